What follows belongs to an exercise in optimizing a design on an open flow for small area, a short achievable clock period and few clock cycles per item; a production flow would make more cautious choices. Where RTL was checked, it was by simulation tests only, not by an equivalence proof against the original. The runs stand in the order in which they began. Some may have run side by side, so a run need not build on the results above it, and the first need not be the original design. The series may have gaps, and a smaller design here may also do less where the tests do not look. For run 1, only the layout was checked, not whether the RTL still works. Power and IR drop assume default switching activity.

===== constraint.sdc =====
create_clock -name core_clock -period 20.0 [get_ports {cpu_clk}]
set_input_delay 4.0000 -clock core_clock [delete_from_list [all_inputs] [get_ports {cpu_clk}]]
set_output_delay 4.0000 -clock core_clock [all_outputs]
set_load 0.01 [all_outputs]

===== run.sh =====
#!/bin/bash
# synth_recipe.tcl (not shown) runs the flow's synth.tcl, then flattens the netlist and writes it again
# the make line also repeats each setting of config.mk as NAME=value (left out here)
make -C /OpenROAD-flow-scripts/flow DESIGN_CONFIG=/design/flow/config.mk WORK_HOME=/design/flow/orfs CLKGATE_MAP_FILE= SYNTH_SCRIPT=/design/flow/synth_recipe.tcl finish

===== design.v =====
module ALU (
   input wire [31:0] A,
   input wire [31:0] B,
   input wire [ 2:0] alu_op,
   input wire [ 2:0] br_op,
   output reg [31:0] ALU_C,
   output reg        ALU_F
);
reg [31:0] sub_result;
always @(*) begin
   case (alu_op)
      3'b000: ALU_C = A + B;
      3'b001: ALU_C = A - B;
      3'b010: ALU_C = A & B;
      3'b011:  ALU_C = A | B;
      3'b100: ALU_C = A ^ B;
      3'b101: ALU_C = A << B[4:0];
      3'b110: ALU_C = A >> B[4:0];
      3'b111: ALU_C = $signed(A) >>> B[4:0];
      default: ALU_C = 0;
   endcase
end
always @(*) begin
   sub_result = A - B; 
   case (br_op)
      3'b111:
         ALU_F = 1'b0;
      3'b000:
         if (sub_result == 0)
            ALU_F = 1'b1;
         else
            ALU_F = 1'b0;
      3'b010:
         if ($signed(A) < $signed(B))
            ALU_F = 1'b1;
         else
            ALU_F = 1'b0;
      3'b001:
         if (sub_result != 0)
            ALU_F = 1'b1;
         else
            ALU_F = 1'b0;
      3'b011:
         if (!($signed(A) < $signed(B)))
            ALU_F = 1'b1;
         else
            ALU_F = 1'b0;
      default: ALU_F = 1'b0;
   endcase
end
endmodule   
module ALUB_MUX (
   input wire        alub_sel,
   input wire [31:0] rD2,
   input wire [31:0] ext,
   output reg [31:0] B
);
   always @(*) begin
      case (alub_sel)
         1'b0: B = rD2;
         1'b1: B = ext;
         default: B = rD2;
      endcase
   end
endmodule  
module Controller (
   input  wire [31:0] inst,
   output wire [ 2:0] sext_op,
   output wire [ 1:0] npc_op,
   output wire        ram_we,
   output wire [ 2:0] alu_op,
   output wire        alub_sel,
   output wire        rf_we,
   output wire [ 1:0] rf_wsel,
   output wire [ 2:0] br_op
);
   wire [6:0] opcode = inst[6:0];
   wire [2:0] funct3 = inst[14:12];
   wire [6:0] funct7 = inst[31:25];
   reg [16:0] ctrl_info;
   always @(*) begin
      case (opcode)
         7'b0110011:
            case (funct3)
               3'b000:
                  case (funct7)
                     7'b0000000: ctrl_info = 16'b111_00_0_000_0_1_00_111;      
                     7'b0100000: ctrl_info = 16'b111_00_0_001_0_1_00_111;      
                     default:    ctrl_info = 16'b111_00_0_000_0_0_00_111;     
                  endcase
               3'b111:  ctrl_info = 16'b111_00_0_010_0_1_00_111;      
               3'b110:  ctrl_info = 16'b111_00_0_011_0_1_00_111;      
               3'b100:  ctrl_info = 16'b111_00_0_100_0_1_00_111;      
               3'b001:  ctrl_info = 16'b111_00_0_101_0_1_00_111;      
               3'b101: 
                  case (funct7)
                     7'b0000000: ctrl_info = 16'b111_00_0_110_0_1_00_111;      
                     7'b0100000: ctrl_info = 16'b111_00_0_111_0_1_00_111;      
                     default:    ctrl_info = 16'b111_00_0_000_0_0_00_111;     
                  endcase
               default: ctrl_info = 16'b111_00_0_000_0_0_00_111;
            endcase
         7'b0010011:
            case (funct3)
               3'b000:  ctrl_info = 16'b000_00_0_000_1_1_00_111;      
               3'b111:  ctrl_info = 16'b000_00_0_010_1_1_00_111;      
               3'b110:  ctrl_info = 16'b000_00_0_011_1_1_00_111;      
               3'b100:  ctrl_info = 16'b000_00_0_100_1_1_00_111;      
               3'b001:  ctrl_info = 16'b000_00_0_101_1_1_00_111;      
               3'b101:
                  case(funct7)
                     7'b0000000:  ctrl_info = 16'b000_00_0_110_1_1_00_111;      
                     7'b0100000:  ctrl_info = 16'b000_00_0_111_1_1_00_111;      
                     default:     ctrl_info = 16'b111_00_0_000_0_0_00_111;     
                  endcase
               default: ctrl_info = 16'b111_00_0_000_0_0_00_111;    
            endcase
         7'b0000011: ctrl_info = 16'b000_00_0_000_1_1_01_111;   
         7'b1100111: ctrl_info = 16'b000_11_0_000_0_1_10_111;     
         7'b0100011: ctrl_info = 16'b001_00_1_000_1_0_10_111;     
         7'b1100011: 
            case (funct3)
               3'b000:  ctrl_info = 16'b010_10_0_000_0_0_00_000;      
               3'b001:  ctrl_info = 16'b010_10_0_000_0_0_00_001;      
               3'b100:  ctrl_info = 16'b010_10_0_000_0_0_00_010;      
               3'b101:  ctrl_info = 16'b010_10_0_000_0_0_00_011;      
               default: ctrl_info = 16'b111_00_0_000_0_0_00_111;     
            endcase
         7'b0110111: ctrl_info = 16'b011_00_0_000_0_1_11_111;    
         7'b1101111: ctrl_info = 16'b100_01_0_000_0_1_10_111;    
         default:   ctrl_info = 16'b111_00_0_000_0_0_00_111;   
      endcase
   end
   assign sext_op  = ctrl_info[15:13];
   assign npc_op   = ctrl_info[12:11];
   assign ram_we   = ctrl_info[10];
   assign alu_op   = ctrl_info[9:7];
   assign alub_sel = ctrl_info[6];
   assign rf_we    = ctrl_info[5];
   assign rf_wsel  = ctrl_info[4:3];
   assign br_op    = ctrl_info[2:0];
endmodule   
module NPC (
   input wire [31:0] pc,
   input wire [ 1:0] op,
   input wire [31:0] baseadr,
   input wire [31:0] offset,
   input wire        br,
   output reg [31:0] npc,
   output reg [31:0] pc4
);
   always @(*) begin
      case (op)
         2'b00:   npc = pc + 4;
         2'b01:   npc = pc + offset;
         2'b10:    if (br) begin
                        npc = pc + offset;
                     end 
                     else npc = pc + 4;
         2'b11:  npc = baseadr + offset;
         default:    npc = 32'h00000000;
      endcase
   end
   always @(*) begin
      pc4 = pc + 4;
   end
endmodule   
module PC (
   input wire        cpu_rst,
   input wire        cpu_clk,
   input wire [31:0] din,
   output reg [31:0] pc
);
   always @(posedge cpu_clk or posedge cpu_rst) begin
      if (cpu_rst) begin
         pc <= 32'h00000000;
      end else pc <= din;
   end
endmodule   
module RF (
   input  wire        cpu_clk,
   input  wire        cpu_rst,
   input  wire [ 4:0] rR1,    
   input  wire [ 4:0] rR2,    
   input  wire [ 4:0] wR,     
   input  wire        we,     
   input  wire [31:0] wD,     
   output reg  [31:0] rD1,    
   output reg  [31:0] rD2     
);
   reg [31:0] registers [31:0];    
   integer i;
   always @(posedge cpu_clk) begin
      if (cpu_rst) begin
         for (i = 0; i < 32; i = i + 1) begin
            registers[i] <= 0;
         end
      end
      if (we) begin
         if (wR == 0) begin
            registers[wR] <= 0;
         end
         else registers[wR] <= wD;
      end
   end
   always @(*) begin
      rD1 = registers[rR1];
      rD2 = registers[rR2];
   end
endmodule   
module RF_MUX (
   input wire [ 1:0] rf_wsel,
   input wire [31:0] pc4,
   input wire [31:0] ext,
   input wire [31:0] ALU_C,
   input wire [31:0] rdo,
   output reg [31:0] wD
);
   always @(*) begin
      case (rf_wsel)
         2'b00: wD = ALU_C;
         2'b01: wD = rdo;
         2'b10: wD = pc4;
         2'b11: wD = ext;
         default: wD = 32'h00000000;
      endcase
   end
endmodule   
module SEXT (
   input wire [ 2:0] op,
   input wire [24:0] din,
   output reg [31:0] ext
);
   always @(*) begin
      case (op)
         3'b000: ext = {(din[24]? 20'hFFFFF : 20'h00000), din[24:13]};
         3'b001: ext = {(din[24]? 20'hFFFFF : 20'h00000), din[24:18], din[4:0]};
         3'b010: ext = {(din[24]? 20'hFFFFF : 20'h00000), din[0], din[23:18], din[4:1], 1'b0};
         3'b011: ext = {din[24:5], 12'h000};
         3'b100: ext = {(din[24]? 12'hFFF : 12'h000), din[12:5], din[13], din[23:14], 1'b0};
         default: ext = 32'h00000000;
      endcase
   end
endmodule  
`timescale 1ns / 1ps
module myCPU (
    input  wire         cpu_rst,
    input  wire         cpu_clk,
    output wire [15:0]  inst_addr,
    input  wire [31:0]  inst
    ,
    output wire [31:0] ram_addr,
    input  wire [31:0] ram_rdata,
    output wire        ram_wen,
    output wire [31:0] ram_wdata,
    output reg         debug_wb_have_inst,
    output reg [31:0]  debug_wb_pc,
    output reg         debug_wb_ena,
    output reg [ 4:0]  debug_wb_reg,
    output reg [31:0]  debug_wb_value
);
    wire [31:0] npc_out;
    wire [31:0] pc_out;
    wire [31:0] pc4;
    wire [2:0] sext_op;
    wire [1:0] npc_op;
    wire ram_we;
    wire [2:0] alu_op;
    wire alub_sel;
    wire rf_we;
    wire [1:0] rf_wsel;
    wire [2:0] br_op;
    wire [31:0] ALU_C;
    wire ALU_F;
    wire [31:0] B;
    wire [31:0] ext;
    wire [24:0] sext_din = inst[31:7];
    wire [4:0] rR1 = inst[19:15];
    wire [4:0] rR2 = inst[24:20];
    wire [4:0] wR  = inst[11:7];
    wire [31:0] wD;
    wire [31:0] rD1;
    wire [31:0] rD2;
    wire [31:0] rdo = ram_rdata;
    assign ram_addr = ALU_C;
    assign ram_wen = ram_we;
    assign ram_wdata = rD2;
    assign inst_addr = pc_out[17:2]; 
    PC pc_inst (
        .cpu_rst(cpu_rst),
        .cpu_clk(cpu_clk),
        .din(npc_out),
        .pc(pc_out)
    );
    NPC npc_inst (
        .pc(pc_out),
        .op(npc_op),
        .baseadr(rD1),
        .offset(ext),
        .br(ALU_F),
        .npc(npc_out),
        .pc4(pc4)
    );
    SEXT sext_inst (
        .op(sext_op),
        .din(sext_din),
        .ext(ext)
    );
    RF rf_inst (
        .cpu_clk(cpu_clk),
        .cpu_rst(cpu_rst),
        .rR1(rR1),
        .rR2(rR2),
        .wR(wR),
        .we(rf_we),
        .wD(wD),
        .rD1(rD1),
        .rD2(rD2)
    );
    RF_MUX rf_mux_inst (
        .rf_wsel(rf_wsel),
        .pc4(pc4),
        .ext(ext),
        .ALU_C(ALU_C),
        .rdo(rdo),
        .wD(wD)
    );
    ALU alu_inst (
        .A(rD1),
        .B(B),
        .alu_op(alu_op),
        .br_op(br_op),
        .ALU_C(ALU_C),
        .ALU_F(ALU_F)
    );
    ALUB_MUX alub_mux_inst (
        .alub_sel(alub_sel),
        .rD2(rD2),
        .ext(ext),
        .B(B)
    );
    Controller controller_inst (
        .inst(inst),
        .sext_op(sext_op),
        .npc_op(npc_op),
        .ram_we(ram_we),
        .alu_op(alu_op),
        .alub_sel(alub_sel),
        .rf_we(rf_we),
        .rf_wsel(rf_wsel),
        .br_op(br_op)
    );
    always @(posedge cpu_clk) begin
        debug_wb_have_inst <= 1'b1 ;
        debug_wb_pc        <= pc_out ;
        debug_wb_ena       <= rf_we ;
        debug_wb_reg       <= inst[11:7] ;
        debug_wb_value     <= wD;
    end
endmodule

===== config.mk =====
export PLATFORM = sky130hd
export DESIGN_NAME = myCPU
export DESIGN_NICKNAME = myCPU
export VERILOG_FILES = /design/flow/design.v
export SDC_FILE = /design/flow/constraint.sdc
export NUM_CORES = 4
export LEC_CHECK = 0
export CAP_MARGIN = 20
export CORE_MARGIN = 2
export CORE_UTILIZATION = 40
export SLEW_MARGIN = 20

==> impl_metrics.ini, run 1 <==
[yosys]
synth_area_sq_um = 69580
post-synth-top-area-fraction_pct = 44.19
yosys-top-cells-area = edfxtp_1 (44%), mux4_2 (11%), mux2i_1 (7.8%), nor2_1 (6.2%), ha_1 (2.9%)
synth_top_area_cell = edfxtp_1
async_flop_share_pct = 2.842
ys_warn_count = 9
synth_cell_types = 107
syn_inst = 6253
synth_ff_type = edfxtp_1
avgSynthCellArea_sq_um = 11.13
synth_most_common_cell = nor2_1
ys_seq_elements = 1126
yosys-top-cells-count = nor2_1 (1142), edfxtp_1 (1024), mux2i_1 (544)
ys_seq_area_share_pct = 47.36
synth-edff-count = 1024

[timing]
worstMarginPinSlew_ns = 1.184
fin_skew_ns = 0.06066
final_max_slew_viol_count = 0
min_period_ns = 16.86
tns_ns = 0
setup_viol = 0
max_slew_margin_pct = 21.08
timing.final.crit_share_pct = 84.30
fin_ws_ns = 3.139
whs_ns = 0.4501
hold_viol = 0
grt_setup_unrepaired = no
max_freq_ghz = 0.05931

[pwr]
p_leak_nw = 29.96
power.total_w = 0.007719
cellPowerDensity_nw_per_um2 = 98.28
ir_drop_v = 0.00006364

[clock_network]
cts_root_buf = clkbuf_16
cts_buffer_depth = 3
cts_hold_buf = 0
post_cts_buffers = 0
cts_tree = yes
cts_resized = 0
clock_latency_ns = 0.85
clock-sinks = 1126
cts_made_buffers = 130
htree_levels = 4
clk_pin_slew_worst_paths_ns = 0.05

[global_route]
grt_overflow = 0
antenna_found_initial = 11
grt_use_total_pct = 35.18
grt_max_degree = 109
first_global_vias = 56344
grt_pass1_wl_um = 441700

[worst_setup_path]
worstReg2RegStart = rf_inst.registers[13][0]$_SDFFCE_PN0P_
cp_slowest_stage_delay_ns = 0.92
crit_fanout = 43
r2r-end = pc_inst.pc[1]$_DFFE_PP0P_
path_class = in2out
reg2reg_slack_ns = 11.43
reg2reg_depth = 22
startpoint = inst[14]
cp_top_family = compound AO/OA/AOI/OAI gates
cp.depth = 22
cp.arrival_ns = 12.86
path_cells = clkdlybuf4s50_1 -> nor2b_1 -> or3_1 -> a32oi_2 -> a311o_2 -> o31ai_4 -> buf_4 -> inv_2 -> ha_1 -> fa_1 -> nor2b_1 -> o21ai_0 -> nand3_1 -> a221o_1 -> a221oi_1 -> o21ai_0 -> a22oi_1 -> o31a_1 -> nor2_1 -> o21ai_0 -> o2111ai_1 -> clkdlybuf4s50_1
cp-end-kind = output pin
crit_buf_inv = 4
start_kind = input port
path_common_cell = o21ai_0
cp.required_ns = 16.00
critPathCapture = ram_addr[26]
slowest_stage = clkdlybuf4s50_1

[layout]
area_delta_synth_final_pct = 12.88
largest_reg_flops = 1024
drive_gt1_share_pct = 15.02
fin_util_pct = 45.28
largest_register = rf_inst.registers
fin_nets = 6505

[hold_path]
min_path_type = reg2reg
min_path_cells = 0

[placed_design]
gp_congestion = 0.9823
dp_hpwl_um = 204300
pre_cts_slack_ns = 3.509
io_buffers = 216

[drt]
drt-initial-drc-count = 10417
vias = 58981
wirelength_um = 321600
dr.pass1.iters = 6
viasPerCell = 6.776
wl_per_cell_um = 36.95
drc = 0
postRouteAntennaNets = 0

[die]
num_rows = 153
initial_core_util_pct = 40.12
die_x_um = 421.1
coreArea_sq_um = 173400
die-area_sq_um = 177300
ios = 218
die_h_um = 421.1

[outcome]
outcome = no timing/DRC/antenna violations

[job]
drv_cap = 0
[through the flow]
step | cell area, sq um | instances
after global routing | 78540 | 8702
after floorplan | 69700 | 6284
after global placement | 74290 | 8466
after CTS | 78470 | 8700
after detailed placement | 74290 | 8466
final | 78540 | 8704
[worst min path at each step]
stage	from	to	slack, ns
finish	pc_inst.pc[28]$_DFF_PP0_	debug_wb_pc[28]$_DFF_P_	0.45
global route	pc_inst.pc[26]$_DFF_PP0_	debug_wb_pc[26]$_DFF_P_	0.46
CTS	pc_inst.pc[28]$_DFF_PP0_	debug_wb_pc[28]$_DFF_P_	0.45
detailed placement	pc_inst.pc[28]$_DFF_PP0_	debug_wb_pc[28]$_DFF_P_	0.44
global placement	pc_inst.pc[26]$_DFF_PP0_	debug_wb_pc[26]$_DFF_P_	0.43
floorplan	pc_inst.pc[0]$_DFFE_PP0P_	debug_wb_pc[0]$_DFF_P_	0.39
[worst reg2reg max path, cell delays in order (launching register included)]
cell and delay, ns:
edfxtp_1 0.42, mux2i_1 0.20, a22oi_1 0.13, nand2_1 0.15, o22ai_1 0.22, o31ai_4 0.22
buf_4 0.55, inv_2 0.58, ha_1 0.44, fa_1 0.52, nand2b_1 0.22, a211o_1 0.33
nand2_1 0.16, a31oi_2 0.23, o41ai_1 0.54, xor2_1 0.15, or4_1 0.59, or4_1 0.51
nor4_1 0.34, a21oi_1 0.26, mux2_2 0.57, a21oi_2 0.83, o221ai_1 0.26
[routing by layer]
metal	part of all wire [%]	wire, um	track usage [%]
met5	0.034	110	0
met4	7.4	23740	21.58
met3	13	43170	10.06
met2	44	141400	53.59
met1	35	113200	44.26
[area by class of cell]
cell class / count / area (sq um)
Multi-Input combinational cell: 4457 / 34180
Tap cell: 2325 / 2909
Sequential cell: 1126 / 32950
Clock inverter: 59 / 619.3
Timing Repair Buffer: 417 / 3769
Antenna cell: 2 / 5.005
Fill cell: 16020 / 94900
Inverter: 143 / 538.0
Clock buffer: 175 / 3566
[placed cells by master, fill, tap and decap left out, types with 105 or more instances in the layout]
cell type | synthesis | layout
o22ai_1 | 105 | 105
nand3_1 | 141 | 139
nor3_1 | 155 | 153
edfxtp_1 | 1024 | 1024
clkdlybuf4s50_1 | 0 | 208
buf_4 | 35 | 197
mux2i_1 | 544 | 543
nor2_1 | 1142 | 1136
a22oi_1 | 132 | 130
a21oi_1 | 236 | 233
inv_1 | 131 | 130
o21ai_0 | 180 | 178
clkbuf_16 | 0 | 133
nand2_1 | 372 | 308
ha_1 | 160 | 160
mux4_2 | 352 | 352
[logic make-up after synthesis]
kind of cell    synth area share, %
compound gates                10.83
fa+ha+maj                     2.992
mux                           20.04
flops                         47.36
simple gates                  12.88
buf+inv                       4.334
xor+xnor                      1.561
other cells                 0.01079
[power breakdown]
group | internal [W] | switching (W) | leakage, nW
Combinational | 0.000815 | 0.00165 | 16.4
Clock | 0.00135 | 0.00106 | 2.04
Sequential | 0.00273 | 0.000123 | 11.5
Total | 0.00489 | 0.00283 | 30.0
==> run 2: changes to the inputs <==
==> design.v (replaced) <==
`timescale 1ns / 1ps
module myCPU (
    input  wire         cpu_rst,
    input  wire         cpu_clk,
    output wire [15:0]  inst_addr,
    input  wire [31:0]  inst,
    output wire [31:0]  ram_addr,
    input  wire [31:0]  ram_rdata,
    output wire         ram_wen,
    output wire [31:0]  ram_wdata,
    output reg          debug_wb_have_inst,
    output reg  [31:0]  debug_wb_pc,
    output reg          debug_wb_ena,
    output reg  [ 4:0]  debug_wb_reg,
    output reg  [31:0]  debug_wb_value
);
    reg         v2;          
    reg  [29:0] pc2;         
    reg  [31:0] A, B, C;     
    reg         cin;         
    reg  [ 4:0] rd2;
    reg         s_wr;        
    reg         s_hasrd;     
    reg         s_sw, s_lw, s_jal, s_jalr, s_br;
    reg         s_add, s_and, s_or, s_xor, s_sl, s_sr, s_sra;
    reg  [ 1:0] s_bop;       
    wire [31:0] sum = A + B + {31'b0, cin};
    wire [31:0] a_rev;
    genvar gi;
    generate
        for (gi = 0; gi < 32; gi = gi + 1) begin : g_rev
            assign a_rev[gi] = A[31 - gi];
        end
    endgenerate
    wire [31:0] sh_in   = s_sl ? a_rev : A;
    wire        sh_fill = s_sra & A[31];
    wire [32:0] sh_ext  = {sh_fill, sh_in};
    wire [32:0] sh_out  = $signed(sh_ext) >>> B[4:0];
    wire [31:0] sh_res;
    generate
        for (gi = 0; gi < 32; gi = gi + 1) begin : g_rev2
            assign sh_res[gi] = s_sl ? sh_out[31 - gi] : sh_out[gi];
        end
    endgenerate
    wire [29:0] pc4 = pc2 + 30'd1;
    wire [29:0] tgt = pc2 + C[31:2];
    wire [31:0] wD = ({32{s_add}}        & sum)
                   | ({32{s_and}}        & (A & B))
                   | ({32{s_or}}         & (A | B))
                   | ({32{s_xor}}        & (A ^ B))
                   | ({32{s_sl | s_sr}}  & sh_res)
                   | ({32{s_jal | s_jalr}} & {pc4, 2'b00})
                   | ({32{s_lw}}         & ram_rdata);
    wire eq   = (A == B);
    wire lt   = $signed(A) < $signed(B);
    wire cond = s_bop[1] ? (lt ^ s_bop[0]) : (eq ^ s_bop[0]);
    wire take = s_jal | (s_br & cond);
    wire [29:0] npc = s_jalr ? sum[31:2] : (take ? tgt : pc4);
    assign inst_addr = npc[15:0];
    assign ram_addr  = sum;
    assign ram_wdata = C;
    assign ram_wen   = s_sw;
    reg [31:0] regs [1:31];
    reg [31:1] valid;
    integer i;
    always @(posedge cpu_clk) begin
        for (i = 1; i < 32; i = i + 1)
            if (s_wr && rd2 == i) regs[i] <= wD;
    end
    always @(posedge cpu_clk or posedge cpu_rst) begin
        if (cpu_rst) valid <= 31'b0;
        else for (i = 1; i < 32; i = i + 1)
            if (s_wr && rd2 == i) valid[i] <= 1'b1;
    end
    wire [4:0] op = inst[6:2];
    wire d_lui  = (op == 5'b01101);
    wire d_jal  = (op == 5'b11011);
    wire d_jalr = (op == 5'b11001);
    wire d_br   = (op == 5'b11000);
    wire d_lw   = (op == 5'b00000);
    wire d_sw   = (op == 5'b01000);
    wire d_opi  = (op == 5'b00100);
    wire d_op   = (op == 5'b01100);
    wire [2:0] f3 = inst[14:12];
    wire d_alu  = d_op | d_opi;
    wire d_sub  = d_op & (f3 == 3'b000) & inst[30];
    wire [4:0] rs1 = d_lui ? 5'd0 : inst[19:15];
    wire [4:0] rs2 = inst[24:20];
    wire [4:0] rd  = inst[11:7];
    reg [31:0] rf1, rf2;
    always @(*) begin
        rf1 = 32'b0;
        rf2 = 32'b0;
        for (i = 1; i < 32; i = i + 1) begin
            rf1 = rf1 | ({32{(rs1 == i) & valid[i]}} & regs[i]);
            rf2 = rf2 | ({32{(rs2 == i) & valid[i]}} & regs[i]);
        end
    end
    wire [31:0] rv1 = (s_wr && rd2 == rs1) ? wD : rf1;
    wire [31:0] rv2 = (s_wr && rd2 == rs2) ? wD : rf2;
    wire [31:0] imm_i = {{20{inst[31]}}, inst[31:20]};
    wire [31:0] imm_s = {{20{inst[31]}}, inst[31:25], inst[11:7]};
    wire [31:0] imm_b = {{20{inst[31]}}, inst[7], inst[30:25], inst[11:8], 1'b0};
    wire [31:0] imm_u = {inst[31:12], 12'b0};
    wire [31:0] imm_j = {{12{inst[31]}}, inst[19:12], inst[20], inst[30:21], 1'b0};
    wire        use_imm = !(d_op | d_br);
    wire [31:0] imm     = d_sw ? imm_s : (d_lui ? imm_u : imm_i);
    always @(posedge cpu_clk) begin
        A   <= rv1;
        B   <= use_imm ? imm : (d_sub ? ~rv2 : rv2);
        C   <= d_sw ? rv2 : (d_jal ? imm_j : imm_b);
        cin <= d_sub;
        rd2 <= rd;
        s_hasrd <= !(d_sw | d_br);
        s_lw  <= d_lw;
        s_add <= (d_alu & (f3 == 3'b000)) | d_lui;
        s_and <= d_alu & (f3 == 3'b111);
        s_or  <= d_alu & (f3 == 3'b110);
        s_xor <= d_alu & (f3 == 3'b100);
        s_sl  <= d_alu & (f3 == 3'b001);
        s_sr  <= d_alu & (f3 == 3'b101);
        s_sra <= inst[30];
        s_bop <= {f3[2], f3[0]};
    end
    always @(posedge cpu_clk or posedge cpu_rst) begin
        if (cpu_rst) begin
            v2     <= 1'b0;
            pc2    <= {30{1'b1}};   
            s_wr   <= 1'b0;
            s_sw   <= 1'b0;
            s_jal  <= 1'b0;
            s_jalr <= 1'b0;
            s_br   <= 1'b0;
        end else begin
            v2     <= 1'b1;
            pc2    <= npc;
            s_wr   <= !(d_sw | d_br) && rd != 5'd0;
            s_sw   <= d_sw;
            s_jal  <= d_jal;
            s_jalr <= d_jalr;
            s_br   <= d_br;
        end
    end
    always @(posedge cpu_clk or posedge cpu_rst) begin
        if (cpu_rst) debug_wb_have_inst <= 1'b0;
        else         debug_wb_have_inst <= v2;
    end
    always @(posedge cpu_clk) begin
        debug_wb_pc    <= {pc2, 2'b00};
        debug_wb_ena   <= s_hasrd;
        debug_wb_reg   <= rd2;
        debug_wb_value <= wD;
    end
endmodule
==> impl_metrics.ini, run 2 <==
[worst_setup_path]
start_kind = flop
cp_slowest_stage_delay_ns = 0.64
reg2reg_depth = 13
cp-end-kind = output pin
cp.required_ns = 16.00
slowest_stage = clkdlybuf4s50_1
cp.arrival_ns = 6.30
r2r-end = C[6]$_DFF_P_
worstReg2RegStart = B[2]$_DFF_P_
path_cells = inv_1 -> ha_1 -> or4_1 -> nor4b_1 -> nand3b_1 -> o32a_1 -> a21o_1 -> a31oi_4 -> buf_4 -> mux2_2 -> a21oi_1 -> clkdlybuf4s50_1
reg2reg_slack_ns = 14.34
crit_fanout = 47
path_class = reg2out

[yosys]
syn_inst = 4650
yosys-top-cells-area = edfxtp_1 (51%), dfxtp_1 (6.2%), a22oi_1 (5.1%), a221oi_1 (4.2%), a22o_1 (3.9%)
ys_seq_area_share_pct = 59.89
synth_top_area_cell = edfxtp_1
async_flop_share_pct = 5.479
synthSimpleGateAreaFrac_pct = 8.418
muxShareOfSynthArea_pct = 3.547
synthXorXnorAreaFrac_pct = 1.403
synth_ff_type = edfxtp_1
ys_seq_elements = 1241
avgSynthCellArea_sq_um = 12.62
synth_area_sq_um = 58700
post-synth-top-area-fraction_pct = 50.75
synth_most_common_cell = edfxtp_1
synth_fa_ha_area_share_pct = 2.788
synth_compound_area_share_pct = 20.36
synth-edff-count = 992
synth_cell_types = 90
yosys-top-cells-count = edfxtp_1 (992), a22oi_1 (398), clkbuf_1 (327)
synth_top_family_by_area = compound AO/OA/AOI/OAI gates
ys_warn_count = 2

[layout]
drive_gt1_share_pct = 13.88
fin_nets = 4989
largest_register = regs
area_delta_synth_final_pct = 16.44
largest_reg_flops = 992
layout_common_cells = edfxtp_1 (992), a22oi_1 (398), a221oi_1 (279)
fin_area_sq_um = 68340
final_common_cell = edfxtp_1
fin_util_pct = 46.89

[timing]
worstMarginPinSlew_ns = 1.314
min_period_ns = 10.30
grt_setup_unrepaired = no
final_max_slew_viol_count = 0
max_slew_margin_pct = 11.76
fin_skew_ns = 0.06183
tns_ns = 0
whs_ns = 0.3275
setup_viol = 0
timing.final.crit_share_pct = 51.48
max_freq_ghz = 0.09713
hold_viol = 0

[drt]
wirelength_um = 298900
vias = 51656
drc = 0
postRouteAntennaNets = 0
viasPerCell = 7.537
drt-initial-drc-count = 11920
dr.pass1.iters = 10
wl_per_cell_um = 43.60

[die]
initial_core_util_pct = 40.27
coreArea_sq_um = 145700
num_rows = 140
die_h_um = 387.1
die_x_um = 387.1
ios = 218
die-area_sq_um = 149800

[global_route]
grt_max_degree = 69
antenna_found_initial = 26
grt_use_total_pct = 38.48
first_global_vias = 47899
grt_pass1_wl_um = 400800
grt_overflow = 0

[pwr]
switching_share_pct = 31.11
p_leak_nw = 23.98
pwr-share-comb_pct = 21.9
p_sw_w = 0.002309
p_seq_share_pct = 42.2
clkPwrFrac_pct = 35.9
p_int_w = 0.005114
ir_drop_v = 0.00007083
cellPowerDensity_nw_per_um2 = 108.6

[clock_network]
post_cts_buffers = 0
cts_resized = 0
clk_pin_slew_worst_paths_ns = 0.06
clock-sinks = 1241
cts_root_buf = clkbuf_16
cts_buffer_depth = 3
htree_levels = 4
cts_made_buffers = 135
cts_tree = yes
cts_hold_buf = 0
clock_latency_ns = 0.82

[hold_path]
hold_end = debug_wb_ena$_DFF_P_
min_path_cells = 0
hp-start = s_hasrd$_DFF_P_
min_path_type = reg2reg

[placed_design]
dp_hpwl_um = 176300
gp_congestion = 1.011
placedInstanceArea_sq_um = 63470
io_buffers = 213

[job]
drv_cap = 0

[outcome]
outcome = no timing/DRC/antenna violations
[run 2: cell count changes after synthesis, sizes merged, moves of 169 or more]
cell,previous run,this run
nor2,1144,192
a22oi,133,398
nand2,372,195
mux4,352,48
a22o,33,260
mux2i,547,52
a221oi,26,280
buf,248,79
[run 2: cell type report]
| class | instances | area [sq um] |
|---|---|---|
| Antenna cell | 32 | 80.08 |
| Clock buffer | 170 | 3705 |
| Timing Repair Buffer | 412 | 3630 |
| Sequential cell | 1241 | 35150 |
| Fill cell | 12918 | 77400 |
| Multi-Input combinational cell | 2887 | 21910 |
| Tap cell | 1917 | 2399 |
| Inverter | 117 | 440.4 |
| Clock inverter | 78 | 1027 |
[run 2: metal layers]
metal / vias to the layer above / track usage (%) / part of all wire [%]
li1: 19204 / - / -
met1: 25178 / 46.80 / 34
met2: 5693 / 55.40 / 41
met3: 1561 / 16.78 / 17
met4: 20 / 25.06 / 8.5
met5: - / 0.6380 / 0.13
[run 2: metrics by stage]
step	setup slack, ns	total power [W]	instances
after global placement	10.61	0.004727	6573
after detailed placement	10.60	0.004731	6573
after floorplan	12.32	0.003995	4651
after CTS	9.763	0.007351	6821
final	9.704	0.007423	6854
after global routing	9.503	0.007596	6826
[run 2: critical path: cells and delay by family (launching register included)]
kind	cells	cell delay, ns
compound gates	4	1.20
flops	1	0.48
fa+ha+maj	1	0.48
buf+inv	3	1.21
simple gates	3	1.64
mux	1	0.41
[run 2: cell families after synthesis]
family | Yosys count
simple gates | 972
fa+ha+maj | 129
buf+inv | 523
flops | 1241
other cells | 2
compound gates | 1553
mux | 136
xor+xnor | 94
[run 2: how the worst max path moves through the flow]
stage	start	end	slack (ns)	cells past startpoint
floorplan	B[4]$_DFF_P_	inst_addr[10]	12.32	16
global placement	A[18]$_DFF_P_	inst_addr[0]	10.61	13
detailed placement	A[18]$_DFF_P_	inst_addr[6]	10.60	13
CTS	A[18]$_DFF_P_	inst_addr[6]	9.76	13
global route	A[19]$_DFF_P_	inst_addr[0]	9.50	12
finish	A[18]$_DFF_P_	inst_addr[6]	9.70	12
[run 2: power groups by stage]
stage | combinational (W) | sequential (W) | clock (W)
after floorplan | 0.000856 | 0.00314 | 0
after global placement | 0.00155 | 0.00317 | 0
after detailed placement | 0.00155 | 0.00318 | 0
after CTS | 0.00156 | 0.00312 | 0.00267
after global routing | 0.00169 | 0.00314 | 0.00276
final | 0.00163 | 0.00313 | 0.00267
Testbench counts for the RTL of run 2, summed over its fixed seeds: cycles 22,894, instrs 22,862.
==> run 3: changes to the inputs <==
==> flow/run.sh (new file) <==
#!/bin/bash
set -euo pipefail
bash standard.sh SETUP_SLACK_MARGIN=13 finish > standard_finish.log 2>&1
==> standard.sh (new file) <==
#!/bin/bash
# synth_recipe.tcl (not shown) runs the flow's synth.tcl, then flattens the netlist and writes it again
# the make line also repeats each setting of config.mk as NAME=value (left out here)
make -C /OpenROAD-flow-scripts/flow DESIGN_CONFIG=/design/flow/config.mk WORK_HOME=/design/flow/orfs CLKGATE_MAP_FILE= SYNTH_SCRIPT=/design/flow/synth_recipe.tcl "${@:-finish}"
removed: run.sh
==> impl_metrics.ini, run 3 <==
[yosys]
ys_warn_count = 2
yosys-top-cells-area = edfxtp_1 (51%), dfxtp_1 (6.2%), a22oi_1 (5.1%), a221oi_1 (4.2%), a22o_1 (3.9%)
synth_most_common_cell = edfxtp_1
synth_area_sq_um = 58700
synth_top_area_cell = edfxtp_1
avgSynthCellArea_sq_um = 12.62
synth_ff_type = edfxtp_1
ys_seq_area_share_pct = 59.89
ys_seq_elements = 1241
post-synth-top-area-fraction_pct = 50.75
synth_cell_types = 90
async_flop_share_pct = 5.479
synth-edff-count = 992
syn_inst = 4650
yosys-top-cells-count = edfxtp_1 (992), a22oi_1 (398), clkbuf_1 (327)

[layout]
largest_register = regs
layout_common_cells = edfxtp_1 (992), a22oi_1 (398), a221oi_1 (279)
largest_reg_flops = 992
area_delta_synth_final_pct = 21.63
final_common_cell = edfxtp_1
fin_nets = 5137
drive_gt1_share_pct = 21.42

[timing]
setup_viol = 0
tns_ns = 0
timing.final.crit_share_pct = 42.56
fin_skew_ns = 0.05710
max_freq_ghz = 0.1175
worstMarginPinSlew_ns = 1.388
hold_viol = 0
whs_ns = 0.3298
min_period_ns = 8.512
grt_setup_unrepaired = yes
max_slew_margin_pct = 6.819
final_max_slew_viol_count = 0

[clock_network]
clock-sinks = 1241
cts_hold_buf = 0
clock_latency_ns = 0.81
clk_pin_slew_worst_paths_ns = 0.06
cts_tree = yes
cts_root_buf = clkbuf_16
htree_levels = 4
cts_made_buffers = 137
cts_buffer_depth = 3

[pwr]
cellPowerDensity_nw_per_um2 = 109.0
p_leak_nw = 25.29
ir_drop_v = 0.00007291

[drt]
viasPerCell = 7.525
vias = 52615
drc = 0
dr.pass1.iters = 12
wl_per_cell_um = 43.58
drt-initial-drc-count = 11760
postRouteAntennaNets = 0
wirelength_um = 304700

[die]
initial_core_util_pct = 40.27
num_rows = 140
die_h_um = 387.1
die_x_um = 387.1
coreArea_sq_um = 145700
die-area_sq_um = 149800
ios = 218

[worst_setup_path]
cp-end-kind = output pin
cp.required_ns = 16.00
start_kind = flop
path_class = reg2out
crit_fanout = 5
cp.arrival_ns = 4.51

[job]
drv_cap = 0

[global_route]
top_usage_layer = met2
met2_usage_pct = 55.26
first_global_vias = 48696
use_met1_pct = 47.27
antenna_found_initial = 27
grt_overflow = 0
grt_pass1_wl_um = 405200
use_met3_pct = 17.92
grt_max_degree = 69
grt_use_total_pct = 39.06

[placed_design]
io_buffers = 213
gp_congestion = 1.006
dp_hpwl_um = 176000

[outcome]
outcome = no timing/DRC/antenna violations

[hold_path]
min_path_type = reg2reg
[run 3: cell types whose count changed in the layout (fill, tap and decap cells not counted), moves of 15 or more]
cell and change:
clkdlybuf4s50_1 -51, buf_4 +54, dfxtp_4 +16, buf_2 +19, dfxtp_2 +19, ha_4 +15, nor2_1 -16, dfxtp_1 -35
and3_2 -22, buf_6 +91, and3_4 +23, a21oi_2 +19, ha_1 -25, a21oi_1 -23
[run 3: critical path: stages (launching register included)]
cell       delay [ns]
dfxtp_4          0.36
inv_2            0.05
ha_4             0.24
or4_4            0.56
nor4b_4          0.34
nand3b_1         0.27
o2bb2ai_2        0.21
o32a_4           0.30
a21o_4           0.25
a31oi_4          0.23
buf_6            0.13
buf_8            0.11
mux2i_1          0.18
nor2_1           0.07
nor2_2           0.23
buf_2            0.19
[run 3: cells by family (layout without fill, tap and decap cells)]
group,after synthesis,in the layout,synth area share (%)
flip-flops,1241,1241,59.89
other,2,23,0.01279
XOR/XNOR,94,94,1.403
multiplexers,136,136,3.547
adder cells (fa/ha/maj),129,129,2.788
AO/OA/AOI/OAI,1553,1554,20.36
AND/OR/NAND/NOR,972,972,8.418
buffers and inverters,523,926,3.581
[run 3: path summary, 6_finish.rpt]
| kind | startpoint | to | slack (ns) | cells after the start |
|---|---|---|---|---|
| min in group asynchronous | cpu_rst | debug_wb_have_inst$_DFF_PP0_ | 3.87 | 3 |
| hold reg to reg | s_hasrd$_DFF_P_ | debug_wb_ena$_DFF_P_ | 0.33 | 0 |
| max in group asynchronous | cpu_rst | valid[6]$_DFFE_PP0P_ | 15.47 | 3 |
| hold / removal | s_hasrd$_DFF_P_ | debug_wb_ena$_DFF_P_ | 0.33 | 0 |
| setup reg to reg | s_sl$_DFF_P_ | B[21]$_DFF_P_ | 14.97 | 10 |
| setup / recovery | A[18]$_DFF_P_ | inst_addr[3] | 11.49 | 15 |
[run 3: metrics by stage]
step	power (W)	util, %	instance area, sq um	worst slack [ns]	cells
floorplan	0.004018	-	58850	12.81	4651
detailed placement	0.004791	43.49	63380	10.67	6551
finish	0.007781	48.99	71390	11.49	6992
global route	0.007942	48.95	71340	11.49	6972
global placement	0.004784	43.48	63370	10.63	6550
CTS	0.007614	48.33	70430	11.56	6918
[run 3: final cells by class]
type | instances | area, sq um
Inverter | 117 | 479.2
Tap cell | 1917 | 2399
Clock inverter | 68 | 902.1
Fill cell | 12692 | 74350
Multi-Input combinational cell | 2888 | 23300
Timing Repair Buffer | 556 | 5206
Sequential cell | 1241 | 35240
Clock buffer | 184 | 3814
Timing Repair inverter | 1 | 5.005
Antenna cell | 20 | 50.05
[run 3: what timing repair did]
item                                   4_1_cts  5_1_grt
cloned                                       7        1
setup endpoints to repair                  135       86
pin swaps                                   70       74
setup buffers                              108       53
gates resized for setup                    493      149
endpoints found under the hold margin        0        0
[run 3: per-layer routing]
metal / vias up / wire, um
li1: 19488 / -
met1: 25489 / 102300
met2: 5920 / 122800
met4: 17 / 27520
met5: - / 224
met3: 1701 / 51920
[run 3: power breakdown]
| part | leakage (nW) | switching (W) | internal [W] | total, W |
|---|---|---|---|---|
| Clock | 2.30 | 0.00113 | 0.00154 | 0.00267 |
| Combinational | 11.5 | 0.00118 | 0.000782 | 0.00196 |
| Sequential | 11.5 | 0.000160 | 0.00299 | 0.00315 |
==> run 4: changes to the inputs <==
==> design.v (replaced) <==
module addr_add (
    input  wire [31:0] a,
    input  wire [11:0] imm,
    output wire [31:0] s
);
    wire [12:0] lo  = {1'b0, a[11:0]} + {1'b0, imm};
    wire        c   = lo[12];
    wire        sg  = imm[11];
    wire [19:0] inc = a[31:12] + 20'd1;
    wire [19:0] dec = a[31:12] - 20'd1;
    assign s[11:0]  = lo[11:0];
    assign s[31:12] = (c & !sg) ? inc : (!c & sg) ? dec : a[31:12];
endmodule
module cmp32 (
    input  wire [31:0] x,
    input  wire        a31,
    input  wire [31:0] b,
    output wire        eq,
    output wire        lt
);
    wire [31:0] l0, e0;
    wire [15:0] l1, e1;
    wire [ 7:0] l2, e2;
    wire [ 3:0] l3, e3;
    wire [ 1:0] l4, e4;
    genvar g;
    generate
        for (g = 0; g < 32; g = g + 1) begin : g0
            if (g == 31) begin : g_sign
                assign l0[g] = x[g] & a31;
            end else begin : g_mag
                assign l0[g] = x[g] & b[g];
            end
            assign e0[g] = ~x[g];
        end
        for (g = 0; g < 16; g = g + 1) begin : g1
            assign l1[g] = l0[2*g+1] | (e0[2*g+1] & l0[2*g]);
            assign e1[g] = e0[2*g+1] & e0[2*g];
        end
        for (g = 0; g < 8; g = g + 1) begin : g2
            assign l2[g] = l1[2*g+1] | (e1[2*g+1] & l1[2*g]);
            assign e2[g] = e1[2*g+1] & e1[2*g];
        end
        for (g = 0; g < 4; g = g + 1) begin : g3
            assign l3[g] = l2[2*g+1] | (e2[2*g+1] & l2[2*g]);
            assign e3[g] = e2[2*g+1] & e2[2*g];
        end
        for (g = 0; g < 2; g = g + 1) begin : g4
            assign l4[g] = l3[2*g+1] | (e3[2*g+1] & l3[2*g]);
            assign e4[g] = e3[2*g+1] & e3[2*g];
        end
    endgenerate
    assign lt = l4[1] | (e4[1] & l4[0]);
    assign eq = e4[1] & e4[0];
endmodule
module rf_read (
    input  wire [ 4:0]       sel,
    input  wire [31:1]       valid,
    input  wire [32*31-1:0]  regs,      
    output reg  [31:0]       q
);
    integer i;
    always @(*) begin
        q = 32'b0;
        for (i = 1; i < 32; i = i + 1)
            q = q | ({32{(sel == i) & valid[i]}} & regs[32*i-1 -: 32]);
    end
endmodule
`timescale 1ns / 1ps
module myCPU (
    input  wire         cpu_rst,
    input  wire         cpu_clk,
    output wire [15:0]  inst_addr,
    input  wire [31:0]  inst,
    output wire [31:0]  ram_addr,
    input  wire [31:0]  ram_rdata,
    output wire         ram_wen,
    output wire [31:0]  ram_wdata,
    output reg          debug_wb_have_inst,
    output reg  [31:0]  debug_wb_pc,
    output reg          debug_wb_ena,
    output reg  [ 4:0]  debug_wb_reg,
    output reg  [31:0]  debug_wb_value
);
    reg         v2;          
    reg  [29:0] pc2;         
    reg  [29:0] tgt2;        
    reg  [31:0] A, B;        
    reg  [31:0] X;           
    reg  [ 7:0] uhi2;        
    reg         s_imm;       
    reg  [11:0] imm2;        
    reg  [ 4:0] rd2;
    reg         s_wr;        
    reg         s_hasrd;     
    reg         s_sw, s_lw, s_jal, s_jalr, s_sub;
    reg         s_lui, s_add, s_and, s_or, s_xor, s_sl, s_sr, s_sra;
    reg         s_beq, s_bne, s_blt, s_bge;
    wire [31:0] addr;
    addr_add u_addr (.a(A), .imm(imm2), .s(addr));
    wire [31:0] opB = s_imm ? {{20{imm2[11]}}, imm2} : B;
    wire [31:0] sum = A + (s_sub ? ~opB : opB) + {31'b0, s_sub};
    wire [31:0] a_rev;
    genvar gi;
    generate
        for (gi = 0; gi < 32; gi = gi + 1) begin : g_rev
            assign a_rev[gi] = A[31 - gi];
        end
    endgenerate
    wire [31:0] sh_in   = s_sl ? a_rev : A;
    wire        sh_fill = s_sra & A[31];
    wire [32:0] sh_ext  = {sh_fill, sh_in};
    wire [32:0] sh_out  = $signed(sh_ext) >>> opB[4:0];
    wire [31:0] sh_res;
    generate
        for (gi = 0; gi < 32; gi = gi + 1) begin : g_rev2
            assign sh_res[gi] = s_sl ? sh_out[31 - gi] : sh_out[gi];
        end
    endgenerate
    wire [29:0] pc4 = pc2 + 30'd1;
    wire [31:0] wD = ({32{s_add}}        & sum)
                   | ({32{s_and}}        & (A & opB))
                   | ({32{s_or}}         & (A | opB))
                   | ({32{s_xor}}        & (A ^ opB))
                   | ({32{s_sl | s_sr}}  & sh_res)
                   | ({32{s_jal | s_jalr}} & {pc4, 2'b00})
                   | ({32{s_lui}}        & {imm2, uhi2, 12'b0})
                   | ({32{s_lw}}         & ram_rdata);
    wire eq, lt;
    cmp32 u_cmp (.x(X), .a31(A[31]), .b(B), .eq(eq), .lt(lt));
    wire take = s_jal | (s_beq & eq) | (s_bne & ~eq) | (s_blt & lt) | (s_bge & ~lt);
    wire [29:0] nseq = s_jalr ? addr[31:2] : pc4;
    wire [29:0] npc  = take ? tgt2 : nseq;
    assign inst_addr = npc[15:0];
    assign ram_addr  = addr;
    assign ram_wdata = B;
    assign ram_wen   = s_sw;
    reg [31:0] regs [1:31];
    reg [31:1] valid;
    integer i;
    always @(posedge cpu_clk) begin
        for (i = 1; i < 32; i = i + 1)
            if (s_wr && rd2 == i) regs[i] <= wD;
    end
    always @(posedge cpu_clk or posedge cpu_rst) begin
        if (cpu_rst) valid <= 31'b0;
        else for (i = 1; i < 32; i = i + 1)
            if (s_wr && rd2 == i) valid[i] <= 1'b1;
    end
    wire i2 = inst[2], i3 = inst[3], i4 = inst[4], i5 = inst[5], i6 = inst[6];
    wire d_lui  = ~i6 & i4 & i2;
    wire d_jal  = i3;
    wire d_jalr = i6 & i2 & ~i3;
    wire d_br   = i6 & ~i2;
    wire d_lw   = ~i6 & ~i5 & ~i4;
    wire d_sw   = ~i6 & i5 & ~i4;
    wire d_opi  = ~i6 & ~i5 & i4;
    wire d_op   = ~i6 & i5 & i4 & ~i2;
    wire [2:0] f3 = inst[14:12];
    wire d_alu  = d_op | d_opi;
    wire [4:0] rs1 = inst[19:15];
    wire [4:0] rs2 = inst[24:20];
    wire [4:0] rd  = inst[11:7];
    wire byp1 = s_wr && rd2 == rs1;
    wire byp2 = s_wr && rd2 == rs2;
    wire [32*31-1:0] regs_flat;
    generate
        for (gi = 1; gi < 32; gi = gi + 1) begin : g_flat
            assign regs_flat[32*gi-1 -: 32] = regs[gi];
        end
    endgenerate
    wire [31:0] rf1, rf2;
    rf_read u_rd1 (.sel(rs1), .valid(valid), .regs(regs_flat), .q(rf1));
    rf_read u_rd2 (.sel(rs2), .valid(valid), .regs(regs_flat), .q(rf2));
    wire [31:0] rv1 = byp1 ? wD : rf1;
    wire [31:0] rv2 = byp2 ? wD : rf2;
    wire [31:0] imm_b = {{20{inst[31]}}, inst[7], inst[30:25], inst[11:8], 1'b0};
    wire [31:0] imm_j = {{12{inst[31]}}, inst[19:12], inst[20], inst[30:21], 1'b0};
    wire [31:0] off   = i3 ? imm_j : imm_b;    
    always @(posedge cpu_clk) begin
        A     <= rv1;
        B     <= rv2;
        X     <= rv1 ^ rv2;
        uhi2  <= inst[19:12];
        s_imm <= d_opi;
        imm2  <= d_sw ? {inst[31:25], inst[11:7]} : inst[31:20];
        tgt2  <= npc + off[31:2];
        rd2   <= rd;
        s_hasrd <= !(d_sw | d_br);
        s_lw  <= d_lw;
        s_sub <= d_op & inst[30];
        s_add <= d_alu & (f3 == 3'b000);
        s_lui <= d_lui;
        s_and <= d_alu & (f3 == 3'b111);
        s_or  <= d_alu & (f3 == 3'b110);
        s_xor <= d_alu & (f3 == 3'b100);
        s_sl  <= d_alu & (f3 == 3'b001);
        s_sr  <= d_alu & (f3 == 3'b101);
        s_sra <= inst[30];
    end
    always @(posedge cpu_clk or posedge cpu_rst) begin
        if (cpu_rst) begin
            v2     <= 1'b0;
            pc2    <= {30{1'b1}};   
            s_wr   <= 1'b0;
            s_sw   <= 1'b0;
            s_jal  <= 1'b0;
            s_jalr <= 1'b0;
            s_beq  <= 1'b0;
            s_bne  <= 1'b0;
            s_blt  <= 1'b0;
            s_bge  <= 1'b0;
        end else begin
            v2     <= 1'b1;
            pc2    <= npc;
            s_wr   <= !(d_sw | d_br) && rd != 5'd0;
            s_sw   <= d_sw;
            s_jal  <= d_jal;
            s_jalr <= d_jalr;
            s_beq  <= d_br & (f3 == 3'b000);
            s_bne  <= d_br & (f3 == 3'b001);
            s_blt  <= d_br & (f3 == 3'b100);
            s_bge  <= d_br & (f3 == 3'b101);
        end
    end
    always @(posedge cpu_clk or posedge cpu_rst) begin
        if (cpu_rst) debug_wb_have_inst <= 1'b0;
        else         debug_wb_have_inst <= v2;
    end
    always @(posedge cpu_clk) begin
        debug_wb_pc    <= {pc2, 2'b00};
        debug_wb_ena   <= s_hasrd;
        debug_wb_reg   <= rd2;
        debug_wb_value <= wD;
    end
endmodule
==> flow/run.sh (replaced) <==
#!/bin/bash
# The standard layout (standard.sh), with three changes to how it is made:
#  - repair_timing aims for a larger setup margin under the design's own SDC,
#  - sizing may swap a cell for one of another footprint,
#  - ports are buffered with buf_2 instead of the default delay-cell buffer.
set -euo pipefail
bash standard.sh SETUP_SLACK_MARGIN=13 MATCH_CELL_FOOTPRINT=0 \
  "BUFFER_PORTS_ARGS=-buffer_cell sky130_fd_sc_hd__buf_2" finish > standard_finish.log 2>&1
--- a/config.mk
+++ b/config.mk
@@ -9,3 +9,6 @@
 export CORE_MARGIN = 2
 export CORE_UTILIZATION = 40
+export CTS_BUF_LIST = sky130_fd_sc_hd__clkbuf_16
+export CTS_CLUSTER_DIAMETER = 200
+export CTS_CLUSTER_SIZE = 20
 export SLEW_MARGIN = 20
==> impl_metrics.ini, run 4 <==
[timing]
max_slew_margin_pct = 17.08
hold_viol = 0
final_max_slew_viol_count = 0
fin_skew_ns = 0.05659
max_freq_ghz = 0.1271
tns_ns = 0
fin_ws_ns = 12.14
timing.final.crit_share_pct = 39.32
worstMarginPinSlew_ns = 1.244
setup_viol = 0
min_period_ns = 7.865
grt_setup_unrepaired = yes

[placed_design]
dp_hpwl_um = 184700
pre_cts_slack_ns = 11.75
io_buffers = 213
placedCellCount = 6981
gp_congestion = 1.026

[die]
die-area_sq_um = 156300
ios = 218
die_h_um = 395.3
coreArea_sq_um = 151900
die_x_um = 395.3
initial_core_util_pct = 40.32
num_rows = 143

[global_route]
grt_use_total_pct = 38.19
antenna_found_initial = 16
met2_usage_pct = 55.58
grt_max_degree = 72
first_global_vias = 49250
top_usage_layer = met2
grt_overflow = 0
use_met1_pct = 45.82
grt_pass1_wl_um = 413500
use_met3_pct = 16.62

[pwr]
power.total_w = 0.007698
ir_drop_v = 0.00006660
cellPowerDensity_nw_per_um2 = 111.2
p_leak_nw = 24.64

[clock_network]
cts_hold_buf = 0
cts_tree = yes
clock_latency_ns = 0.73
htree_levels = 3
cts_made_buffers = 74
clock-sinks = 1293
cts_buffer_depth = 3
clk_pin_slew_worst_paths_ns = 0.10
cts_root_buf = clkbuf_16

[worst_setup_path]
cp.required_ns = 16.00
cp-end-kind = output pin
worstReg2RegStart = s_imm$_DFF_P_
r2r-end = X[30]$_DFF_P_
path_cells = buf_6 -> clkinvlp_4 -> fa_2 -> nor2b_2 -> o31a_1 -> o21ai_2 -> a21o_4 -> a211oi_4 -> buf_6 -> buf_6 -> nand4_1 -> o22a_1 -> xnor2_2 -> buf_2
crit_fanout = 4
start_kind = flop
path_class = reg2out
slowest_stage = fa_2
cp_slowest_stage_delay_ns = 0.41
reg2reg_depth = 16
reg2reg_slack_ns = 13.38
path_common_cell = buf_6
cp.arrival_ns = 3.86

[job]
drv_cap = 0

[hold_path]
hp-start = s_hasrd$_DFF_P_
hold_end = debug_wb_ena$_DFF_P_
min_path_type = reg2reg
min_path_cells = 0

[drt]
wirelength_um = 310700
drt-initial-drc-count = 12012
wl_per_cell_um = 43.09
drc = 0
dr.pass1.iters = 10
postRouteAntennaNets = 0
viasPerCell = 7.406
vias = 53388

[yosys]
yosys-top-cells-area = edfxtp_1 (49%), dfxtp_1 (7.5%), a22oi_1 (5.2%), a221oi_1 (3.9%), a22o_1 (3.6%)
syn_inst = 4959
ys_seq_elements = 1293
post-synth-top-area-fraction_pct = 48.64
async_flop_share_pct = 5.491
yosys-top-cells-count = edfxtp_1 (992), a22oi_1 (424), clkbuf_1 (344)
synth_most_common_cell = edfxtp_1
synth-edff-count = 992
synth_cell_types = 95
ys_warn_count = 3
ys_seq_area_share_pct = 59.12
synth_top_area_cell = edfxtp_1
avgSynthCellArea_sq_um = 12.35
synth_area_sq_um = 61240
synth_ff_type = edfxtp_1

[layout]
drive_gt1_share_pct = 18.60
fill_cells = 13619
instances_no_fill = 7209
layout_common_cells = edfxtp_1 (992), a22oi_1 (422), a221oi_1 (271)
fin_nets = 5321
largest_reg_flops = 992
final_common_cell = edfxtp_1
area_delta_synth_final_pct = 13.05
largest_register = regs

[outcome]
outcome = no timing/DRC/antenna violations
[run 4: cell count changes after synthesis, sizes merged, moves of 17 or more]
cell | before | now
a31oi | 14 | 31
o21a | 22 | 49
a21boi | 4 | 23
dfxtp | 181 | 230
a22oi | 398 | 424
nand2 | 195 | 262
xor2 | 32 | 51
xnor2 | 62 | 101
mux4 | 48 | 16
nor4 | 9 | 27
clkbuf | 327 | 344
o211ai | 25 | 42
nor2 | 192 | 152
mux2i | 52 | 112
[run 4: worst max path at each step]
stage                 start             to  slack, ns  cells after the start
4_1_cts        A[0]$_DFF_P_   ram_addr[24]      12.11                     13
6_report       A[1]$_DFF_P_   ram_addr[24]      12.14                     14
5_1_grt        A[1]$_DFF_P_  inst_addr[11]      12.07                     15
3_3_place_gp   B[9]$_DFF_P_   inst_addr[2]      11.76                     10
2_1_floorplan  B[9]$_DFF_P_  inst_addr[10]      13.02                     10
3_5_place_dp   A[0]$_DFF_P_  inst_addr[12]      11.75                     14
[run 4: layout make-up]
class | instances | area [sq um] | area share (%)
well taps | 2030 | 2540 | 3.668
clock inverters | 52 | 290.3 | 0.4192
repair buffers | 487 | 3430 | 4.953
inverters | 118 | 447.9 | 0.6469
diodes | 13 | 32.53 | 0.04698
multi-input cells | 3140 | 24340 | 35.16
clock buffers | 76 | 1902 | 2.747
flip-flops and latches | 1293 | 36250 | 52.36
[run 4: critical path: cells and delay by family, from the launching register on]
family                     cells  cell delay [ns]
AOI/OAI and AO/OA              5             1.07
xor gates and xnor gates       1             0.29
adders and majority gates      1             0.41
buffers and inverters          5             0.70
DFF                            1             0.33
and+or+nand+nor                2             0.32
[run 4: layer usage]
metal  share of wire (%)  vias to the layer above
met2                  41                     5655
li1                    -                    20267
met1                  33                    25912
met5               0.017                        -
met4                 8.8                        8
met3                  17                     1546
[run 4: through the flow]
step | cell area (sq um) | hold slack, ns | util (%)
6_report | 69240 | 0.3378 | 45.58
5_1_grt | 69210 | 0.3582 | 45.56
4_1_cts | 68540 | 0.3405 | 45.12
3_5_place_dp | 65070 | 0.3247 | 42.83
3_3_place_gp | 65060 | 0.3174 | 42.83
2_1_floorplan | 61260 | 0.3096 | -
[run 4: kinds of logic (layout without fill, tap and decap cells)]
family	Yosys count	count (layout)	share of synthesized area, %
buffers and inverters	527	733	3.361
flip-flops	1293	1293	59.12
multiplexers	158	158	2.997
adder cells (fa/ha/maj)	141	141	2.917
AO/OA/AOI/OAI	1664	1664	20.89
AND/OR/NAND/NOR	1021	1021	8.485
XOR/XNOR	153	153	2.223
other	2	16	0.01226
[run 4: what timing repair did]
| item | 4_1_cts | 5_1_grt |
|---|---|---|
| setup endpoints to repair | 46 | 49 |
| gates cloned | 3 | 1 |
| pin swaps | 42 | 54 |
| resized for setup | 182 | 88 |
| setup buffers | 52 | 30 |
[run 4: power breakdown]
part / switching [W] / total (W) / internal [W]
logic: 0.00164 / 0.00251 / 0.000871
clock network: 0.000933 / 0.00164 / 0.000702
registers: 0.000213 / 0.00355 / 0.00334
Testbench counts for the RTL of run 4, summed over its fixed seeds: cycles 22,894, instrs 22,862.
==> run 5: changes to the inputs <==
--- a/design.v
+++ b/design.v
@@ -1,56 +1,115 @@
 module addr_add (
     input  wire [31:0] a,
-    input  wire [11:0] imm,
+    input  wire        sg,
+    input  wire [11:0] lo0,
+    input  wire [11:4] lo1,
+    input  wire [ 2:0] co0,
+    input  wire [ 2:1] co1,
+    input  wire [ 3:0] ones,
+    input  wire [ 3:0] zeros,
     output wire [31:0] s
 );
-    wire [12:0] lo  = {1'b0, a[11:0]} + {1'b0, imm};
-    wire        c   = lo[12];
-    wire        sg  = imm[11];
-    wire [19:0] inc = a[31:12] + 20'd1;
-    wire [19:0] dec = a[31:12] - 20'd1;
-    assign s[11:0]  = lo[11:0];
-    assign s[31:12] = (c & !sg) ? inc : (!c & sg) ? dec : a[31:12];
-endmodule
-module cmp32 (
-    input  wire [31:0] x,
-    input  wire        a31,
+    wire c4  = co0[0];
+    wire c8  = c4 ? co1[1] : co0[1];
+    wire c   = c8 ? co1[2] : co0[2];
+    assign s[3:0]  = lo0[3:0];
+    assign s[7:4]  = c4 ? lo1[7:4]  : lo0[7:4];
+    assign s[11:8] = c8 ? lo1[11:8] : lo0[11:8];
+    genvar i;
+    generate
+        for (i = 0; i < 20; i = i + 1) begin : g_hi
+            localparam integer K = i / 4;
+            localparam integer J = i % 4;
+            wire gi_one, gi_zero, in_one, in_zero;
+            if (K == 0) begin : g_k0
+                assign gi_one  = 1'b1;
+                assign gi_zero = 1'b1;
+            end else begin : g_kn
+                assign gi_one  = &ones[K-1:0];
+                assign gi_zero = &zeros[K-1:0];
+            end
+            if (J == 0) begin : g_j0
+                assign in_one  = 1'b1;
+                assign in_zero = 1'b1;
+            end else begin : g_jn
+                assign in_one  = &a[12+4*K+J-1 : 12+4*K];
+                assign in_zero = ~|a[12+4*K+J-1 : 12+4*K];
+            end
+            wire t_inc = gi_one & in_one;     
+            wire t_dec = gi_zero & in_zero;   
+            assign s[12+i] = a[12+i] ^ (c ? (~sg & t_inc) : (sg & t_dec));
+        end
+    endgenerate
+endmodule
+module addr_groups (
+    input  wire [11:0] a,
+    input  wire [11:0] b,
+    output wire [11:0] lo0,
+    output wire [11:4] lo1,
+    output wire [ 2:0] co0,
+    output wire [ 2:1] co1
+);
+    genvar k;
+    generate
+        for (k = 0; k < 3; k = k + 1) begin : g_grp
+            wire [4:0] s0 = {1'b0, a[4*k+3 -: 4]} + {1'b0, b[4*k+3 -: 4]};
+            assign lo0[4*k+3 -: 4] = s0[3:0];
+            assign co0[k] = s0[4];
+            if (k > 0) begin : g_c1
+                wire [4:0] s1 = {1'b0, a[4*k+3 -: 4]} + {1'b0, b[4*k+3 -: 4]} + 5'd1;
+                assign lo1[4*k+3 -: 4] = s1[3:0];
+                assign co1[k] = s1[4];
+            end
+        end
+    endgenerate
+endmodule
+module cmp_groups (
+    input  wire [31:0] a,
     input  wire [31:0] b,
-    output wire        eq,
-    output wire        lt
-);
-    wire [31:0] l0, e0;
-    wire [15:0] l1, e1;
-    wire [ 7:0] l2, e2;
-    wire [ 3:0] l3, e3;
-    wire [ 1:0] l4, e4;
+    output wire [ 7:0] ltg,
+    output wire [ 7:0] eqg
+);
+    wire [31:0] x = a ^ b;
+    wire [31:0] l, e;
     genvar g;
     generate
-        for (g = 0; g < 32; g = g + 1) begin : g0
+        for (g = 0; g < 32; g = g + 1) begin : g_bit
             if (g == 31) begin : g_sign
-                assign l0[g] = x[g] & a31;
+                assign l[g] = x[g] & a[g];
             end else begin : g_mag
-                assign l0[g] = x[g] & b[g];
+                assign l[g] = x[g] & b[g];
             end
-            assign e0[g] = ~x[g];
-        end
-        for (g = 0; g < 16; g = g + 1) begin : g1
-            assign l1[g] = l0[2*g+1] | (e0[2*g+1] & l0[2*g]);
-            assign e1[g] = e0[2*g+1] & e0[2*g];
-        end
-        for (g = 0; g < 8; g = g + 1) begin : g2
+            assign e[g] = ~x[g];
+        end
+        for (g = 0; g < 8; g = g + 1) begin : g_grp
+            assign eqg[g] = &e[4*g+3 -: 4];
+            assign ltg[g] = l[4*g+3]
+                          | (e[4*g+3] & l[4*g+2])
+                          | (e[4*g+3] & e[4*g+2] & l[4*g+1])
+                          | (e[4*g+3] & e[4*g+2] & e[4*g+1] & l[4*g]);
+        end
+    endgenerate
+endmodule
+module cmp_tree (
+    input  wire [7:0] ltg,
+    input  wire [7:0] eqg,
+    output wire       eq,
+    output wire       lt
+);
+    wire [3:0] l1, e1;
+    wire [1:0] l2, e2;
+    genvar g;
+    generate
+        for (g = 0; g < 4; g = g + 1) begin : g1
+            assign l1[g] = ltg[2*g+1] | (eqg[2*g+1] & ltg[2*g]);
+            assign e1[g] = eqg[2*g+1] & eqg[2*g];
+        end
+        for (g = 0; g < 2; g = g + 1) begin : g2
             assign l2[g] = l1[2*g+1] | (e1[2*g+1] & l1[2*g]);
             assign e2[g] = e1[2*g+1] & e1[2*g];
         end
-        for (g = 0; g < 4; g = g + 1) begin : g3
-            assign l3[g] = l2[2*g+1] | (e2[2*g+1] & l2[2*g]);
-            assign e3[g] = e2[2*g+1] & e2[2*g];
-        end
-        for (g = 0; g < 2; g = g + 1) begin : g4
-            assign l4[g] = l3[2*g+1] | (e3[2*g+1] & l3[2*g]);
-            assign e4[g] = e3[2*g+1] & e3[2*g];
-        end
-    endgenerate
-    assign lt = l4[1] | (e4[1] & l4[0]);
-    assign eq = e4[1] & e4[0];
+    endgenerate
+    assign lt = l2[1] | (e2[1] & l2[0]);
+    assign eq = e2[1] & e2[0];
 endmodule
 module rf_read (
@@ -87,5 +146,10 @@
     reg  [29:0] tgt2;        
     reg  [31:0] A, B;        
-    reg  [31:0] X;           
+    reg  [ 7:0] LTG, EQG;    
+    reg  [ 3:0] ONES, ZEROS;  
+    reg  [11:0] LO0;         
+    reg  [11:4] LO1;         
+    reg  [ 2:0] CO0;         
+    reg  [ 2:1] CO1;         
     reg  [ 7:0] uhi2;        
     reg         s_imm;       
@@ -98,5 +162,6 @@
     reg         s_beq, s_bne, s_blt, s_bge;
     wire [31:0] addr;
-    addr_add u_addr (.a(A), .imm(imm2), .s(addr));
+    addr_add u_addr (.a(A), .sg(imm2[11]), .lo0(LO0), .lo1(LO1), .co0(CO0), .co1(CO1),
+                     .ones(ONES), .zeros(ZEROS), .s(addr));
     wire [31:0] opB = s_imm ? {{20{imm2[11]}}, imm2} : B;
     wire [31:0] sum = A + (s_sub ? ~opB : opB) + {31'b0, s_sub};
@@ -128,5 +193,5 @@
                    | ({32{s_lw}}         & ram_rdata);
     wire eq, lt;
-    cmp32 u_cmp (.x(X), .a31(A[31]), .b(B), .eq(eq), .lt(lt));
+    cmp_tree u_cmp (.ltg(LTG), .eqg(EQG), .eq(eq), .lt(lt));
     wire take = s_jal | (s_beq & eq) | (s_bne & ~eq) | (s_blt & lt) | (s_bge & ~lt);
     wire [29:0] nseq = s_jalr ? addr[31:2] : pc4;
@@ -175,4 +240,20 @@
     wire [31:0] rv1 = byp1 ? wD : rf1;
     wire [31:0] rv2 = byp2 ? wD : rf2;
+    wire [7:0] ltg1, eqg1;
+    cmp_groups u_cmpg (.a(rv1), .b(rv2), .ltg(ltg1), .eqg(eqg1));
+    wire [11:0] off12 = d_sw ? {inst[31:25], inst[11:7]} : inst[31:20];
+    wire [11:0] lo0_1;
+    wire [11:4] lo1_1;
+    wire [ 2:0] co0_1;
+    wire [ 2:1] co1_1;
+    addr_groups u_addrg (.a(rv1[11:0]), .b(off12), .lo0(lo0_1), .lo1(lo1_1),
+                         .co0(co0_1), .co1(co1_1));
+    wire [3:0] ones1, zeros1;
+    generate
+        for (gi = 0; gi < 4; gi = gi + 1) begin : g_oz
+            assign ones1[gi]  = &rv1[12+4*gi+3 -: 4];
+            assign zeros1[gi] = ~|rv1[12+4*gi+3 -: 4];
+        end
+    endgenerate
     wire [31:0] imm_b = {{20{inst[31]}}, inst[7], inst[30:25], inst[11:8], 1'b0};
     wire [31:0] imm_j = {{12{inst[31]}}, inst[19:12], inst[20], inst[30:21], 1'b0};
@@ -181,8 +262,15 @@
         A     <= rv1;
         B     <= rv2;
-        X     <= rv1 ^ rv2;
+        LTG   <= ltg1;
+        EQG   <= eqg1;
+        ONES  <= ones1;
+        LO0   <= lo0_1;
+        LO1   <= lo1_1;
+        CO0   <= co0_1;
+        CO1   <= co1_1;
+        ZEROS <= zeros1;
         uhi2  <= inst[19:12];
         s_imm <= d_opi;
-        imm2  <= d_sw ? {inst[31:25], inst[11:7]} : inst[31:20];
+        imm2  <= off12;
         tgt2  <= npc + off[31:2];
         rd2   <= rd;
==> impl_metrics.ini, run 5 <==
[drt]
wirelength_um = 311300
drc = 0
drt-initial-drc-count = 11904
postRouteAntennaNets = 0
vias = 53320
dr.pass1.iters = 11
wl_per_cell_um = 43.21
viasPerCell = 7.399

[placed_design]
gp_congestion = 1.024
dp_hpwl_um = 189800
io_buffers = 213
pre_cts_slack_ns = 10.94

[worst_setup_path]
start_kind = input port
reg2reg_depth = 20
path_class = in2reg
cp.required_ns = 20.61
cp.arrival_ns = 7.82
crit_fanout = 17
cp-end-kind = flop

[layout]
final_common_cell = edfxtp_1
largest_reg_flops = 992
area_delta_synth_final_pct = 14.44
fin_util_pct = 46.18
largest_register = regs
fin_nets = 5339
layout_common_cells = edfxtp_1 (992), a22oi_1 (338), a221oi_1 (287)
drive_gt1_share_pct = 19.22

[clock_network]
clk_pin_slew_worst_paths_ns = 0.09
htree_levels = 3
cts_tree = yes
cts_buffer_depth = 3
cts_made_buffers = 75
clock-sinks = 1310
cts_root_buf = clkbuf_16
clock_latency_ns = 0.75

[yosys]
async_flop_share_pct = 5.420
syn_inst = 4928
yosys-top-cells-area = edfxtp_1 (48%), dfxtp_1 (8.0%), a221oi_1 (4.3%), a22oi_1 (4.1%), a22o_1 (4.0%)
synth_top_area_cell = edfxtp_1
ys_seq_area_share_pct = 59.48
synth_ff_type = edfxtp_1
synth_most_common_cell = edfxtp_1
ys_warn_count = 3
avgSynthCellArea_sq_um = 12.47
synth_cell_types = 93
ys_seq_elements = 1310
yosys-top-cells-count = edfxtp_1 (992), a22oi_1 (338), a221oi_1 (305)
post-synth-top-area-fraction_pct = 48.48
synth_area_sq_um = 61440
synth-edff-count = 992

[die]
num_rows = 143
initial_core_util_pct = 40.35
die_x_um = 395.9
ios = 218
coreArea_sq_um = 152300
die_h_um = 395.9
die-area_sq_um = 156800

[global_route]
antenna_found_initial = 17
first_global_vias = 49396
grt_pass1_wl_um = 414300
grt_use_total_pct = 38.25
grt_overflow = 0
grt_max_degree = 59

[timing]
final_max_slew_viol_count = 0
whs_ns = 0.3370
worstMarginPinSlew_ns = 1.302
min_period_ns = 7.212
setup_viol = 0
grt_setup_unrepaired = yes
timing.final.crit_share_pct = 36.06
max_freq_ghz = 0.1387
tns_ns = 0
fin_skew_ns = 0.05579
max_slew_margin_pct = 13.23
hold_viol = 0
fin_ws_ns = 12.79

[job]
drv_cap = 0

[pwr]
ir_drop_v = 0.00007119
p_leak_nw = 25.41
cellPowerDensity_nw_per_um2 = 105.9

[outcome]
outcome = no timing/DRC/antenna violations

[hold_path]
min_path_type = reg2reg
min_path_cells = 0
-- run 5: worst paths after layout --
kind,from,end,slack (ns)
min in group asynchronous,cpu_rst,valid[15]$_DFFE_PP0P_,3.40
hold / removal,s_hasrd$_DFF_P_,debug_wb_ena$_DFF_P_,0.34
hold reg to reg,s_hasrd$_DFF_P_,debug_wb_ena$_DFF_P_,0.34
setup reg to reg,s_imm$_DFF_P_,LTG[7]$_DFF_P_,13.15
max in group asynchronous,cpu_rst,s_sw$_DFF_PP0_,15.42
setup / recovery,inst[24],LTG[5]$_DFF_P_,12.79
-- run 5: logic make-up (layout without fill, tap and decap cells) --
kind of cell               count (synthesis)  after routing  synth area share [%]
AOI/OAI and AO/OA                       1564           1564                 19.59
xor gates and xnor gates                 151            151                 2.152
adders and majority gates                173            173                 3.560
buffers and inverters                    517            754                 3.419
DFF                                     1310           1310                 59.48
muxes                                    182            182                 3.199
other                                      2             13               0.01222
and+or+nand+nor                         1029           1029                 8.589
-- run 5: layout make-up --
| class | instances | area [sq um] |
|---|---|---|
| Tap cell | 2030 | 2540 |
| Clock buffer | 76 | 1902 |
| Fill cell | 13554 | 81950 |
| Sequential cell | 1310 | 36560 |
| Multi-Input combinational cell | 3102 | 24660 |
| Timing Repair Buffer | 489 | 3820 |
| Antenna cell | 10 | 25.02 |
| Inverter | 128 | 489.2 |
| Clock inverter | 61 | 319.1 |
-- run 5: per-layer routing --
| metal | vias to the layer above | GRT usage (%) | share of wire [%] |
|---|---|---|---|
| met5 | - | 0.8005 | 0.16 |
| met4 | 20 | 28.36 | 9.9 |
| met3 | 1648 | 16.29 | 17 |
| met2 | 5781 | 54.10 | 40 |
| met1 | 25723 | 46.16 | 33 |
| li1 | 20148 | - | - |
-- run 5: repair_timing --
item | CTS | global route
gates cloned | 0 | 2
resized for setup | 284 | 165
pin swaps | 35 | 52
hold buffers | 0 | 0
buffers inserted | 48 | 31
endpoints found under the setup margin | 80 | 56
-- run 5: power breakdown --
part           total [W]  switching (W)  internal, W
registers        0.00355       0.000210      0.00334
logic            0.00224        0.00149     0.000752
clock network    0.00166       0.000950     0.000705
-- run 5: metrics by stage --
stage,instances,total power [W],cell area [sq um]
final,7206,0.007447,70310
after global routing,7196,0.007643,70290
after CTS,7162,0.007292,69250
after detailed placement,6977,0.005540,65390
after global placement,6977,0.005535,65390
after floorplan,4929,0.004657,61810
-- run 5: worst max-delay path, stage by stage --
cell,delay [ns]
clkbuf_4,0.23
nor3b_2,0.42
and3_4,0.61
buf_4,0.57
a221oi_1,0.18
nand4_1,0.16
nor3_2,0.08
a21oi_2,0.35
ha_1,0.33
a21o_1,0.18
a21oi_2,0.19
o21ai_0,0.11
a221o_1,0.36
Testbench counts for the RTL of run 5, summed over its fixed seeds: cycles 22,894, instrs 22,862.
==> run 6: changes to the inputs <==
--- a/design.v
+++ b/design.v
@@ -67,6 +67,6 @@
     input  wire [31:0] a,
     input  wire [31:0] b,
-    output wire [ 7:0] ltg,
-    output wire [ 7:0] eqg
+    output wire [15:0] ltg,
+    output wire [15:0] eqg
 );
     wire [31:0] x = a ^ b;
@@ -82,34 +82,36 @@
             assign e[g] = ~x[g];
         end
-        for (g = 0; g < 8; g = g + 1) begin : g_grp
-            assign eqg[g] = &e[4*g+3 -: 4];
-            assign ltg[g] = l[4*g+3]
-                          | (e[4*g+3] & l[4*g+2])
-                          | (e[4*g+3] & e[4*g+2] & l[4*g+1])
-                          | (e[4*g+3] & e[4*g+2] & e[4*g+1] & l[4*g]);
+        for (g = 0; g < 16; g = g + 1) begin : g_grp
+            assign eqg[g] = e[2*g+1] & e[2*g];
+            assign ltg[g] = l[2*g+1] | (e[2*g+1] & l[2*g]);
         end
     endgenerate
 endmodule
 module cmp_tree (
-    input  wire [7:0] ltg,
-    input  wire [7:0] eqg,
-    output wire       eq,
-    output wire       lt
+    input  wire [15:0] ltg,
+    input  wire [15:0] eqg,
+    output wire        eq,
+    output wire        lt
 );
-    wire [3:0] l1, e1;
-    wire [1:0] l2, e2;
+    wire [7:0] l1, e1;
+    wire [3:0] l2, e2;
+    wire [1:0] l3, e3;
     genvar g;
     generate
-        for (g = 0; g < 4; g = g + 1) begin : g1
+        for (g = 0; g < 8; g = g + 1) begin : g1
             assign l1[g] = ltg[2*g+1] | (eqg[2*g+1] & ltg[2*g]);
             assign e1[g] = eqg[2*g+1] & eqg[2*g];
         end
-        for (g = 0; g < 2; g = g + 1) begin : g2
+        for (g = 0; g < 4; g = g + 1) begin : g2
             assign l2[g] = l1[2*g+1] | (e1[2*g+1] & l1[2*g]);
             assign e2[g] = e1[2*g+1] & e1[2*g];
         end
+        for (g = 0; g < 2; g = g + 1) begin : g3
+            assign l3[g] = l2[2*g+1] | (e2[2*g+1] & l2[2*g]);
+            assign e3[g] = e2[2*g+1] & e2[2*g];
+        end
     endgenerate
-    assign lt = l2[1] | (e2[1] & l2[0]);
-    assign eq = e2[1] & e2[0];
+    assign lt = l3[1] | (e3[1] & l3[0]);
+    assign eq = e3[1] & e3[0];
 endmodule
 module rf_read (
@@ -146,5 +148,5 @@
     reg  [29:0] tgt2;        
     reg  [31:0] A, B;        
-    reg  [ 7:0] LTG, EQG;    
+    reg  [15:0] LTG, EQG;    
     reg  [ 3:0] ONES, ZEROS;  
     reg  [11:0] LO0;         
@@ -240,5 +242,5 @@
     wire [31:0] rv1 = byp1 ? wD : rf1;
     wire [31:0] rv2 = byp2 ? wD : rf2;
-    wire [7:0] ltg1, eqg1;
+    wire [15:0] ltg1, eqg1;
     cmp_groups u_cmpg (.a(rv1), .b(rv2), .ltg(ltg1), .eqg(eqg1));
     wire [11:0] off12 = d_sw ? {inst[31:25], inst[11:7]} : inst[31:20];
--- a/config.mk
+++ b/config.mk
@@ -11,4 +11,4 @@
 export CTS_BUF_LIST = sky130_fd_sc_hd__clkbuf_16
 export CTS_CLUSTER_DIAMETER = 200
-export CTS_CLUSTER_SIZE = 20
+export CTS_CLUSTER_SIZE = 18
 export SLEW_MARGIN = 20
==> impl_metrics.ini, run 6 <==
[yosys]
muxShareOfSynthArea_pct = 3.174
syn_inst = 5029
avgSynthCellArea_sq_um = 12.38
yosys-top-cells-count = edfxtp_1 (992), a22oi_1 (385), clkbuf_1 (300)
synth_cell_types = 96
synthXorXnorAreaFrac_pct = 2.278
synth_fa_ha_area_share_pct = 3.433
synth_compound_area_share_pct = 19.57
ys_seq_area_share_pct = 59.20
synth_most_common_cell = edfxtp_1
ys_warn_count = 3
yosys-top-cells-area = edfxtp_1 (48%), dfxtp_1 (8.5%), a22oi_1 (4.6%), a221oi_1 (3.9%), a22o_1 (3.7%)
synth_area_sq_um = 62280
post-synth-top-area-fraction_pct = 47.83
synth_ff_type = edfxtp_1
async_flop_share_pct = 5.354
synth_top_family_by_area = compound AO/OA/AOI/OAI gates
synth_top_area_cell = edfxtp_1
synth-edff-count = 992
ys_seq_elements = 1326
synthSimpleGateAreaFrac_pct = 8.793

[drt]
wl_per_cell_um = 42.79
viasPerCell = 7.375
drt-initial-drc-count = 12761
vias = 54215
wirelength_um = 314500
dr.pass1.iters = 15
drc = 0
postRouteAntennaNets = 0

[layout]
final_common_cell = edfxtp_1
area_delta_synth_final_pct = 14.00
largest_reg_flops = 992
multi_input_area_sq_um = 24680
drive_gt1_share_pct = 19.24
layout_common_cells = edfxtp_1 (992), a22oi_1 (384), a22o_1 (266)
fin_nets = 5447
largest_register = regs
fill_cells = 13795
ff_latch_area_sq_um = 36880

[placed_design]
gp_congestion = 1.059
io_buffers = 213
dp_hpwl_um = 190400

[pwr]
p_int_w = 0.004901
p_leak_nw = 25.58
ir_drop_v = 0.00007045
p_seq_share_pct = 47.8
clkPwrFrac_pct = 23.2
pwr-share-comb_pct = 29.0
cellPowerDensity_nw_per_um2 = 106.6
power.total_w = 0.007569
p_sw_w = 0.002668
switching_share_pct = 35.25

[global_route]
antenna_found_initial = 23
first_global_vias = 50439
grt_pass1_wl_um = 418200
grt_max_degree = 58
grt_overflow = 0
grt_use_total_pct = 38.31

[timing]
max_freq_ghz = 0.1398
worstMarginPinSlew_ns = 1.216
whs_ns = 0.3322
max_slew_margin_pct = 18.34
min_period_ns = 7.154
setup_viol = 0
hold_viol = 0
timing.final.crit_share_pct = 35.77
grt_setup_unrepaired = yes
fin_skew_ns = 0.06219
final_max_slew_viol_count = 0
tns_ns = 0

[worst_setup_path]
cp_slowest_stage_delay_ns = 0.54
cp-end-kind = flop
start_kind = input port
path_class = in2reg
path_cells = buf_8 -> and3b_1 -> and3_2 -> buf_4 -> a22o_1 -> a221oi_1 -> nand4_1 -> nor3_4 -> nand2_1 -> o21ai_1 -> buf_4 -> inv_1 -> ha_1 -> a21o_1 -> a21oi_1 -> xnor2_1
slowest_stage = nor3_4
cp.required_ns = 20.69
path_common_cell = buf_4
crit_fanout = 14
cp.arrival_ns = 7.84

[job]
drv_cap = 0

[die]
die_h_um = 398.6
coreArea_sq_um = 154400
die-area_sq_um = 158900
initial_core_util_pct = 40.33
die_x_um = 398.6
num_rows = 144
ios = 218

[hold_path]
min_path_type = reg2reg

[clock_network]
cts_made_buffers = 83
clock-sinks = 1326
clock_latency_ns = 0.78
cts_tree = yes
htree_levels = 3
cts_buffer_depth = 3
cts_hold_buf = 0
cts_root_buf = clkbuf_16
clk_pin_slew_worst_paths_ns = 0.08

[outcome]
outcome = no timing/DRC/antenna violations
==> run 6: cell count changes after synthesis, moves of 22 or more <==
cell,before,now
mux2i_1,139,85
a221oi_1,305,275
a21o_1,53,30
nor2_1,182,217
a22oi_1,338,385
clkbuf_1,278,300
==> run 6: logic make-up (layout without fill, tap and decap cells) <==
family | Yosys count | after routing
AND/OR/NAND/NOR | 1085 | 1086
XOR/XNOR | 162 | 162
other | 2 | 20
AO/OA/AOI/OAI | 1583 | 1583
multiplexers | 163 | 164
flip-flops | 1326 | 1326
adder cells (fa/ha/maj) | 170 | 170
buffers and inverters | 538 | 796
==> run 6: final timing paths <==
path | startpoint | end | slack [ns] | cells past startpoint
worst max-delay path | inst[19] | LO0[3]$_DFF_P_ | 12.85 | 16
worst max register to register | s_imm$_DFF_P_ | CO1[2]$_DFF_P_ | 13.56 | 21
worst min register to register | s_hasrd$_DFF_P_ | debug_wb_ena$_DFF_P_ | 0.33 | 0
max in group asynchronous | cpu_rst | s_jalr$_DFF_PP0_ | 15.54 | 3
min in group asynchronous | cpu_rst | valid[4]$_DFFE_PP0P_ | 3.36 | 2
worst min-delay path | s_hasrd$_DFF_P_ | debug_wb_ena$_DFF_P_ | 0.33 | 0
==> run 6: area by class of cell <==
class	count	area share (%)
Antenna cell	17	0.05992
Multi-Input combinational cell	3168	34.77
Clock inverter	70	0.5798
Inverter	142	0.7525
Tap cell	2044	3.602
Clock buffer	83	2.925
Sequential cell	1326	51.94
Timing Repair Buffer	501	5.370
==> run 6: worst max-delay path: cells and delay by family <==
family	cells	cell delay [ns]
AND/OR/NAND/NOR	5	1.52
AO/OA/AOI/OAI	5	0.96
XOR/XNOR	1	0.13
adder cells (fa/ha/maj)	1	0.29
buffers and inverters	4	0.89
==> run 6: per-stage QoR <==
step / utilization, % / instance area [sq um] / worst slack, ns / cells
after CTS: 45.34 / 70020 / 12.85 / 7291
after floorplan: - / 62460 / 12.99 / 5030
final: 45.98 / 71000 / 12.85 / 7351
after detailed placement: 42.85 / 66170 / 11.10 / 7085
after global routing: 45.96 / 70970 / 12.84 / 7337
after global placement: 42.84 / 66150 / 11.14 / 7084
==> run 6: power groups by stage <==
| stage | Combinational, W | Clock, W | Sequential [W] |
|---|---|---|---|
| after floorplan | 0.00113 | 0 | 0.00358 |
| after global placement | 0.00191 | 0 | 0.00366 |
| after detailed placement | 0.00191 | 0 | 0.00366 |
| after CTS | 0.00205 | 0.00175 | 0.00360 |
| after global routing | 0.00230 | 0.00185 | 0.00363 |
| final | 0.00220 | 0.00175 | 0.00362 |
==> run 6: per-layer routing <==
layer | global-route usage (%) | routed length (um) | up-vias
li1 | - | - | 20491
met2 | 54.60 | 127800 | 5705
met1 | 45.62 | 102800 | 26179
met4 | 29.83 | 32850 | 30
met3 | 15.76 | 50630 | 1810
met5 | 1.695 | 480 | -
==> run 6: timing repair <==
| action | CTS | global route |
|---|---|---|
| pin swaps | 38 | 33 |
| endpoints found under the setup margin | 99 | 69 |
| setup buffers | 48 | 39 |
| gates cloned | 5 | 2 |
| gates resized for setup | 212 | 132 |
Testbench counts for the RTL of run 6, summed over its fixed seeds: cycles 22,894, instrs 22,862.
==> run 7: changes to the inputs <==
--- a/design.v
+++ b/design.v
@@ -5,5 +5,6 @@
     input  wire [11:4] lo1,
     input  wire [ 2:0] co0,
-    input  wire [ 2:1] co1,
+    input  wire [ 2:2] co1,
+    input  wire        c8,
     input  wire [ 3:0] ones,
     input  wire [ 3:0] zeros,
@@ -11,5 +12,4 @@
 );
     wire c4  = co0[0];
-    wire c8  = c4 ? co1[1] : co0[1];
     wire c   = c8 ? co1[2] : co0[2];
     assign s[3:0]  = lo0[3:0];
@@ -153,5 +153,6 @@
     reg  [11:4] LO1;         
     reg  [ 2:0] CO0;         
-    reg  [ 2:1] CO1;         
+    reg  [ 2:2] CO1;         
+    reg         C8;          
     reg  [ 7:0] uhi2;        
     reg         s_imm;       
@@ -164,5 +165,5 @@
     reg         s_beq, s_bne, s_blt, s_bge;
     wire [31:0] addr;
-    addr_add u_addr (.a(A), .sg(imm2[11]), .lo0(LO0), .lo1(LO1), .co0(CO0), .co1(CO1),
+    addr_add u_addr (.a(A), .sg(imm2[11]), .lo0(LO0), .lo1(LO1), .co0(CO0), .co1(CO1), .c8(C8),
                      .ones(ONES), .zeros(ZEROS), .s(addr));
     wire [31:0] opB = s_imm ? {{20{imm2[11]}}, imm2} : B;
@@ -270,5 +271,6 @@
         LO1   <= lo1_1;
         CO0   <= co0_1;
-        CO1   <= co1_1;
+        CO1   <= co1_1[2];
+        C8    <= co0_1[0] ? co1_1[1] : co0_1[1];
         ZEROS <= zeros1;
         uhi2  <= inst[19:12];
==> impl_metrics.ini, run 7 <==
[die]
initial_core_util_pct = 40.27
num_rows = 144
die_h_um = 397.8
ios = 218
die-area_sq_um = 158300
coreArea_sq_um = 154000
die_x_um = 397.8

[yosys]
async_flop_share_pct = 5.358
synth_cell_types = 90
ys_seq_area_share_pct = 59.40
yosys-top-cells-area = edfxtp_1 (48%), dfxtp_1 (8.5%), a22oi_1 (4.5%), a221oi_1 (4.1%), a22o_1 (3.9%)
syn_inst = 4962
post-synth-top-area-fraction_pct = 48.02
synth_top_area_cell = edfxtp_1
avgSynthCellArea_sq_um = 12.50
synth-edff-count = 992
synth_most_common_cell = edfxtp_1
ys_warn_count = 3
yosys-top-cells-count = edfxtp_1 (992), a22oi_1 (370), a221oi_1 (288)
synth_area_sq_um = 62030
synth_ff_type = edfxtp_1
ys_seq_elements = 1325

[worst_setup_path]
cp.required_ns = 20.61
start_kind = input port
reg2reg_depth = 18
path_class = in2reg
cp-end-kind = flop
crit_fanout = 25
cp.arrival_ns = 7.84
worstReg2RegStart = s_imm$_DFF_P_
reg2reg_slack_ns = 13.39
r2r-end = regs[31][28]$_DFFE_PP_

[placed_design]
pre_cts_slack_ns = 11.17
io_buffers = 213
dp_hpwl_um = 184000
gp_congestion = 1.014

[timing]
tns_ns = 0
grt_setup_unrepaired = yes
final_max_slew_viol_count = 0
worstMarginPinSlew_ns = 1.155
min_period_ns = 7.236
timing.final.crit_share_pct = 36.18
fin_ws_ns = 12.76
max_freq_ghz = 0.1382
max_slew_margin_pct = 23.01
hold_viol = 0
fin_skew_ns = 0.07051
setup_viol = 0

[hold_path]
hold_end = debug_wb_ena$_DFF_P_
min_path_cells = 0
min_path_type = reg2reg
hp-start = s_hasrd$_DFF_P_

[layout]
largest_reg_flops = 992
multi_input_area_sq_um = 24520
area_delta_synth_final_pct = 13.37
ff_latch_area_sq_um = 36860
fin_nets = 5325
fill_cells = 13760
largest_register = regs
drive_gt1_share_pct = 18.30
final_common_cell = edfxtp_1
layout_common_cells = edfxtp_1 (992), a22oi_1 (370), a22o_1 (275)

[drt]
wl_per_cell_um = 42.19
drc = 0
postRouteAntennaNets = 0
drt-initial-drc-count = 12161
dr.pass1.iters = 10
vias = 53186
viasPerCell = 7.354
wirelength_um = 305100

[global_route]
grt_max_degree = 61
grt_overflow = 0
grt_use_total_pct = 37.21
first_global_vias = 49320
antenna_found_initial = 29
grt_pass1_wl_um = 406500

[clock_network]
cts_tree = yes
cts_hold_buf = 0
clock_latency_ns = 0.76
cts_made_buffers = 83
htree_levels = 3
cts_buffer_depth = 3
cts_root_buf = clkbuf_16
clock-sinks = 1325
clk_pin_slew_worst_paths_ns = 0.08

[pwr]
ir_drop_v = 0.00008439
p_leak_nw = 25.12
cellPowerDensity_nw_per_um2 = 107.8

[outcome]
outcome = no timing/DRC/antenna violations

[job]
drv_cap = 0
## run 7: final cells by class
| type | count | area share (%) |
|---|---|---|
| timing repair buffer | 439 | 4.599 |
| multi-input combinational | 3092 | 34.87 |
| sequential | 1325 | 52.41 |
| antenna | 24 | 0.08539 |
| inverter | 158 | 0.8557 |
| tap | 2044 | 3.636 |
| clock inverter | 64 | 0.5141 |
| clock buffer | 85 | 3.024 |
| timing repair inverter | 1 | 0.007116 |
## run 7: timing repair
action	CTS	global route
buffers inserted	30	18
pin swaps	26	14
resized for setup	224	99
setup endpoints to repair	74	62
endpoints found under the hold margin	0	0
cloned	4	2
## run 7: worst max path at each step
stage	from	to	slack [ns]	cells after the start
after floorplan	inst[19]	C8$_DFF_P_	12.99	18
after global placement	inst[17]	C8$_DFF_P_	11.23	17
after detailed placement	inst[17]	C8$_DFF_P_	11.17	17
after CTS	EQG[9]$_DFF_P_	inst_addr[1]	12.74	13
after global routing	LTG[4]$_DFF_P_	inst_addr[1]	12.67	13
final	inst[24]	EQG[11]$_DFF_P_	12.76	12
## run 7: worst max-delay path, cell delays in order
cell and delay, ns:
buf_2 0.23, nor2b_1 0.63, and3_2 0.56, buf_4 0.69, a22o_1 0.25, a221oi_1 0.05
nand4_1 0.13, nor3_1 0.05, buf_4 0.19, a21oi_2 0.53, ha_1 0.34, and2_1 0.15
## run 7: power by group
part           switching, W  internal (W)  total [W]
combinational       0.00146      0.000740    0.00220
clock              0.000977      0.000781    0.00176
sequential         0.000228       0.00339    0.00362
## run 7: routing by layer
layer	vias to the layer above	global-route usage, %	wire length (um)
met5	-	0.5751	447
met4	24	26.66	28100
met3	1669	14.84	49570
met2	5681	53.36	125400
met1	25645	45.31	101600
li1	20167	-	-
## run 7: cell families (layout without fill, tap and decap cells)
logic type,after synthesis,count (layout),synth area share (%)
buffers and inverters,546,747,3.518
multiplexers,164,164,3.326
AO/OA/AOI/OAI,1563,1563,19.45
XOR/XNOR,169,169,2.386
AND/OR/NAND/NOR,1025,1025,8.499
flip-flops,1325,1325,59.40
other,2,27,0.01211
adder cells (fa/ha/maj),168,168,3.415
## run 7: metrics by stage
stage	hold WS [ns]	power (W)	area [sq um]	instances	util [%]
global placement	0.3166	0.005607	65940	7004	42.81
finish	0.3350	0.007578	70330	7232	45.66
floorplan	0.3096	0.004737	62500	4963	-
global route	0.3467	0.007789	70290	7214	45.63
detailed placement	0.3186	0.005620	65940	7004	42.81
CTS	0.3363	0.007442	69570	7187	45.16
Testbench counts for the RTL of run 7, summed over its fixed seeds: cycles 22,894, instrs 22,862.
==> run 8: changes to the inputs <==
--- a/design.v
+++ b/design.v
@@ -5,6 +5,5 @@
     input  wire [11:4] lo1,
     input  wire [ 2:0] co0,
-    input  wire [ 2:2] co1,
-    input  wire        c8,
+    input  wire [ 2:1] co1,
     input  wire [ 3:0] ones,
     input  wire [ 3:0] zeros,
@@ -12,4 +11,5 @@
 );
     wire c4  = co0[0];
+    wire c8  = c4 ? co1[1] : co0[1];
     wire c   = c8 ? co1[2] : co0[2];
     assign s[3:0]  = lo0[3:0];
@@ -153,6 +153,5 @@
     reg  [11:4] LO1;         
     reg  [ 2:0] CO0;         
-    reg  [ 2:2] CO1;         
-    reg         C8;          
+    reg  [ 2:1] CO1;         
     reg  [ 7:0] uhi2;        
     reg         s_imm;       
@@ -165,5 +164,5 @@
     reg         s_beq, s_bne, s_blt, s_bge;
     wire [31:0] addr;
-    addr_add u_addr (.a(A), .sg(imm2[11]), .lo0(LO0), .lo1(LO1), .co0(CO0), .co1(CO1), .c8(C8),
+    addr_add u_addr (.a(A), .sg(imm2[11]), .lo0(LO0), .lo1(LO1), .co0(CO0), .co1(CO1),
                      .ones(ONES), .zeros(ZEROS), .s(addr));
     wire [31:0] opB = s_imm ? {{20{imm2[11]}}, imm2} : B;
@@ -271,6 +270,5 @@
         LO1   <= lo1_1;
         CO0   <= co0_1;
-        CO1   <= co1_1[2];
-        C8    <= co0_1[0] ? co1_1[1] : co0_1[1];
+        CO1   <= co1_1;
         ZEROS <= zeros1;
         uhi2  <= inst[19:12];
--- a/config.mk
+++ b/config.mk
@@ -8,5 +8,5 @@
 export CAP_MARGIN = 20
 export CORE_MARGIN = 2
-export CORE_UTILIZATION = 40
+export CORE_UTILIZATION = 55
 export CTS_BUF_LIST = sky130_fd_sc_hd__clkbuf_16
 export CTS_CLUSTER_DIAMETER = 200
==> impl_metrics.ini, run 8 <==
[global_route]
grt_max_degree = 64
antenna_found_initial = 18
use_met1_pct = 60.29
grt_pass1_wl_um = 408100
top_usage_layer = met2
met2_usage_pct = 73.24
use_met3_pct = 22.86
grt_use_total_pct = 51.14
grt_overflow = 0
first_global_vias = 50003

[hold_path]
min_path_type = reg2reg

[timing]
final_max_slew_viol_count = 0
max_slew_margin_pct = 15.19
max_freq_ghz = 0.1391
grt_setup_unrepaired = yes
whs_ns = 0.3336
worstMarginPinSlew_ns = 1.272
setup_viol = 0
tns_ns = 0
fin_skew_ns = 0.06488
hold_viol = 0
timing.final.crit_share_pct = 35.94
min_period_ns = 7.188

[drt]
wirelength_um = 306900
vias = 54454
wl_per_cell_um = 45.35
drc = 0
drt-initial-drc-count = 11813
postRouteAntennaNets = 0
viasPerCell = 8.046
dr.pass1.iters = 13

[layout]
fill_cells = 8794
drive_gt1_share_pct = 18.76
largest_register = regs
fin_nets = 5421
largest_reg_flops = 992
fin_area_sq_um = 70090
final_common_cell = edfxtp_1
layout_common_cells = edfxtp_1 (992), a22oi_1 (384), a22o_1 (266), a221oi_1 (266), dfxtp_1 (258)
area_delta_synth_final_pct = 12.54
fin_util_pct = 62.39

[worst_setup_path]
critPathCapture = EQG[9]$_DFF_P_
cp_top_family = simple AND/OR/NAND/NOR gates
start_kind = input port
reg2reg_depth = 18
path_class = in2reg
slowest_stage = buf_4
cp.arrival_ns = 7.79
cp.depth = 11
startpoint = inst[24]
crit_fanout = 26
cp-end-kind = flop
cp_slowest_stage_delay_ns = 0.70
path_cells = buf_2 -> nor3b_1 -> and3_2 -> buf_4 -> a22o_1 -> a221oi_1 -> nand4_1 -> nor3_4 -> a21oi_1 -> ha_1 -> and2_1
worstReg2RegStart = s_imm$_DFF_P_
reg2reg_slack_ns = 13.09
crit_buf_inv = 2
r2r-end = EQG[15]$_DFF_P_
cp.required_ns = 20.60

[clock_network]
cts_made_buffers = 84
cts_buffer_depth = 3
cts_root_buf = clkbuf_16
clk_pin_slew_worst_paths_ns = 0.10
cts_tree = yes
cts_hold_buf = 0
clock_latency_ns = 0.73
clock-sinks = 1326
htree_levels = 3

[yosys]
ys_seq_elements = 1326
synth-edff-count = 992
synth_area_sq_um = 62280
post-synth-top-area-fraction_pct = 47.83
synth_ff_type = edfxtp_1
syn_inst = 5029
yosys-top-cells-area = edfxtp_1 (48%), dfxtp_1 (8.5%), a22oi_1 (4.6%), a221oi_1 (3.9%), a22o_1 (3.7%)
synth_cell_types = 96
yosys-top-cells-count = edfxtp_1 (992), a22oi_1 (385), clkbuf_1 (300)
async_flop_share_pct = 5.354
avgSynthCellArea_sq_um = 12.38
synth_top_area_cell = edfxtp_1
ys_seq_area_share_pct = 59.20
ys_warn_count = 3
synth_most_common_cell = edfxtp_1

[placed_design]
placedInstanceArea_sq_um = 65360
gp_congestion = 1.039
dp_hpwl_um = 182100
io_buffers = 213

[outcome]
outcome = no timing/DRC/antenna violations

[pwr]
cellPowerDensity_nw_per_um2 = 107.6
p_leak_nw = 25.39
ir_drop_v = 0.00009241

[die]
num_rows = 123
die_x_um = 340.5
coreArea_sq_um = 112300
initial_core_util_pct = 55.44
ios = 218
die_h_um = 340.5
die-area_sq_um = 115900

[job]
drv_cap = 0
run 8: cell count changes in the layout (fill, tap and decap cells not counted), sizes merged, moves of 15 or more:
cell	previous run	this run
o21a	17	33
inv	213	196
o21ai	130	157
nand3	141	126
nor2	159	217
mux2	31	58
mux2i	107	87
a22oi	370	385
nand2	232	251
buf	434	469
run 8: cell type report:
type / instances / area [sq um] / area share (%)
antenna: 13 / 32.53 / 0.04641
clock inverter: 59 / 352.8 / 0.5034
inverter: 142 / 534.3 / 0.7623
tap: 1500 / 1877 / 2.678
clock buffer: 86 / 2152 / 3.070
sequential: 1326 / 36880 / 52.62
multi-input combinational: 3168 / 24670 / 35.20
timing repair buffer: 474 / 3591 / 5.123
run 8: metrics by stage:
stage	total power (W)	setup WS [ns]	cells
after floorplan	0.004707	12.99	5030
after global placement	0.005561	11.38	6527
after detailed placement	0.005570	11.28	6527
after CTS	0.007335	12.82	6700
after global routing	0.007710	12.90	6755
final	0.007540	12.81	6768
run 8: metal layers:
metal | vias to the layer above | share of wire [%]
met4 | 22 | 10
met5 | - | 0.18
met1 | 26106 | 32
li1 | 20430 | -
met2 | 6061 | 41
met3 | 1835 | 17
run 8: worst min-delay path by stage:
| stage | startpoint | end | slack [ns] | cells after the start |
|---|---|---|---|---|
| global placement | s_hasrd$_DFF_P_ | debug_wb_ena$_DFF_P_ | 0.31 | 0 |
| detailed placement | s_hasrd$_DFF_P_ | debug_wb_ena$_DFF_P_ | 0.32 | 0 |
| CTS | s_hasrd$_DFF_P_ | debug_wb_ena$_DFF_P_ | 0.33 | 0 |
| finish | s_hasrd$_DFF_P_ | debug_wb_ena$_DFF_P_ | 0.33 | 0 |
| global route | s_hasrd$_DFF_P_ | debug_wb_ena$_DFF_P_ | 0.36 | 0 |
| floorplan | s_hasrd$_DFF_P_ | debug_wb_ena$_DFF_P_ | 0.31 | 0 |
run 8: timing repair:
item                                    CTS  global route
gates resized for setup                 174           172
buffers inserted                         25            51
pin swaps                                16            51
gates cloned                              3             4
endpoints found under the setup margin   89            66
run 8: power by group:
part           switching (W)  total [W]  internal [W]
Clock               0.000968    0.00176      0.000791
Sequential          0.000218    0.00361       0.00339
Combinational        0.00146    0.00217      0.000715
run 8: worst register-to-register path, cell delays in order (launching register included):
cell and delay, ns:
dfxtp_1 0.32, buf_4 0.34, inv_1 0.50, nor2_1 0.63, buf_4 0.32, a21oi_1 0.12, xnor2_1 0.21, ha_1 0.39
a21o_1 0.19, a21o_1 0.17, a21oi_1 0.36, o31ai_1 0.19, o32ai_1 0.65, a21oi_1 0.24, a21oi_1 0.78, nand2_2 0.62
o21ai_0 0.35, ha_1 0.26, and2_1 0.14
run 8: cells by family after synthesis:
family / after synthesis / synth area share [%]
fa+ha+maj: 170 / 3.433
other cells: 2 / 0.01206
compound gates: 1583 / 19.57
mux: 163 / 3.174
simple gates: 1085 / 8.793
flops: 1326 / 59.20
xor+xnor: 162 / 2.278
buf+inv: 538 / 3.546
Testbench counts for the RTL of run 8, summed over its fixed seeds: cycles 22,894, instrs 22,862.

## what the ideal ports hide
In the flow no input, the clock included, has a driving cell. The finished layouts below were timed again as built, in two steps. Step 1 (the two cells are an assumption about what drives the block):
set clk [get_ports {cpu_clk}]
set_driving_cell -lib_cell sky130_fd_sc_hd__clkbuf_16 $clk
set_driving_cell -lib_cell sky130_fd_sc_hd__buf_2 [delete_from_list [all_inputs] $clk]
Step 2 also shifts input and output timing later by t, the mid clock arrival at the registers, as if the neighbouring blocks saw the same clock. a / b / c = ideal ports / drivers / drivers and shift; a / b = the first two.
run	shift t [ns]	setup slack, ns	worst setup path at the end
run 1	0.905	3.139 / 3.109 / 3.109	input to output
run 2	0.865	9.704 / 9.625 / 10.490	register to output
run 3	0.865	11.488 / 11.404 / 11.966	input to register
run 4	0.783	12.135 / 12.056 / 12.087	input to register
run 5	0.799	12.788 / 12.815 / 12.044	input to register
run 6	0.824	12.846 / 12.853 / 12.042	input to register
run 7	0.808	12.764 / 12.636 / 11.828	input to register
run 8	0.780	12.812 / 12.850 / 12.070	input to register
After both steps every run listed still meets setup and hold. For run 7, which loses most, drivers alone change the setup slack by -0.128 ns; drivers and shift together by -0.936 ns.
